What follows belongs to an exercise in optimizing a design on an open flow for small area, a short achievable clock period and few clock cycles per item; a production flow would make more cautious choices.
At most, simulation tests tie the RTL to the original design; equivalence was not proved.
The runs stand in the order in which they began. Some may have run side by side, so a run need not build on the results above it, and the first need not be the original design.
The series may have gaps, and a smaller design here may also do less where the tests do not look.
For run 1, only the layout was checked, not whether the RTL still works.

==> flow/design.v <==
module modexp1 (
  input  wire [7:0] a,
  input  wire [7:0] b,
  input  wire [7:0] n,
  output wire [7:0] r
);
  reg [15:0] p;
  reg [7:0]  acc;    
  reg        c;
  reg        x, y;
  integer i, j;
  always @* begin
    acc = a & {8{b[0]}};
    p   = 16'd0;
    p[0] = acc[0];
    acc = {1'b0, acc[7:1]};
    for (i = 1; i < 8; i = i + 1) begin
      c = 1'b0;
      for (j = 0; j < 8; j = j + 1) begin
        x = acc[j];
        y = a[j] & b[i];
        acc[j] = x ^ y ^ c;
        c = (x & y) | (x & c) | (y & c);
      end
      p[i] = acc[0];
      acc = {c, acc[7:1]};
    end
    p[15:8] = acc;
  end
  reg [7:0] rem;
  reg [8:0] xr, d;
  reg       bc;
  integer k, t;
  always @* begin
    rem = p[15:8];
    for (k = 7; k >= 0; k = k - 1) begin
      xr = {rem, p[k]};
      bc = 1'b1;
      for (t = 0; t < 8; t = t + 1) begin
        d[t] = xr[t] ^ ~n[t] ^ bc;
        bc = (xr[t] & ~n[t]) | (xr[t] & bc) | (~n[t] & bc);
      end
      d[8] = xr[8] | bc;   
      rem = d[8] ? d[7:0] : xr[7:0];
    end
  end
  assign r = rem;
endmodule
module modexp_top (
  input  wire       clk,
  input  wire       rst,
  input  wire       in_valid,
  output wire       in_ready,
  input  wire [7:0] e,
  input  wire [7:0] n,
  input  wire [7:0] m,
  output reg        out_valid,
  output wire [7:0] r
);
  reg       busy;    
  reg       first;   
  reg       op_s;    
  reg       op_m;    
  reg       last;    
  reg [8:0] w;       
  reg [7:0] e_q, n_q, m_q, r_q;
  assign in_ready = !busy || last;
  assign r = r_q;
  wire accept = in_valid && in_ready && !rst;
  wire [7:0] a = first ? ((e_q == 8'd0) ? 8'd1 : m_q) : r_q;
  wire [7:0] b = op_s ? r_q : op_m ? m_q : 8'd1;
  wire [7:0] prod;
  modexp1 mm (.a(a), .b(b), .n(n_q), .r(prod));
  reg [8:0] w0;
  integer i;
  always @* begin
    w0 = 9'd0;
    for (i = 0; i < 8; i = i + 1)
      if (e_q[i]) w0 = {e_q, 1'b1} << (8 - i);
  end
  reg [8:0] w_n;
  reg       s_n, m_n, last_n;
  always @* begin
    w_n = w;
    s_n = 1'b0;
    m_n = 1'b0;
    if (first) begin
      w_n = w0;
      s_n = (w0[7:0] != 8'd0);
    end else if (op_s && w[8]) begin
      m_n = 1'b1;
    end else begin
      w_n = {w[7:0], 1'b0};
      s_n = 1'b1;
    end
    if (m_n)      last_n = (w_n[7:0] == 8'h80);
    else if (s_n) last_n = !w_n[8] && (w_n[7:0] == 8'h80);
    else          last_n = 1'b1;
  end
  always @(posedge clk) begin
    if (rst) begin
      busy      <= 1'b0;
      out_valid <= 1'b0;
    end else begin
      busy      <= accept || (busy && !last);
      out_valid <= busy && last;
    end
  end
  always @(posedge clk) begin
    if (accept) begin
      e_q   <= e;
      n_q   <= n;
      m_q   <= m;
      first <= 1'b1;
      op_s  <= 1'b0;
      op_m  <= 1'b0;
      last  <= 1'b0;
    end else if (busy && !last) begin
      w     <= w_n;
      first <= 1'b0;
      op_s  <= s_n;
      op_m  <= m_n;
      last  <= last_n;
    end
    if (busy)
      r_q <= prod;
  end
endmodule
==> flow/run.sh <==
#!/bin/bash
# synth_recipe.tcl (not shown) runs the flow's synth.tcl, then flattens the netlist and writes it again
# the make line also repeats each setting of config.mk as NAME=value (left out here)
make -C /OpenROAD-flow-scripts/flow DESIGN_CONFIG=/design/flow/config.mk WORK_HOME=/design/flow/orfs CLKGATE_MAP_FILE= SYNTH_SCRIPT=/design/flow/synth_recipe.tcl finish
==> flow/config.mk <==
export PLATFORM = sky130hd
export DESIGN_NAME = modexp_top
export DESIGN_NICKNAME = modexp_top
export VERILOG_FILES = /design/flow/design.v
export SDC_FILE = /design/flow/constraint.sdc
export NUM_CORES = 4
export LEC_CHECK = 0
export CAP_MARGIN = 20
export CORE_MARGIN = 2
export CORE_UTILIZATION = 60
export PLACE_DENSITY = 0.75
export SLEW_MARGIN = 20
==> flow/constraint.sdc <==
create_clock -name core_clock -period 320.0 [get_ports {clk}]
set_input_delay 64.0000 -clock core_clock [delete_from_list [all_inputs] [get_ports {clk}]]
set_output_delay 64.0000 -clock core_clock [all_outputs]
set_load 0.01 [all_outputs]
==> flow_summary.ini, run 1 <==
[critical_path]
worstPathCellList = nor2b_1, buf_4, inv_1, clkdlybuf4s50_1
worstReg2RegEnd = r_q[7]$_DFFE_PP_
worstSetupEndpoint = in_ready
crit_fanout = 16
start_kind = register
r2r_cells = 123
r2r_slack_ns = 282.33
crit_start = busy$_SDFF_PP0_
cp_data_arrival_time_ns = 1.88
worstPathRequired_ns = 256.00
critPathKind = register to output pin
endpoint_kind = output pin
rr_startpoint = first$_SDFFE_PP1P_
cpPeakStageDelay_ns = 0.56
cp_slowest_cell = dfxtp_1

[yosys]
yosysWarnings = 2
syn_nets = 728
synthTopCellsByArea = fa_1 (32%), edfxtp_1 (20%), nor2_1 (5.5%), ha_1 (4.5%), inv_1 (4.0%)
seq_area_frac_synth = 0.223
synthMuxAreaShare = 0.0759
synth_top_area_frac = 0.324
synth_compound_area_frac = 0.136
synth-adder-area-share = 0.369
yosys.area.top_type = fa_1
synthSimpleGateAreaFrac = 0.131
synth-main-ff-cell = edfxtp_1
synthDistinctLibCells = 66
synth_top_family_by_area = adder cells
synth_xor_area_frac = 0.00867
synthCells = 581
async_reset_ff_frac = 0
synth.cell_area_sq_mm = 0.00606
synth-seq-cells = 47
synth_edf_count = 41
postSynthAreaPerCell_sq_um = 10.4

[layout]
area_delta_synth_final_pct = 9.20
final_layout_size_suffix_gt1_frac = 0.0854
fin_nets = 755
n_fill_cell = 775
layout_commonest_cell = fa_1
layout_common_cells = fa_1 (98), nor2_1 (88), inv_1 (64)
antenna_cells = 0

[sta]
maxSlewHeadroom = 0.426
worst_pin_slew_ns = 0.860
hold_viol = 0
fin_skew_ns = 0.00960
fin_setup_tns_ns = 0
rsz0062_at_grt = no
finalSetupViolCount = 0
drv_slew = 0
max_freq_mhz = 15.2
fin_crit_ns = 65.88
final.period_utilization = 0.206

[die]
dieArea_sq_mm = 0.0109
rows = 36
core_sq_mm = 0.00977
io_pins = 37
start_util = 0.620
chipWidth_um = 105
fp.dieH_um = 105

[cts]
clock_latency_ns = 0.31
cts.sinks = 47
post-cts-setup-buffers = 0
ctsHoldBuffers = 0
root_buffer = clkbuf_8
clk_pin_slew_ns = 0.09
cts_tree = yes
clk_path_buf_depth = 2
numCtsBuffers = 5
h-tree-depth = 2
post_cts_resized = 0

[route]
wire_per_inst_um = 17.1
final_antenna_net_count = 0
drt_iter0_drc = 291
drc = 0
num_vias = 4408
wl_um = 12700
viasPerCell = 5.94
first_pass_iters = 5

[grt]
grt_pass1_wl_um = 22400
use_met1 = 0.341
grt.met2_usage = 0.433
grt_busiest_layer = met2
grtUsageMet3 = 0.0376
grt_overflow = 0
grt_usage = 0.254
antenna_found_initial = 0
grt_pass1_vias = 4672
grt_max_degree = 29

[placement]
routabilityCongestion = 0.896
portBuffers = 36
dpl.hpwl_um = 10500

[outcome]
status = no timing/DRC/antenna violations

[flow_run]
cap_violations = 0

[worst_hold_path]
min_path_type = register to register
Yosys cell counts (all sizes together) (7+ instances only):
| master | instances |
|---|---|
| nor2b | 14 |
| clkbuf | 12 |
| mux2 | 23 |
| a211oi | 7 |
| mux2i | 19 |
| ha | 22 |
| nand2b | 9 |
| a21oi | 26 |
| inv | 65 |
| nor2 | 89 |
| nand2 | 28 |
| fa | 98 |
| edfxtp | 41 |
| a22oi | 9 |
| o21ai | 25 |
sequential cells by signal, summed over array words and instances (netlist names):
name / cells
e_q: 8
busy: 1
last: 1
r_q: 8
out_valid: 1
m_q: 8
op_m: 1
n_q: 8
op_s: 1
first: 1
w: 9
worst max-delay path, delay by kind of cell, from the launching register on:
| family | cells | cell delay (ns) |
|---|---|---|
| buffers and inverters | 3 | 0.83 |
| DFF | 1 | 0.56 |
| and+or+nand+nor | 1 | 0.19 |
area by class of cell:
cell class / instances / area, sq um / area share
multi-input cells: 451 / 4370 / 0.660
flip-flops and latches: 47 / 1350 / 0.204
repair buffers: 38 / 375 / 0.0567
inverters: 65 / 246 / 0.0372
well taps: 133 / 166 / 0.0251
clock buffers: 5 / 68.8 / 0.0104
clock inverters: 3 / 42.5 / 0.00642
cells by family after synthesis:
logic type,Yosys count
AOI/OAI and AO/OA,113
xor gates and xnor gates,6
adders and majority gates,120
buffers and inverters,83
DFF,47
muxes,42
and+or+nand+nor,170
per-stage QoR:
step	worst slack, ns	util	area, sq um	hold slack (ns)	instances
2_1_floorplan	254.42	-	6060	0.417	581
3_3_place_gp	254.30	0.666	6510	0.445	734
3_5_place_dp	254.25	0.666	6510	0.452	734
4_1_cts	254.10	0.677	6620	0.461	742
5_1_grt	253.97	0.677	6620	0.485	742
6_report	254.12	0.677	6620	0.461	742
worst min path at each step:
stage | slack (ns) | from | depth (start not counted) | to
floorplan | 0.42 | op_m$_SDFFE_PP0P_ | 2 | op_m$_SDFFE_PP0P_
global placement | 0.45 | last$_SDFFE_PP0P_ | 2 | out_valid$_SDFF_PP0_
detailed placement | 0.45 | last$_SDFFE_PP0P_ | 2 | out_valid$_SDFF_PP0_
CTS | 0.46 | last$_SDFFE_PP0P_ | 2 | out_valid$_SDFF_PP0_
global route | 0.48 | last$_SDFFE_PP0P_ | 2 | out_valid$_SDFF_PP0_
finish | 0.46 | last$_SDFFE_PP0P_ | 2 | out_valid$_SDFF_PP0_
per-layer routing:
layer,vias to the layer above,routed length (um)
met2,117,6460
met3,25,612
met5,-,0
met4,0,256
li1,2050,-
met1,2216,5390
Power of run 1 is left out: the tool's default activity adds up to more than one toggle a clock period on the data nets, which glitch-free logic cannot reach.
==> inputs of run 2 (changes only) <==
--- a/flow/design.v
+++ b/flow/design.v
@@ -50,7 +50,7 @@
   input  wire       clk,
   input  wire       rst,
   input  wire       in_valid,
-  output wire       in_ready,
+  output reg        in_ready,
   input  wire [7:0] e,
   input  wire [7:0] n,
   input  wire [7:0] m,
@@ -63,11 +63,10 @@
   reg       op_m;    
   reg       last;    
   reg [8:0] w;       
-  reg [7:0] e_q, n_q, m_q, r_q;
-  assign in_ready = !busy || last;
+  reg [7:0] n_q, m_q, r_q;
   assign r = r_q;
   wire accept = in_valid && in_ready && !rst;
-  wire [7:0] a = first ? ((e_q == 8'd0) ? 8'd1 : m_q) : r_q;
+  wire [7:0] a = first ? ((w == 9'd1) ? 8'd1 : m_q) : r_q;
   wire [7:0] b = op_s ? r_q : op_m ? m_q : 8'd1;
   wire [7:0] prod;
   modexp1 mm (.a(a), .b(b), .n(n_q), .r(prod));
@@ -75,8 +74,8 @@
   integer i;
   always @* begin
     w0 = 9'd0;
-    for (i = 0; i < 8; i = i + 1)
-      if (e_q[i]) w0 = {e_q, 1'b1} << (8 - i);
+    for (i = 1; i < 9; i = i + 1)
+      if (w[i]) w0 = w << (9 - i);
   end
   reg [8:0] w_n;
   reg       s_n, m_n, last_n;
@@ -101,22 +100,27 @@
     if (rst) begin
       busy      <= 1'b0;
       out_valid <= 1'b0;
+      in_ready  <= 1'b1;
     end else begin
       busy      <= accept || (busy && !last);
       out_valid <= busy && last;
+      in_ready  <= !accept && (!busy || last || last_n);
     end
   end
   always @(posedge clk) begin
-    if (accept) begin
-      e_q   <= e;
-      n_q   <= n;
-      m_q   <= m;
+    if (in_ready) begin
+      w   <= {e, 1'b1};
+      n_q <= n;
+      m_q <= m;
+    end else begin
+      w   <= w_n;
+    end
+    if (in_ready) begin
       first <= 1'b1;
       op_s  <= 1'b0;
       op_m  <= 1'b0;
       last  <= 1'b0;
-    end else if (busy && !last) begin
-      w     <= w_n;
+    end else begin
       first <= 1'b0;
       op_s  <= s_n;
       op_m  <= m_n;
==> run 2 against run 1 <==
  * Register-to-register slack got worse by 1.3 ns
  * Sequential cell count decreased by 7
  * Sequential share of layout area decreased by 4.0 points
  * Largest cell class unchanged
  * Highest routed layer unchanged
==> flow_summary.ini, run 2 <==
[critical_path]
endpoint_kind = output pin
start_kind = register
crit_fanout = 3
worstPathRequired_ns = 256.00
critPathKind = register to output pin
crit_family = buffers and inverters
crit_buf_inv = 1
worstPathCellList = clkdlybuf4s50_1
cpPeakStageDelay_ns = 0.57
cp_slowest_cell = clkdlybuf4s50_1
cp_data_arrival_time_ns = 1.25

[layout]
top_register = w
largest_reg_flops = 9
layout_common_cells = fa_1 (98), nor2_1 (79), inv_1 (68)
n_fill_cell = 743
area_delta_synth_final_pct = 8.82
antenna_cells = 0
fin_nets = 752
layout_commonest_cell = fa_1
final_layout_size_suffix_gt1_frac = 0.0891
final_cells = 735

[yosys]
seq_area_frac_synth = 0.179
synth-main-ff-cell = edfxtp_1
synth.cell_area_sq_mm = 0.00583
synthTopCellsByArea = fa_1 (34%), edfxtp_1 (12%), dfxtp_1 (5.5%), mux2_2 (5.2%), nor2_1 (5.1%)
yosys.area.top_type = fa_1
yosysWarnings = 2
postSynthAreaPerCell_sq_um = 10.0
synthCells = 581
synth_top_area_frac = 0.336
synth-seq-cells = 40
yosysMostFrequentCell = fa_1
synthTopCellsByCount = fa_1 (98), nor2_1 (79), inv_1 (68), nand2_1 (37), o21ai_0 (33)
async_reset_ff_frac = 0
synthDistinctLibCells = 64
synth_edf_count = 24
syn_nets = 728

[cts]
h-tree-depth = 2
clk_pin_slew_ns = 0.09
root_buffer = clkbuf_8
cts.sinks = 40
numCtsBuffers = 5
clk_path_buf_depth = 2
clock_latency_ns = 0.30
post-cts-setup-buffers = 0
ctsHoldBuffers = 0
post_cts_resized = 0
cts_tree = yes

[sta]
worst_pin_slew_ns = 1.06
drv_slew = 0
rsz0062_at_grt = no
fin_crit_ns = 65.25
final.period_utilization = 0.204
hold_viol = 0
finalSetupViolCount = 0
max_freq_mhz = 15.3
maxSlewHeadroom = 0.285
holdWs_ns = 0.441
fin_skew_ns = 0.00805
fin_setup_tns_ns = 0

[route]
viasPerCell = 6.07
wl_met1_um = 5630
wl_met2_um = 6090
dr.max_layer_used = met4
drt_iter0_drc = 229
wl_um = 12700
num_vias = 4462
first_pass_iters = 6
final_antenna_net_count = 0
dr_wl_met3_um = 775
wire_per_inst_um = 17.3
drc = 0

[worst_hold_path]
min_path_type = register to register

[flow_run]
cap_violations = 0

[placement]
dpl.hpwl_um = 10500
portBuffers = 36
dpl.cell_count = 727
routabilityCongestion = 0.890

[die]
rows = 35
io_pins = 37
fp.dieH_um = 103
start_util = 0.625
chipWidth_um = 103
core_sq_mm = 0.00933
dieArea_sq_mm = 0.0105

[grt]
grt_pass1_vias = 4447
antenna_found_initial = 0
grt_max_degree = 34
grt_overflow = 0
grt_usage = 0.263
grt_pass1_wl_um = 21500

[outcome]
status = no timing/DRC/antenna violations
==> run 2: per-stage QoR <==
stage,utilization,area [sq um],worst slack [ns]
4_1_cts,0.680,6340,254.75
3_3_place_gp,0.671,6260,255.09
5_1_grt,0.680,6340,254.70
3_5_place_dp,0.671,6260,255.08
2_1_floorplan,-,5830,255.30
6_report,0.680,6340,254.75
==> run 2: kinds of logic (layout without fill, tap and decap cells) <==
family | Yosys count | in the layout | share of synthesized area
AO/OA/AOI/OAI | 116 | 116 | 0.150
XOR/XNOR | 6 | 6 | 0.00901
adder cells (fa/ha/maj) | 120 | 120 | 0.384
buffers and inverters | 89 | 114 | 0.0609
flip-flops | 40 | 40 | 0.179
multiplexers | 49 | 49 | 0.0936
AND/OR/NAND/NOR | 161 | 161 | 0.124
==> run 2: final timing paths <==
kind / from / to / slack [ns] / depth (start not counted)
min reg2reg: last$_SDFF_PP0_ / out_valid$_SDFF_PP0_ / 0.44 / 2
min: last$_SDFF_PP0_ / out_valid$_SDFF_PP0_ / 0.44 / 2
max reg2reg: first$_DFF_P_ / r_q[4]$_DFFE_PP_ / 281.08 / 126
max: r_q[5]$_DFFE_PP_ / r[5] / 254.75 / 1
==> run 2: per-layer routing <==
layer  track usage  up-vias
met3        0.0346       17
met1         0.375     2252
met4        0.0574        0
met2         0.436      160
li1              -     2033
met5             0        -
==> run 2: layout make-up <==
class                   instances  area, sq um  area share
repair buffers                 37          368      0.0580
flip-flops and latches         40         1040       0.164
multi-input cells             452         4430       0.699
well taps                     129          161      0.0254
clock inverters                 1         5.00    0.000789
clock buffers                   7         76.3      0.0120
inverters                      69          259      0.0408
Testbench counts for the RTL of run 2, summed over its fixed seeds: cycles 20,640, items 2,048.
Power of run 2 is left out for the same reason.
==> inputs of run 3 (changes only) <==
--- a/flow/design.v
+++ b/flow/design.v
@@ -66,8 +66,10 @@
   reg [7:0] n_q, m_q, r_q;
   assign r = r_q;
   wire accept = in_valid && in_ready && !rst;
+  wire e_ge2  = |w[8:2];
+  wire direct = first && e_ge2 && (m_q < n_q);
   wire [7:0] a = first ? ((w == 9'd1) ? 8'd1 : m_q) : r_q;
-  wire [7:0] b = op_s ? r_q : op_m ? m_q : 8'd1;
+  wire [7:0] b = op_s ? r_q : (op_m || direct) ? m_q : 8'd1;
   wire [7:0] prod;
   modexp1 mm (.a(a), .b(b), .n(n_q), .r(prod));
   reg [8:0] w0;
@@ -77,20 +79,19 @@
     for (i = 1; i < 9; i = i + 1)
       if (w[i]) w0 = w << (9 - i);
   end
-  reg [8:0] w_n;
-  reg       s_n, m_n, last_n;
+  reg [8:0] cw, w_n;
+  reg       cs, s_n, m_n, last_n;
   always @* begin
-    w_n = w;
+    cw = first ? w0 : w;
+    cs = first ? direct : op_s;
+    w_n = cw;
     s_n = 1'b0;
     m_n = 1'b0;
-    if (first) begin
-      w_n = w0;
-      s_n = (w0[7:0] != 8'd0);
-    end else if (op_s && w[8]) begin
+    if (cs && cw[8]) begin
       m_n = 1'b1;
     end else begin
-      w_n = {w[7:0], 1'b0};
-      s_n = 1'b1;
+      if (cs || !first) w_n = {cw[7:0], 1'b0};
+      s_n = (w_n[7:0] != 8'd0);
     end
     if (m_n)      last_n = (w_n[7:0] == 8'h80);
     else if (s_n) last_n = !w_n[8] && (w_n[7:0] == 8'h80);
==> run 3 against run 2 <==
  * Synthesized area grew 5.6%
  * Sequential share of layout area shrank 0.89 points
  * Die area grew 5.4%
  * Setup slack lost 0.0090 ns
  * Global-route usage grew 2.2 points
  * Clock skew grew 0.0052 ns
  * Sequential cell count is the same
  * Register-to-register slack gained 0.68 ns
  * Critical endpoint is now r[3]
==> flow_summary.ini, run 3 <==
[outcome]
status = no timing/DRC/antenna violations

[worst_hold_path]
holdPathStages = 2
min_path_type = register to register

[critical_path]
endpoint_kind = output pin
crit_buf_inv = 1
critPathKind = register to output pin
start_kind = register
crit_fanout = 3
crit_family = buffers and inverters
worstPathCellList = clkdlybuf4s50_1
worstPathRequired_ns = 256.00
r2r_cells = 128
cp_data_arrival_time_ns = 1.26
cp_slowest_cell = clkdlybuf4s50_1
cpPeakStageDelay_ns = 0.55
cp.depth = 1

[layout]
layout_commonest_cell = fa_1
top_register = w
n_fill_cell = 784
antenna_cells = 0
largest_reg_flops = 9
fin_util = 0.680
final_layout_size_suffix_gt1_frac = 0.0872
layout_common_cells = fa_1 (98), nor2_1 (93), inv_1 (67)
fin_nets = 807
area_delta_synth_final_pct = 8.90
final_cells = 787

[yosys]
seq_area_frac_synth = 0.169
synthMuxAreaShare = 0.0752
synth_compound_area_frac = 0.166
async_reset_ff_frac = 0
synthTopCellsByCount = fa_1 (98), nor2_1 (93), inv_1 (67), a21oi_1 (37), nand2_1 (36)
synthSimpleGateAreaFrac = 0.145
synth_edf_count = 24
synthCells = 631
yosysWarnings = 2
yosys.area.top_type = fa_1
synth-seq-cells = 40
synth.cell_area_sq_mm = 0.00616
yosysMostFrequentCell = fa_1
synthDistinctLibCells = 75
synth_top_family_by_area = adder cells
synth_xor_area_frac = 0.00853
postSynthAreaPerCell_sq_um = 9.76
synth-adder-area-share = 0.377
synth-main-ff-cell = edfxtp_1
syn_nets = 785
synthTopCellsByArea = fa_1 (32%), edfxtp_1 (12%), ha_1 (5.9%), nor2_1 (5.7%), dfxtp_1 (5.2%)
synth_top_area_frac = 0.319

[grt]
grt_busiest_layer = met2
grt.met2_usage = 0.484
grt_pass1_wl_um = 25100
grt_overflow = 0
grt_usage = 0.286
grtUsageMet3 = 0.0445
antenna_found_initial = 0
grt_max_degree = 32
grt_pass1_vias = 5022
use_met1 = 0.377

[cts]
clk_path_buf_depth = 2
cts_tree = yes
root_buffer = clkbuf_8
post-cts-setup-buffers = 0
ctsHoldBuffers = 0
cts.sinks = 40
clock_latency_ns = 0.31
numCtsBuffers = 5
post_cts_resized = 0
h-tree-depth = 2
clk_pin_slew_ns = 0.09

[placement]
dpl.hpwl_um = 11800
portBuffers = 36
dpl.cell_count = 779
routabilityCongestion = 0.918

[route]
final_antenna_net_count = 0
first_pass_iters = 5
drc = 0
num_vias = 4883
wl_um = 14800
wire_per_inst_um = 18.8
drt_iter0_drc = 247
viasPerCell = 6.20

[sta]
holdWs_ns = 0.415
drv_slew = 0
worst_pin_slew_ns = 0.894
hold_viol = 0
finalSetupViolCount = 0
fin_crit_ns = 65.26
final.period_utilization = 0.204
fin_skew_ns = 0.0133
fin_setup_tns_ns = 0
max_freq_mhz = 15.3
rsz0062_at_grt = no
maxSlewHeadroom = 0.404

[die]
core_sq_mm = 0.00986
dieArea_sq_mm = 0.0111
rows = 36
io_pins = 37
start_util = 0.624
fp.dieH_um = 105
chipWidth_um = 105

[flow_run]
cap_violations = 0
## run 3: changes by cell type after synthesis, sizes merged, moves of 5 or more
cell	before	now
ha	22	29
o32a	0	5
a221o	7	2
a22oi	13	8
mux2	28	22
nor3b	3	9
o21ai	33	26
a21oi	18	38
nor2	79	94
## run 3: layer usage
metal  wire (um)  vias to the layer above
li1            -                     2230
met4         373                        0
met5           0                        -
met3         872                       33
met1        6130                     2430
met2        7380                      190
## run 3: path summary, 6_finish.rpt
| kind | slack [ns] | from | endpoint |
|---|---|---|---|
| max reg2reg | 281.76 | n_q[1]$_DFFE_PP_ | r_q[3]$_DFFE_PP_ |
| min reg2reg | 0.42 | last$_SDFF_PP0_ | out_valid$_SDFF_PP0_ |
| min | 0.42 | last$_SDFF_PP0_ | out_valid$_SDFF_PP0_ |
| max | 254.74 | r_q[3]$_DFFE_PP_ | r[3] |
## run 3: cell type report
type                    instances  area [sq um]  area share
multi-input cells             501          4760       0.710
repair buffers                 38           375      0.0560
well taps                     133           166      0.0248
clock buffers                   5          68.8      0.0103
flip-flops and latches         40          1040       0.155
clock inverters                 3          42.5     0.00634
inverters                      67           251      0.0375
## run 3: kinds of logic (layout without fill, tap and decap cells)
logic type | count (synthesis) | count (layout)
buffers and inverters | 90 | 113
multiplexers | 42 | 42
AO/OA/AOI/OAI | 136 | 136
adder cells (fa/ha/maj) | 127 | 127
XOR/XNOR | 6 | 6
flip-flops | 40 | 40
AND/OR/NAND/NOR | 190 | 190
## run 3: stage by stage
step	setup WS [ns]	instance area, sq um
final	254.74	6710
after global routing	254.69	6710
after CTS	254.73	6700
after detailed placement	255.07	6590
after global placement	255.08	6590
after floorplan	255.22	6160
## run 3: worst reg2reg max path: cells and delay by family, from the launching register on
family / cells / cell delay [ns]
compound gates: 21 / 4.95
fa+ha+maj: 69 / 27.57
mux: 2 / 0.66
flops: 1 / 0.55
buf+inv: 17 / 1.64
simple gates: 19 / 2.56
Testbench counts for the RTL of run 3, summed over its fixed seeds: cycles 19,620, items 2,048.
Power of run 3 is left out for the same reason.
==> inputs of run 4 (changes only) <==
==> flow/flow/run.sh (new file) <==
#!/bin/bash
# Own layout flow: the standard layout (standard.sh) with two changes:
#  - ABC maps the logic with an area-oriented script (flow/abc_area.script)
#    instead of ORFS's delay-oriented one. Registers are mapped before ABC,
#    so they are the standard synthesis's.
#  - the port buffers that ORFS inserts are sky130_fd_sc_hd__buf_1.
# Each tool's log is under orfs/logs/; make's output goes to make_flow.log.
set -euo pipefail
W=$(pwd)
orig=$(grep -o 'SYNTH_SCRIPT=[^ ]*' standard.sh | head -1 | cut -d= -f2-)
cat > flow/own_synth.tcl <<EOT
proc abc {args} {
  set i [lsearch \$args -script]
  if {\$i >= 0} { set args [lreplace \$args \$i [expr {\$i + 1}] -script $W/flow/abc_area.script] }
  yosys abc {*}\$args
}
source $orig
EOT
{ cat config.mk
  echo "export BUFFER_PORTS_ARGS = -buffer_cell sky130_fd_sc_hd__buf_1"
  echo "export ABC_CLOCK_PERIOD_IN_PS = 50000"
} > flow/own.mk
sed -e "s#SYNTH_SCRIPT=[^ ]*#SYNTH_SCRIPT=$W/flow/own_synth.tcl#" \
    -e "s#DESIGN_CONFIG=[^ ]*#DESIGN_CONFIG=$W/flow/own.mk#" standard.sh > flow/own_standard.sh
bash flow/own_standard.sh > make_flow.log 2>&1
==> flow/flow/abc_area.script (new file) <==
strash
balance
rewrite
refactor
balance
rewrite
rewrite -z
balance
refactor -z
rewrite -z
balance
dch
map -a
mfs2
strash
dch
map -a
mfs2
strash
dch
map -a
mfs2
strash
dch
map -a
topo
stime -c
dnsize -c
==> flow/flow/own.mk (new file) <==
export PLATFORM = sky130hd
export DESIGN_NAME = modexp_top
export DESIGN_NICKNAME = bench
export VERILOG_FILES = /design/flow/design.v
export SDC_FILE = /design/flow/constraint.sdc
export NUM_CORES = 4
export LEC_CHECK = 0
export CAP_MARGIN = 20
export CORE_MARGIN = 2
export CORE_UTILIZATION = 60
export PLACE_DENSITY = 0.75
export SLEW_MARGIN = 20
export BUFFER_PORTS_ARGS = -buffer_cell sky130_fd_sc_hd__buf_1
export ABC_CLOCK_PERIOD_IN_PS = 50000
==> flow/flow/own_standard.sh (new file) <==
#!/bin/bash
# The standard flow's own layout of this design, on the ORFS make targets given (by default finish). After
# finish it leaves the final layout's DEF at /design/flow/out/final.def.
set -euo pipefail
make -C /OpenROAD-flow-scripts/flow DESIGN_CONFIG=/design/flow/flow/own.mk WORK_HOME=/design/flow/orfs CLKGATE_MAP_FILE= SYNTH_SCRIPT=/design/flow/flow/own_synth.tcl CAP_MARGIN=20 CORE_MARGIN=2 CORE_UTILIZATION=60 PLACE_DENSITY=0.75 SLEW_MARGIN=20 "${@:-finish}"
if [[ -f /design/flow/orfs/results/sky130hd/modexp_top/base/6_final.odb ]]; then
  : # left out here: write the final layout as DEF
fi
==> flow/flow/own_synth.tcl (new file) <==
proc abc {args} {
  set i [lsearch $args -script]
  if {$i >= 0} { set args [lreplace $args $i [expr {$i + 1}] -script /design/flow/flow/abc_area.script] }
  yosys abc {*}$args
}
source /design/flow/synth_recipe.tcl
==> flow/standard.sh (new file) <==
#!/bin/bash
# synth_recipe.tcl (not shown) runs the flow's synth.tcl, then flattens the netlist and writes it again
# the make line also repeats each setting of config.mk as NAME=value (left out here)
make -C /OpenROAD-flow-scripts/flow DESIGN_CONFIG=/design/flow/config.mk WORK_HOME=/design/flow/orfs CLKGATE_MAP_FILE= SYNTH_SCRIPT=/design/flow/synth_recipe.tcl "${@:-finish}"
removed: flow/run.sh
==> run 4 against run 3 <==
  * Cell area down 13%
  * Synthesized area down 12%
  * Clock-buffer cell count is 3 higher
  * Maximum frequency grew 0.56%
  * Synthesized cell count decreased by 2.1%
  * Via count shrank 8.6%
  * Global-route usage fell by 1.0 points
==> flow_summary.ini, run 4 <==
[critical_path]
worstReg2RegEnd = r_q[1]$_DFFE_PP_
r2r_cells = 131
crit_family = flip-flops
cp.depth = 1
rr_startpoint = n_q[1]$_DFFE_PP_
critPathKind = register to output pin
cp_data_arrival_time_ns = 0.90
start_kind = register
endpoint_kind = output pin
cp_slowest_cell = edfxtp_1
worstPathRequired_ns = 256.00
crit_buf_inv = 1
worstSetupEndpoint = r[0]
cpPeakStageDelay_ns = 0.43
worstPathCellList = buf_1
r2r_slack_ns = 283.19
crit_start = r_q[0]$_DFFE_PP_
crit_fanout = 3

[placement]
dpl.hpwl_um = 10200
routabilityCongestion = 0.900
pre_cts_ws_ns = 255.26
portBuffers = 36

[cts]
clk_pin_slew_ns = 0.09
numCtsBuffers = 5
post-cts-setup-buffers = 0
cts.sinks = 40
root_buffer = clkbuf_8
clock_latency_ns = 0.31
post_cts_resized = 0
cts_tree = yes
clk_path_buf_depth = 2
h-tree-depth = 2
ctsHoldBuffers = 0

[yosys]
yosysMostFrequentCell = nor2_1
postSynthAreaPerCell_sq_um = 8.76
synthTopCellsByCount = nor2_1 (119), nand2_1 (110), fa_1 (98), clkinv_1 (79), a21oi_1 (39)
seq_area_frac_synth = 0.192
synth_edf_count = 24
syn_nets = 772
synthCells = 618
synth.cell_area_sq_mm = 0.00541
yosys.area.top_type = fa_1
synth_top_area_frac = 0.363
synth-seq-cells = 40
synth-main-ff-cell = edfxtp_1
synthTopCellsByArea = fa_1 (36%), edfxtp_1 (13%), nor2_1 (8.3%), nand2_1 (7.6%), ha_1 (6.7%)
synthDistinctLibCells = 27
yosysWarnings = 2
async_reset_ff_frac = 0

[die]
fp.dieH_um = 99.0
io_pins = 37
dieArea_sq_mm = 0.00980
chipWidth_um = 99.0
start_util = 0.621
rows = 34
core_sq_mm = 0.00872

[grt]
grt_max_degree = 33
grt_pass1_vias = 4586
grt_overflow = 0
antenna_found_initial = 0
grt_usage = 0.276
grt_pass1_wl_um = 21700

[flow_run]
cap_violations = 0

[layout]
antenna_cells = 0
largest_reg_flops = 9
layout_commonest_cell = nor2_1
final_layout_size_suffix_gt1_frac = 0.0255
top_register = w
fin_util = 0.671
area_delta_synth_final_pct = 8.21
layout_common_cells = nor2_1 (119), nand2_1 (110), fa_1 (98)
fin_nets = 819

[route]
first_pass_iters = 5
num_vias = 4461
drt_iter0_drc = 175
wire_per_inst_um = 15.8
final_antenna_net_count = 0
wl_um = 12300
drc = 0
viasPerCell = 5.76

[sta]
hold_viol = 0
maxSlewHeadroom = 0.428
drv_slew = 0
finalSetupViolCount = 0
final.period_utilization = 0.203
fin_setup_tns_ns = 0
max_freq_mhz = 15.4
fin_crit_ns = 64.90
worst_pin_slew_ns = 0.854
worst_slack_ns = 255.10
rsz0062_at_grt = no
fin_skew_ns = 0.0175

[worst_hold_path]
hold_start = last$_SDFF_PP0_
min_path_type = register to register

[outcome]
status = no timing/DRC/antenna violations
==> run 4: kinds of logic after synthesis <==
logic type / Yosys count / synth area share
buffers and inverters: 79 / 0.0548
and+or+nand+nor: 246 / 0.176
adders and majority gates: 127 / 0.430
AOI/OAI and AO/OA: 113 / 0.125
xor gates and xnor gates: 6 / 0.00971
muxes: 7 / 0.0129
DFF: 40 / 0.192
==> run 4: area by class of cell <==
class | instances | area [sq um]
Multi-Input combinational cell | 499 | 4070
Fill cell | 704 | 2870
Sequential cell | 40 | 1040
Inverter | 79 | 297
Timing Repair Buffer | 40 | 165
Clock buffer | 8 | 144
Tap cell | 108 | 135
==> run 4: worst min-delay path by stage <==
stage	endpoint	slack [ns]	cells after the start
final	out_valid$_SDFF_PP0_	0.47	2
after global routing	out_valid$_SDFF_PP0_	0.49	2
after CTS	out_valid$_SDFF_PP0_	0.47	2
after detailed placement	out_valid$_SDFF_PP0_	0.43	2
after global placement	out_valid$_SDFF_PP0_	0.43	2
after floorplan	out_valid$_SDFF_PP0_	0.41	2
==> run 4: stage by stage <==
| step | hold WS, ns | instances | instance area [sq um] |
|---|---|---|---|
| floorplan | 0.414 | 618 | 5410 |
| global placement | 0.431 | 766 | 5710 |
| detailed placement | 0.431 | 766 | 5710 |
| CTS | 0.474 | 774 | 5860 |
| global route | 0.491 | 774 | 5860 |
| finish | 0.474 | 774 | 5860 |
==> run 4: per-layer routing <==
layer  global-route usage  part of all wire  vias up
met5                    0                 0        -
met2                0.469              0.50      152
met3               0.0362             0.068       16
li1                     -                 -     2126
met1                0.386              0.42     2167
met4               0.0506             0.011        0
Power of run 4 is left out for the same reason.
==> inputs of run 5 (changes only) <==
--- a/flow/design.v
+++ b/flow/design.v
@@ -62,39 +62,42 @@
   reg       op_s;    
   reg       op_m;    
   reg       last;    
-  reg [8:0] w;       
-  reg [7:0] n_q, m_q, r_q;
+  reg [2:0] pos;     
+  reg [7:0] e_q, n_q, m_q, r_q;
   assign r = r_q;
   wire accept = in_valid && in_ready && !rst;
-  wire e_ge2  = |w[8:2];
+  reg [2:0] lead1;
+  integer i;
+  always @* begin
+    lead1 = 3'd0;
+    for (i = 2; i < 8; i = i + 1)
+      if (e_q[i]) lead1 = i - 1;
+  end
+  wire e_ge2 = |e_q[7:1];
+  wire e_z   = !e_q[0] && !e_ge2;
   wire direct = first && e_ge2 && (m_q < n_q);
-  wire [7:0] a = first ? ((w == 9'd1) ? 8'd1 : m_q) : r_q;
+  wire [7:0] a = first ? (e_z ? 8'd1 : m_q) : r_q;
   wire [7:0] b = op_s ? r_q : (op_m || direct) ? m_q : 8'd1;
   wire [7:0] prod;
   modexp1 mm (.a(a), .b(b), .n(n_q), .r(prod));
-  reg [8:0] w0;
-  integer i;
+  wire [2:0] cur = first ? lead1 : pos;
+  wire       cs  = first ? direct : op_s;
+  wire       mul = cs && e_q[cur];
+  reg  [2:0] pos_n;
+  reg        s_n, last_n;
   always @* begin
-    w0 = 9'd0;
-    for (i = 1; i < 9; i = i + 1)
-      if (w[i]) w0 = w << (9 - i);
-  end
-  reg [8:0] cw, w_n;
-  reg       cs, s_n, m_n, last_n;
-  always @* begin
-    cw = first ? w0 : w;
-    cs = first ? direct : op_s;
-    w_n = cw;
-    s_n = 1'b0;
-    m_n = 1'b0;
-    if (cs && cw[8]) begin
-      m_n = 1'b1;
+    if (mul) begin
+      pos_n = cur;
+      s_n   = 1'b0;
+    end else if (first && !cs) begin
+      pos_n = lead1;
+      s_n   = e_ge2;
     end else begin
-      if (cs || !first) w_n = {cw[7:0], 1'b0};
-      s_n = (w_n[7:0] != 8'd0);
+      pos_n = cur - 3'd1;
+      s_n   = (cur != 3'd0);
     end
-    if (m_n)      last_n = (w_n[7:0] == 8'h80);
-    else if (s_n) last_n = !w_n[8] && (w_n[7:0] == 8'h80);
+    if (mul)      last_n = (pos_n == 3'd0);
+    else if (s_n) last_n = (pos_n == 3'd0) && !e_q[0];
     else          last_n = 1'b1;
   end
   always @(posedge clk) begin
@@ -110,13 +113,9 @@
   end
   always @(posedge clk) begin
     if (in_ready) begin
-      w   <= {e, 1'b1};
-      n_q <= n;
-      m_q <= m;
-    end else begin
-      w   <= w_n;
-    end
-    if (in_ready) begin
+      e_q   <= e;
+      n_q   <= n;
+      m_q   <= m;
       first <= 1'b1;
       op_s  <= 1'b0;
       op_m  <= 1'b0;
@@ -124,10 +123,10 @@
     end else begin
       first <= 1'b0;
       op_s  <= s_n;
-      op_m  <= m_n;
+      op_m  <= mul;
       last  <= last_n;
     end
-    if (busy)
-      r_q <= prod;
+    pos <= pos_n;
+    r_q <= prod;
   end
 endmodule
removed: flow/flow/own.mk
removed: flow/flow/own_standard.sh
removed: flow/flow/own_synth.tcl
==> run 5 against run 4 <==
  * Utilization is 0.27 points lower
  * Hold slack worse by 0.040 ns
  * Final cell count is 8.3% lower
  * Register-to-register slack better by 0.24 ns
  * Sequential share of layout area is 1.7 points higher
  * Maximum frequency is 0.50% lower
  * Largest cell class unchanged
==> flow_summary.ini, run 5 <==
[route]
drc = 0
viasPerCell = 5.66
wire_per_inst_um = 15.9
num_vias = 4021
wl_um = 11300
drt_iter0_drc = 229
first_pass_iters = 5
final_antenna_net_count = 0

[critical_path]
crit_family = flip-flops
cp_data_arrival_time_ns = 1.23
cp_slowest_cell = dfxtp_2
worstReg2RegEnd = r_q[3]$_DFF_P_
cpPeakStageDelay_ns = 0.72
worstPathRequired_ns = 256.00
worstSetupEndpoint = in_ready
endpoint_kind = output pin
crit_start = in_ready$_SDFF_PP1_
start_kind = register
r2r_slack_ns = 283.43
crit_buf_inv = 1
worstPathCellList = buf_1
rr_startpoint = n_q[1]$_DFFE_PP_
r2r_cells = 130
crit_fanout = 29
cp.depth = 1
critPathKind = register to output pin

[cts]
h-tree-depth = 2
ctsHoldBuffers = 0
root_buffer = clkbuf_8
numCtsBuffers = 5
clock_latency_ns = 0.30
cts_tree = yes
cts.sinks = 42
clk_pin_slew_ns = 0.08
clk_path_buf_depth = 2
post_cts_resized = 0
post-cts-setup-buffers = 0

[layout]
layout_commonest_cell = nor2_1
final_layout_size_suffix_gt1_frac = 0.0264
fin_nets = 760
ff_latch_area_sq_mm = 0.00108
n_fill_cell = 681
multiInputGateArea_sq_mm = 0.00381
layout_common_cells = nor2_1 (118), fa_1 (98), nand2_1 (82)
area_delta_synth_final_pct = 7.38
antenna_cells = 0

[die]
io_pins = 37
chipWidth_um = 96.8
fp.dieH_um = 96.8
rows = 33
dieArea_sq_mm = 0.00937
start_util = 0.623
core_sq_mm = 0.00830

[grt]
grt_pass1_vias = 4227
grt_usage = 0.256
antenna_found_initial = 0
grt_pass1_wl_um = 19300
grt_overflow = 0
grt_max_degree = 30

[sta]
max_freq_mhz = 15.3
worst_pin_slew_ns = 0.861
rsz0062_at_grt = no
hold_viol = 0
finalSetupViolCount = 0
fin_crit_ns = 65.23
worst_slack_ns = 254.78
fin_setup_tns_ns = 0
drv_slew = 0
final.period_utilization = 0.204
maxSlewHeadroom = 0.426
holdWs_ns = 0.434
fin_skew_ns = 0.00653

[yosys]
synthTopCellsByArea = fa_1 (38%), edfxtp_1 (14%), nor2_1 (8.6%), ha_1 (7.5%), dfxtp_1 (7.0%)
syn_nets = 715
synth_edf_count = 24
synth_top_area_frac = 0.380
yosysWarnings = 2
yosysMostFrequentCell = nor2_1
synth-main-ff-cell = edfxtp_1
async_reset_ff_frac = 0
synthTopCellsByCount = nor2_1 (118), fa_1 (98), nand2_1 (82), clkinv_1 (75), a21oi_1 (32)
synth.cell_area_sq_mm = 0.00517
postSynthAreaPerCell_sq_um = 9.25
yosys.area.top_type = fa_1
synthDistinctLibCells = 23
synthCells = 559
seq_area_frac_synth = 0.209
synth-seq-cells = 42

[outcome]
status = no timing/DRC/antenna violations

[worst_hold_path]
min_path_type = register to register

[placement]
pre_cts_ws_ns = 254.71
dpl.hpwl_um = 9380
portBuffers = 36
routabilityCongestion = 0.943

[flow_run]
cap_violations = 0
run 5: worst min path at each step:
| stage | from | to | slack, ns | depth (start not counted) |
|---|---|---|---|---|
| 6_report | last$_SDFF_PP0_ | out_valid$_SDFF_PP0_ | 0.43 | 2 |
| 5_1_grt | busy$_SDFF_PP0_ | out_valid$_SDFF_PP0_ | 0.47 | 2 |
| 3_5_place_dp | last$_SDFF_PP0_ | out_valid$_SDFF_PP0_ | 0.42 | 2 |
| 3_3_place_gp | last$_SDFF_PP0_ | out_valid$_SDFF_PP0_ | 0.42 | 2 |
| 4_1_cts | last$_SDFF_PP0_ | out_valid$_SDFF_PP0_ | 0.43 | 2 |
| 2_1_floorplan | last$_SDFF_PP0_ | out_valid$_SDFF_PP0_ | 0.41 | 2 |
run 5: cell families (layout without fill, tap and decap cells):
group / count (synthesis) / count (layout) / share of synthesized area
compound gates: 88 / 88 / 0.0995
xor+xnor: 8 / 8 / 0.0136
fa+ha+maj: 129 / 129 / 0.455
buf+inv: 75 / 121 / 0.0545
flops: 42 / 42 / 0.209
mux: 6 / 6 / 0.0116
simple gates: 211 / 211 / 0.157
run 5: routing by layer:
metal / vias to the layer above / wire length [um] / track usage / share of wire
met3: 31 / 451 / 0.0224 / 0.040
met4: 0 / 303 / 0.101 / 0.027
met1: 1969 / 4640 / 0.326 / 0.41
met2: 127 / 5860 / 0.454 / 0.52
met5: - / 0 / 0 / 0
li1: 1894 / - / - / -
run 5: layout make-up:
type / count / share of cell area
Tap cell: 105 / 0.0237
Clock buffer: 6 / 0.0149
Timing Repair Buffer: 38 / 0.0271
Clock inverter: 2 / 0.00293
Inverter: 75 / 0.0507
Multi-Input combinational cell: 442 / 0.686
Sequential cell: 42 / 0.195
run 5: stage by stage:
| step | std cells | util | area (sq um) |
|---|---|---|---|
| floorplan | 559 | - | 5170 |
| global placement | 702 | 0.657 | 5450 |
| detailed placement | 702 | 0.657 | 5450 |
| CTS | 710 | 0.669 | 5550 |
| global route | 710 | 0.669 | 5550 |
| finish | 710 | 0.669 | 5550 |
Testbench counts for the RTL of run 5, summed over its fixed seeds: cycles 19,620, items 2,048.
Power of run 5 is left out for the same reason.
==> inputs of run 6 (changes only) <==
--- a/flow/flow/run.sh
+++ b/flow/flow/run.sh
@@ -4,6 +4,7 @@
 #    instead of ORFS's delay-oriented one. Registers are mapped before ABC,
 #    so they are the standard synthesis's.
 #  - the port buffers that ORFS inserts are sky130_fd_sc_hd__buf_1.
+#  - clock tree synthesis inserts no dummy loads.
 # Each tool's log is under orfs/logs/; make's output goes to make_flow.log.
 set -euo pipefail
 W=$(pwd)
@@ -19,6 +20,7 @@
 { cat config.mk
   echo "export BUFFER_PORTS_ARGS = -buffer_cell sky130_fd_sc_hd__buf_1"
   echo "export ABC_CLOCK_PERIOD_IN_PS = 50000"
+  echo "export CTS_ARGS = -sink_clustering_enable -repair_clock_nets -dont_use_dummy_load"
 } > flow/own.mk
 sed -e "s#SYNTH_SCRIPT=[^ ]*#SYNTH_SCRIPT=$W/flow/own_synth.tcl#" \
     -e "s#DESIGN_CONFIG=[^ ]*#DESIGN_CONFIG=$W/flow/own.mk#" standard.sh > flow/own_standard.sh
==> flow/flow/own.mk (new file) <==
export PLATFORM = sky130hd
export DESIGN_NAME = modexp_top
export DESIGN_NICKNAME = bench
export VERILOG_FILES = /design/flow/design.v
export SDC_FILE = /design/flow/constraint.sdc
export NUM_CORES = 4
export LEC_CHECK = 0
export CAP_MARGIN = 20
export CORE_MARGIN = 2
export CORE_UTILIZATION = 60
export PLACE_DENSITY = 0.75
export SLEW_MARGIN = 20
export BUFFER_PORTS_ARGS = -buffer_cell sky130_fd_sc_hd__buf_1
export ABC_CLOCK_PERIOD_IN_PS = 50000
export CTS_ARGS = -sink_clustering_enable -repair_clock_nets -dont_use_dummy_load
==> flow/flow/own_standard.sh (new file) <==
#!/bin/bash
# The standard flow's own layout of this design, on the ORFS make targets given (by default finish). After
# finish it leaves the final layout's DEF at /design/flow/out/final.def.
set -euo pipefail
make -C /OpenROAD-flow-scripts/flow DESIGN_CONFIG=/design/flow/flow/own.mk WORK_HOME=/design/flow/orfs CLKGATE_MAP_FILE= SYNTH_SCRIPT=/design/flow/flow/own_synth.tcl CAP_MARGIN=20 CORE_MARGIN=2 CORE_UTILIZATION=60 PLACE_DENSITY=0.75 SLEW_MARGIN=20 "${@:-finish}"
if [[ -f /design/flow/orfs/results/sky130hd/modexp_top/base/6_final.odb ]]; then
  : # left out here: write the final layout as DEF
fi
==> flow/flow/own_synth.tcl (new file) <==
proc abc {args} {
  set i [lsearch $args -script]
  if {$i >= 0} { set args [lreplace $args $i [expr {$i + 1}] -script /design/flow/flow/abc_area.script] }
  yosys abc {*}$args
}
source /design/flow/synth_recipe.tcl
==> run 6 against run 5 <==
  * Hold slack about the same
  * Register-to-register slack worse by 0.02 ns
  * Maximum frequency about the same
  * First-iteration DRC count down 21%
  * Sequential share of layout area up 0.11 points
  * Clock skew up 0.011 ns
  * Highest routed layer unchanged
==> flow_summary.ini, run 6 <==
[cts]
numCtsBuffers = 5
cts.sinks = 42
post_cts_resized = 0
clk_path_buf_depth = 2
post-cts-setup-buffers = 0
root_buffer = clkbuf_8
h-tree-depth = 2
ctsHoldBuffers = 0
clock_latency_ns = 0.30
clk_pin_slew_ns = 0.08
cts_tree = yes

[sta]
maxSlewHeadroom = 0.431
worst_slack_ns = 254.77
final.period_utilization = 0.204
max_freq_mhz = 15.3
fin_setup_tns_ns = 0
drv_slew = 0
fin_skew_ns = 0.0170
holdWs_ns = 0.434
fin_crit_ns = 65.23
finalSetupViolCount = 0
rsz0062_at_grt = no
hold_viol = 0
worst_pin_slew_ns = 0.853

[route]
num_vias = 4010
viasPerCell = 5.67
drt_iter0_drc = 182
drc = 0
first_pass_iters = 5
final_antenna_net_count = 0
wl_um = 11100
wire_per_inst_um = 15.8

[yosys]
synthCells = 559
synthTopCellsByCount = nor2_1 (118), fa_1 (98), nand2_1 (82), clkinv_1 (75), a21oi_1 (32)
synthMuxAreaShare = 0.0116
synth_top_family_by_area = adder cells
yosys.area.top_type = fa_1
synthDistinctLibCells = 23
postSynthAreaPerCell_sq_um = 9.25
yosysWarnings = 2
synth_xor_area_frac = 0.0136
synthTopCellsByArea = fa_1 (38%), edfxtp_1 (14%), nor2_1 (8.6%), ha_1 (7.5%), dfxtp_1 (7.0%)
synth_top_area_frac = 0.380
synth-adder-area-share = 0.455
synth_compound_area_frac = 0.0995
synthSimpleGateAreaFrac = 0.157
synth.cell_area_sq_mm = 0.00517
async_reset_ff_frac = 0
yosysMostFrequentCell = nor2_1
syn_nets = 715
synth_edf_count = 24
synth-main-ff-cell = edfxtp_1
synth-seq-cells = 42
seq_area_frac_synth = 0.209

[critical_path]
cp_slowest_cell = dfxtp_2
cpPeakStageDelay_ns = 0.72
critPathKind = register to output pin
endpoint_kind = output pin
worstPathCellList = buf_1
crit_start = in_ready$_SDFF_PP1_
worstPathRequired_ns = 256.00
rr_startpoint = n_q[1]$_DFFE_PP_
start_kind = register
crit_fanout = 29
r2r_slack_ns = 283.41
cp_data_arrival_time_ns = 1.23
crit_family = flip-flops
crit_buf_inv = 1

[flow_run]
cap_violations = 0

[placement]
dpl_cell_area_sq_mm = 0.00545
dpl.hpwl_um = 9380
pre_cts_ws_ns = 254.71
routabilityCongestion = 0.943
portBuffers = 36

[grt]
antenna_found_initial = 0
grt_usage = 0.254
grt_overflow = 0
grt_pass1_wl_um = 19100
grt_pass1_vias = 4187
grt_max_degree = 30

[layout]
area_delta_synth_final_pct = 6.80
antenna_cells = 0
final_layout_size_suffix_gt1_frac = 0.0216
layout_common_cells = nor2_1 (118), fa_1 (98), nand2_1 (82)
n_fill_cell = 686
stdcell_area_sq_mm = 0.00552
ff_latch_area_sq_mm = 0.00108
fin_nets = 760
multiInputGateArea_sq_mm = 0.00381
layout_commonest_cell = nor2_1

[die]
rows = 33
start_util = 0.623
dieArea_sq_mm = 0.00937
io_pins = 37
chipWidth_um = 96.8
core_sq_mm = 0.00830
fp.dieH_um = 96.8

[worst_hold_path]
hold_start = last$_SDFF_PP0_
min_path_type = register to register

[outcome]
status = no timing/DRC/antenna violations
-- run 6: changes by cell type in the layout (fill, tap and decap cells not counted), sizes merged --
cell	previous run	this run
clkbuf	6	5
inv	1	0
clkinvlp	1	0
-- run 6: final cells by class --
type,instances,share of cell area
timing repair buffer,38,0.0272
sequential,42,0.196
tap,105,0.0238
clock buffer,5,0.0125
inverter,75,0.0510
multi-input combinational,442,0.689
-- run 6: final timing paths --
path                               end  depth (start not counted)
hold reg to reg   out_valid$_SDFF_PP0_                          2
hold / removal    out_valid$_SDFF_PP0_                          2
setup reg to reg        r_q[1]$_DFF_P_                        129
setup / recovery              in_ready                          1
-- run 6: logic make-up after synthesis --
group                      Yosys count
and+or+nand+nor                    211
DFF                                 42
buffers and inverters               75
AOI/OAI and AO/OA                   88
adders and majority gates          129
xor gates and xnor gates             8
muxes                                6
-- run 6: metrics by stage --
step           utilization  cells
2_1_floorplan            -    559
3_3_place_gp         0.657    702
3_5_place_dp         0.657    702
4_1_cts              0.665    707
5_1_grt              0.665    707
6_report             0.665    707
-- run 6: layer usage --
metal | share of wire | vias up | global-route usage
li1 | - | 1894 | -
met1 | 0.41 | 1966 | 0.325
met2 | 0.52 | 119 | 0.451
met3 | 0.043 | 31 | 0.0224
met4 | 0.030 | 0 | 0.0953
met5 | 0 | - | 0
Power of run 6 is left out for the same reason.
==> inputs of run 7 (changes only) <==
--- a/flow/design.v
+++ b/flow/design.v
@@ -28,20 +28,20 @@
     p[15:8] = acc;
   end
   reg [7:0] rem;
-  reg [8:0] xr, d;
-  reg       bc;
+  reg [8:0] xr;
+  reg [7:0] d;
+  reg       bw;
   integer k, t;
   always @* begin
     rem = p[15:8];
     for (k = 7; k >= 0; k = k - 1) begin
       xr = {rem, p[k]};
-      bc = 1'b1;
+      bw = 1'b0;
       for (t = 0; t < 8; t = t + 1) begin
-        d[t] = xr[t] ^ ~n[t] ^ bc;
-        bc = (xr[t] & ~n[t]) | (xr[t] & bc) | (~n[t] & bc);
+        d[t] = xr[t] ^ n[t] ^ bw;
+        bw = (~xr[t] & n[t]) | (~xr[t] & bw) | (n[t] & bw);
       end
-      d[8] = xr[8] | bc;   
-      rem = d[8] ? d[7:0] : xr[7:0];
+      rem = (xr[8] || !bw) ? d : xr[7:0];
     end
   end
   assign r = rem;
@@ -66,6 +66,7 @@
   reg [7:0] e_q, n_q, m_q, r_q;
   assign r = r_q;
   wire accept = in_valid && in_ready && !rst;
+  wire ld = !busy || last;
   reg [2:0] lead1;
   integer i;
   always @* begin
@@ -75,7 +76,14 @@
   end
   wire e_ge2 = |e_q[7:1];
   wire e_z   = !e_q[0] && !e_ge2;
-  wire direct = first && e_ge2 && (m_q < n_q);
+  reg  lt;   
+  integer j;
+  always @* begin
+    lt = 1'b0;
+    for (j = 0; j < 8; j = j + 1)
+      lt = (!m_q[j] && n_q[j]) || (!(m_q[j] ^ n_q[j]) && lt);
+  end
+  wire direct = first && e_ge2 && lt;
   wire [7:0] a = first ? (e_z ? 8'd1 : m_q) : r_q;
   wire [7:0] b = op_s ? r_q : (op_m || direct) ? m_q : 8'd1;
   wire [7:0] prod;
@@ -112,7 +120,7 @@
     end
   end
   always @(posedge clk) begin
-    if (in_ready) begin
+    if (ld) begin
       e_q   <= e;
       n_q   <= n;
       m_q   <= m;
removed: flow/flow/own.mk
removed: flow/flow/own_standard.sh
removed: flow/flow/own_synth.tcl
==> run 7 against run 6 <==
  * Clock skew shrank 0.0046 ns
  * Setup slack improved by 0.40 ns
  * Final cell count is 0.71% higher
  * Critical path depth unchanged
  * Sequential share of layout area rose by 0.10 points
  * Wire length shrank 6.4%
  * Clock-buffer cell count unchanged
  * Die area decreased by 0.96%
  * Via count fell by 2.5%
==> flow_summary.ini, run 7 <==
[outcome]
status = no timing/DRC/antenna violations

[die]
chipWidth_um = 96.4
start_util = 0.620
core_sq_mm = 0.00826
rows = 33
fp.dieH_um = 96.4
dieArea_sq_mm = 0.00928
io_pins = 37

[sta]
maxSlewHeadroom = 0.452
fin_setup_tns_ns = 0
drv_slew = 0
final.period_utilization = 0.203
fin_crit_ns = 64.83
holdWs_ns = 0.493
worst_pin_slew_ns = 0.813
fin_skew_ns = 0.0124
rsz0062_at_grt = no
hold_viol = 0
finalSetupViolCount = 0
max_freq_mhz = 15.4

[worst_hold_path]
min_path_type = register to register
hold_start = last$_SDFF_PN0_
holdPathStages = 2

[yosys]
synthCells = 562
postSynthAreaPerCell_sq_um = 9.11
yosysMostFrequentCell = nand2_1
synth-main-ff-cell = edfxtp_1
synthTopCellsByArea = fa_1 (38%), edfxtp_1 (14%), nand2_1 (7.8%), nor2_1 (7.6%), dfxtp_1 (7.0%)
synth_edf_count = 24
synthDistinctLibCells = 25
synth.cell_area_sq_mm = 0.00512
yosys.area.top_type = fa_1
synth-seq-cells = 42
yosysWarnings = 2
async_reset_ff_frac = 0
syn_nets = 710
synth_top_area_frac = 0.376
seq_area_frac_synth = 0.211
synthTopCellsByCount = nand2_1 (107), nor2_1 (103), fa_1 (96), clkinv_1 (74), ha_1 (25)

[critical_path]
rr_startpoint = n_q[1]$_DFFE_PN_
r2r_slack_ns = 281.43
cpPeakStageDelay_ns = 0.37
worstReg2RegEnd = r_q[1]$_DFF_P_
critPathKind = register to output pin
cp_data_arrival_time_ns = 0.83
cp_slowest_cell = dfxtp_1
r2r_cells = 128
crit_start = r_q[5]$_DFF_P_
endpoint_kind = output pin
worstPathCellList = buf_1
start_kind = register
cp.depth = 1
crit_fanout = 3
crit_family = flip-flops
crit_buf_inv = 1
worstPathRequired_ns = 256.00
worstSetupEndpoint = r[5]

[cts]
clk_pin_slew_ns = 0.08
post_cts_resized = 0
clock_latency_ns = 0.29
cts.sinks = 42
h-tree-depth = 2
root_buffer = clkbuf_8
clk_path_buf_depth = 2
post-cts-setup-buffers = 0
ctsHoldBuffers = 0
cts_tree = yes
numCtsBuffers = 5

[layout]
n_fill_cell = 713
area_delta_synth_final_pct = 7.19
final_layout_size_suffix_gt1_frac = 0.0297
layout_common_cells = nand2_1 (106), nor2_1 (103), fa_1 (96)
antenna_cells = 0
fin_nets = 757
layout_commonest_cell = nand2_1

[route]
drc = 0
num_vias = 3911
viasPerCell = 5.49
first_pass_iters = 4
drt_iter0_drc = 203
wl_um = 10400
final_antenna_net_count = 0
wire_per_inst_um = 14.7

[flow_run]
cap_violations = 0

[grt]
grt_usage = 0.245
grt_pass1_vias = 3827
antenna_found_initial = 0
grt_max_degree = 29
grt_overflow = 0
grt_pass1_wl_um = 17400

[placement]
portBuffers = 36
routabilityCongestion = 0.942
dpl.hpwl_um = 8880
[run 7: final cells by class]
| type | instances | area (sq um) | area share |
|---|---|---|---|
| tap | 105 | 131 | 0.0240 |
| clock buffer | 5 | 68.8 | 0.0125 |
| inverter | 74 | 278 | 0.0506 |
| multi-input combinational | 446 | 3760 | 0.686 |
| sequential | 42 | 1080 | 0.197 |
| timing repair buffer | 40 | 165 | 0.0301 |
[run 7: cell families (layout without fill, tap and decap cells)]
logic type,count (synthesis),after routing,share of synthesized area
buffers and inverters,74,119,0.0543
muxes,4,4,0.00782
DFF,42,42,0.211
adders and majority gates,121,121,0.437
xor gates and xnor gates,10,10,0.0171
AOI/OAI and AO/OA,85,85,0.0998
and+or+nand+nor,226,226,0.173
[run 7: layer usage]
metal,track usage,part of all wire
met1,0.334,0.41
met2,0.427,0.50
met3,0.0251,0.067
met4,0.0563,0.015
met5,0,0
[run 7: stage by stage]
step / std cells / area [sq um] / util / setup WS (ns)
after CTS: 712 / 5480 / 0.664 / 255.17
after global placement: 707 / 5410 / 0.656 / 255.51
after floorplan: 562 / 5120 / - / 255.62
after global routing: 712 / 5490 / 0.664 / 255.12
after detailed placement: 707 / 5410 / 0.656 / 255.48
final: 712 / 5490 / 0.664 / 255.17
[run 7: how the worst min path moves through the flow]
stage	endpoint
2_1_floorplan	out_valid$_SDFF_PP0_
3_3_place_gp	out_valid$_SDFF_PP0_
3_5_place_dp	out_valid$_SDFF_PP0_
4_1_cts	out_valid$_SDFF_PP0_
5_1_grt	out_valid$_SDFF_PP0_
6_report	out_valid$_SDFF_PP0_
Testbench counts for the RTL of run 7, summed over its fixed seeds: cycles 19,620, items 2,048.
Power of run 7 is left out for the same reason.
==> inputs of run 8 (changes only) <==
--- a/flow/design.v
+++ b/flow/design.v
@@ -107,6 +107,8 @@
     if (mul)      last_n = (pos_n == 3'd0);
     else if (s_n) last_n = (pos_n == 3'd0) && !e_q[0];
     else          last_n = 1'b1;
+    if (prod[7:1] == 7'd0 && (!prod[0] || (first && !direct)))
+      last_n = 1'b1;
   end
   always @(posedge clk) begin
     if (rst) begin
==> run 8 against run 7 <==
  * Wire length decreased by 0.38%
  * Utilization increased by 0.12 points
  * Die area increased by 0.33%
  * Clock-buffer cell count unchanged
  * Sequential share of layout area about the same
  * Clock skew decreased by 0.00081 ns
  * Cell area increased by 0.18%
  * Critical path type unchanged
  * Largest cell class unchanged
==> flow_summary.ini, run 8 <==
[outcome]
status = no timing/DRC/antenna violations

[route]
wl_um = 10400
drt_iter0_drc = 232
final_antenna_net_count = 0
viasPerCell = 5.52
first_pass_iters = 5
drc = 0
wire_per_inst_um = 14.6
num_vias = 3944

[yosys]
synth-seq-cells = 42
synth_top_family_by_area = adder cells
synthMuxAreaShare = 0.00975
syn_nets = 713
synthSimpleGateAreaFrac = 0.172
synth-main-ff-cell = edfxtp_1
synthCells = 565
yosys.area.top_type = fa_1
synth_top_area_frac = 0.374
synthTopCellsByArea = fa_1 (37%), edfxtp_1 (14%), nor2_1 (8.0%), nand2_1 (7.6%), dfxtp_1 (7.0%)
synth_xor_area_frac = 0.0171
synth.cell_area_sq_mm = 0.00513
async_reset_ff_frac = 0
synth_edf_count = 24
yosysMostFrequentCell = nor2_1
synthDistinctLibCells = 27
synth-adder-area-share = 0.435
seq_area_frac_synth = 0.211
synthTopCellsByCount = nor2_1 (109), nand2_1 (104), fa_1 (96), clkinv_1 (75), ha_1 (25)
synth_compound_area_frac = 0.101
postSynthAreaPerCell_sq_um = 9.09
yosysWarnings = 2

[flow_run]
cap_violations = 0

[cts]
h-tree-depth = 2
clk_path_buf_depth = 2
ctsHoldBuffers = 0
cts.sinks = 42
post_cts_resized = 0
root_buffer = clkbuf_8
numCtsBuffers = 5
cts_tree = yes
clk_pin_slew_ns = 0.08
clock_latency_ns = 0.30
post-cts-setup-buffers = 0

[placement]
portBuffers = 36
routabilityCongestion = 0.907
dpl.hpwl_um = 8840

[layout]
layout_common_cells = nor2_1 (109), nand2_1 (103), fa_1 (96)
fin_nets = 759
antenna_cells = 0
layout_commonest_cell = nor2_1
area_delta_synth_final_pct = 7.02
n_fill_cell = 690
final_layout_size_suffix_gt1_frac = 0.0296

[critical_path]
critPathKind = register to output pin
rr_startpoint = n_q[1]$_DFFE_PN_
endpoint_kind = output pin
cp_slowest_cell = dfxtp_1
cp_data_arrival_time_ns = 0.85
worstPathCellList = buf_1
r2r_slack_ns = 280.76
cpPeakStageDelay_ns = 0.38
crit_fanout = 3
worstReg2RegEnd = in_ready$_SDFF_PP1_
crit_family = flip-flops
r2r_cells = 132
crit_buf_inv = 1
worstPathRequired_ns = 256.00
start_kind = register

[die]
dieArea_sq_mm = 0.00931
core_sq_mm = 0.00826
fp.dieH_um = 96.5
io_pins = 37
chipWidth_um = 96.5
start_util = 0.622
rows = 33

[sta]
rsz0062_at_grt = no
hold_viol = 0
worst_pin_slew_ns = 0.909
drv_slew = 0
max_freq_mhz = 15.4
fin_crit_ns = 64.85
final.period_utilization = 0.203
maxSlewHeadroom = 0.387
fin_setup_tns_ns = 0
fin_skew_ns = 0.0116
finalSetupViolCount = 0

[grt]
grt_pass1_wl_um = 17300
grt_pass1_vias = 3694
antenna_found_initial = 0
grt_overflow = 0
grt_max_degree = 30
grt_usage = 0.244

[worst_hold_path]
min_to = out_valid$_SDFF_PP0_
holdPathStages = 2
min_path_type = register to register
hold_start = last$_SDFF_PN0_
==> run 8: tightest hold or removal path, delay by kind of cell (launching register included) <==
family / cells / cell delay, ns
flops: 1 / 0.31
simple gates: 2 / 0.10
==> run 8: kinds of logic after synthesis <==
family / count (synthesis)
XOR/XNOR: 10
flip-flops: 42
AND/OR/NAND/NOR: 227
AO/OA/AOI/OAI: 85
adder cells (fa/ha/maj): 121
buffers and inverters: 75
multiplexers: 5
==> run 8: worst max-delay path by stage <==
stage	start	to	slack (ns)	depth (start not counted)
after global placement	in_valid	in_ready$_SDFF_PP1_	255.48	4
after detailed placement	in_valid	in_ready$_SDFF_PP1_	255.41	4
after floorplan	in_valid	in_ready$_SDFF_PP1_	255.58	3
after CTS	r_q[2]$_DFF_P_	r[2]	255.16	1
after global routing	r_q[0]$_DFF_P_	r[0]	255.10	1
final	r_q[2]$_DFF_P_	r[2]	255.15	1
==> run 8: per-stage QoR <==
stage	util	std cells	setup slack (ns)	hold slack (ns)	cell area (sq um)
floorplan	-	565	255.58	0.414	5130
global placement	0.657	709	255.48	0.436	5420
detailed placement	0.657	709	255.41	0.439	5420
CTS	0.665	714	255.16	0.446	5490
global route	0.665	714	255.10	0.472	5500
finish	0.665	714	255.15	0.443	5500
==> run 8: area by class of cell <==
type	instances	area, sq um	area share
Sequential cell	42	1080	0.197
Multi-Input combinational cell	448	3770	0.687
Clock buffer	5	68.8	0.0125
Tap cell	105	131	0.0239
Inverter	75	282	0.0512
Timing Repair Buffer	39	158	0.0287
==> run 8: routing by layer <==
layer / vias to the layer above / global-route usage / share of wire / wire [um]
met5: - / 0 / 0 / 0
met4: 0 / 0.0481 / 0.015 / 151
met3: 12 / 0.0380 / 0.051 / 528
met2: 100 / 0.410 / 0.48 / 4940
met1: 1927 / 0.339 / 0.46 / 4770
li1: 1905 / - / - / -
Testbench counts for the RTL of run 8, summed over its fixed seeds: cycles 18,461, items 2,048.
Power of run 8 is left out for the same reason.
==> inputs of run 9 (changes only) <==
--- a/flow/flow/run.sh
+++ b/flow/flow/run.sh
@@ -20,7 +20,7 @@
 { cat config.mk
   echo "export BUFFER_PORTS_ARGS = -buffer_cell sky130_fd_sc_hd__buf_1"
   echo "export ABC_CLOCK_PERIOD_IN_PS = 50000"
-  echo "export CTS_ARGS = -sink_clustering_enable -repair_clock_nets -dont_use_dummy_load"
+  echo "export CTS_ARGS = -sink_clustering_enable -sink_clustering_size 64 -sink_clustering_max_diameter 400 -repair_clock_nets -dont_use_dummy_load"
 } > flow/own.mk
 sed -e "s#SYNTH_SCRIPT=[^ ]*#SYNTH_SCRIPT=$W/flow/own_synth.tcl#" \
     -e "s#DESIGN_CONFIG=[^ ]*#DESIGN_CONFIG=$W/flow/own.mk#" standard.sh > flow/own_standard.sh
==> flow/flow/own.mk (new file) <==
export PLATFORM = sky130hd
export DESIGN_NAME = modexp_top
export DESIGN_NICKNAME = bench
export VERILOG_FILES = /design/flow/design.v
export SDC_FILE = /design/flow/constraint.sdc
export NUM_CORES = 4
export LEC_CHECK = 0
export CAP_MARGIN = 20
export CORE_MARGIN = 2
export CORE_UTILIZATION = 60
export PLACE_DENSITY = 0.75
export SLEW_MARGIN = 20
export BUFFER_PORTS_ARGS = -buffer_cell sky130_fd_sc_hd__buf_1
export ABC_CLOCK_PERIOD_IN_PS = 50000
export CTS_ARGS = -sink_clustering_enable -sink_clustering_size 64 -sink_clustering_max_diameter 400 -repair_clock_nets -dont_use_dummy_load
==> flow/flow/own_standard.sh (new file) <==
#!/bin/bash
# The standard flow's own layout of this design, on the ORFS make targets given (by default finish). After
# finish it leaves the final layout's DEF at /design/flow/out/final.def.
set -euo pipefail
make -C /OpenROAD-flow-scripts/flow DESIGN_CONFIG=/design/flow/flow/own.mk WORK_HOME=/design/flow/orfs CLKGATE_MAP_FILE= SYNTH_SCRIPT=/design/flow/flow/own_synth.tcl CAP_MARGIN=20 CORE_MARGIN=2 CORE_UTILIZATION=60 PLACE_DENSITY=0.75 SLEW_MARGIN=20 "${@:-finish}"
if [[ -f /design/flow/orfs/results/sky130hd/modexp_top/base/6_final.odb ]]; then
  : # left out here: write the final layout as DEF
fi
==> flow/flow/own_synth.tcl (new file) <==
proc abc {args} {
  set i [lsearch $args -script]
  if {$i >= 0} { set args [lreplace $args $i [expr {$i + 1}] -script /design/flow/flow/abc_area.script] }
  yosys abc {*}$args
}
source /design/flow/synth_recipe.tcl
==> run 9 against run 8 <==
  * Final cell count stayed put
  * Synthesized area unchanged
  * Via count unchanged
  * Register-to-register slack about the same
  * Sequential share of layout area did not move
  * Sequential cell count did not move
  * Setup slack unchanged
  * Wire length unchanged
==> flow_summary.ini, run 9 <==
[critical_path]
start_kind = register
crit_start = r_q[2]$_DFF_P_
crit_buf_inv = 1
cpPeakStageDelay_ns = 0.38
cp_slowest_cell = dfxtp_1
worstPathRequired_ns = 256.00
worstPathCellList = buf_1
crit_family = flip-flops
critPathKind = register to output pin
cp_data_arrival_time_ns = 0.85
crit_fanout = 3
endpoint_kind = output pin
rr_startpoint = n_q[1]$_DFFE_PN_
r2r_slack_ns = 280.76

[yosys]
yosys.area.top_type = fa_1
postSynthAreaPerCell_sq_um = 9.09
synth-seq-cells = 42
synth_edf_count = 24
synth-main-ff-cell = edfxtp_1
synthTopCellsByArea = fa_1 (37%), edfxtp_1 (14%), nor2_1 (8.0%), nand2_1 (7.6%), dfxtp_1 (7.0%)
synth_top_area_frac = 0.374
syn_nets = 713
seq_area_frac_synth = 0.211
yosysMostFrequentCell = nor2_1
synth.cell_area_sq_mm = 0.00513
synthCells = 565
synthDistinctLibCells = 27
synthTopCellsByCount = nor2_1 (109), nand2_1 (104), fa_1 (96), clkinv_1 (75), ha_1 (25)
yosysWarnings = 2
async_reset_ff_frac = 0

[cts]
post-cts-setup-buffers = 0
post_cts_resized = 0
clock_latency_ns = 0.30
cts_tree = yes
ctsHoldBuffers = 0
h-tree-depth = 2
numCtsBuffers = 5
root_buffer = clkbuf_8
clk_path_buf_depth = 2
clk_pin_slew_ns = 0.08
cts.sinks = 42

[sta]
rsz0062_at_grt = no
max_freq_mhz = 15.4
fin_setup_tns_ns = 0
fin_crit_ns = 64.85
hold_viol = 0
worst_pin_slew_ns = 0.909
finalSetupViolCount = 0
drv_slew = 0
fin_skew_ns = 0.0116
final.period_utilization = 0.203
holdWs_ns = 0.443
maxSlewHeadroom = 0.387

[outcome]
status = no timing/DRC/antenna violations

[placement]
portBuffers = 36
dpl_cell_area_sq_mm = 0.00542
dpl.hpwl_um = 8840
routabilityCongestion = 0.907

[die]
core_sq_mm = 0.00826
io_pins = 37
start_util = 0.622
rows = 33
fp.dieH_um = 96.5
chipWidth_um = 96.5
dieArea_sq_mm = 0.00931

[grt]
grt_max_degree = 30
grt_pass1_vias = 3694
antenna_found_initial = 0
grt_usage = 0.244
grt_pass1_wl_um = 17300
grt_overflow = 0

[layout]
fin_util = 0.665
layout_commonest_cell = nor2_1
area_delta_synth_final_pct = 7.02
final_layout_size_suffix_gt1_frac = 0.0296
layout_common_cells = nor2_1 (109), nand2_1 (103), fa_1 (96)
antenna_cells = 0
stdcell_area_sq_mm = 0.00550
fin_nets = 759

[worst_hold_path]
hold_start = last$_SDFF_PN0_
min_path_type = register to register

[route]
wire_per_inst_um = 14.6
num_vias = 3944
drt_iter0_drc = 232
drc = 0
viasPerCell = 5.52
wl_um = 10400
first_pass_iters = 5
final_antenna_net_count = 0

[flow_run]
cap_violations = 0
==> run 9: cell counts after synthesis <==
No cell type changed its count.
==> run 9: cells by family after synthesis <==
group / count (synthesis) / synth area share
AND/OR/NAND/NOR: 227 / 0.172
adder cells (fa/ha/maj): 121 / 0.435
AO/OA/AOI/OAI: 85 / 0.101
buffers and inverters: 75 / 0.0548
flip-flops: 42 / 0.211
XOR/XNOR: 10 / 0.0171
multiplexers: 5 / 0.00975
==> run 9: cell type report <==
cell class	count	area, sq um
multi-input combinational	448	3770
fill	690	2760
sequential	42	1080
inverter	75	282
timing repair buffer	39	158
tap	105	131
clock buffer	5	68.8
==> run 9: per-stage QoR <==
stage / std cells / setup WS [ns]
6_report: 714 / 255.15
5_1_grt: 714 / 255.10
4_1_cts: 714 / 255.16
3_5_place_dp: 709 / 255.41
3_3_place_gp: 709 / 255.48
2_1_floorplan: 565 / 255.58
==> run 9: final timing paths <==
check	endpoint	cells after the start
setup / recovery	r[2]	1
hold / removal	out_valid$_SDFF_PP0_	2
setup reg to reg	in_ready$_SDFF_PP1_	132
hold reg to reg	out_valid$_SDFF_PP0_	2
==> run 9: metal layers <==
metal	wire length [um]	track usage
met1	4770	0.339
met2	4940	0.410
met3	528	0.0380
met4	151	0.0481
met5	0	0
Power of run 9 is left out for the same reason.
==> inputs of run 10 (changes only) <==
--- a/flow/flow/run.sh
+++ b/flow/flow/run.sh
@@ -20,7 +20,7 @@
 { cat config.mk
   echo "export BUFFER_PORTS_ARGS = -buffer_cell sky130_fd_sc_hd__buf_1"
   echo "export ABC_CLOCK_PERIOD_IN_PS = 50000"
-  echo "export CTS_ARGS = -sink_clustering_enable -sink_clustering_size 64 -sink_clustering_max_diameter 400 -repair_clock_nets -dont_use_dummy_load"
+  echo "export CTS_ARGS = -sink_clustering_enable -repair_clock_nets -dont_use_dummy_load -sink_clustering_size 50 -sink_clustering_max_diameter 500 -sink_clustering_levels 1"
 } > flow/own.mk
 sed -e "s#SYNTH_SCRIPT=[^ ]*#SYNTH_SCRIPT=$W/flow/own_synth.tcl#" \
     -e "s#DESIGN_CONFIG=[^ ]*#DESIGN_CONFIG=$W/flow/own.mk#" standard.sh > flow/own_standard.sh
--- a/flow/flow/own.mk
+++ b/flow/flow/own.mk
@@ -12,4 +12,4 @@
 export SLEW_MARGIN = 20
 export BUFFER_PORTS_ARGS = -buffer_cell sky130_fd_sc_hd__buf_1
 export ABC_CLOCK_PERIOD_IN_PS = 50000
-export CTS_ARGS = -sink_clustering_enable -sink_clustering_size 64 -sink_clustering_max_diameter 400 -repair_clock_nets -dont_use_dummy_load
+export CTS_ARGS = -sink_clustering_enable -repair_clock_nets -dont_use_dummy_load -sink_clustering_size 50 -sink_clustering_max_diameter 500 -sink_clustering_levels 1
==> run 10 against run 9 <==
  * Final cell count unchanged
  * Critical endpoint unchanged
  * Sequential share of layout area stayed put
  * Setup slack unchanged
  * Die area stayed put
  * Largest cell class unchanged
  * Synthesized cell count stayed put
  * Hold slack did not move
==> flow_summary.ini, run 10 <==
[outcome]
status = no timing/DRC/antenna violations

[critical_path]
cpPeakStageDelay_ns = 0.38
r2r_slack_ns = 280.76
crit_buf_inv = 1
cp_data_arrival_time_ns = 0.85
rr_startpoint = n_q[1]$_DFFE_PN_
crit_fanout = 3
crit_start = r_q[2]$_DFF_P_
worstPathCellList = buf_1
crit_family = flip-flops
cp_slowest_cell = dfxtp_1
r2r_cells = 132
cp.depth = 1
critPathKind = register to output pin
endpoint_kind = output pin
worstReg2RegEnd = in_ready$_SDFF_PP1_
start_kind = register
worstSetupEndpoint = r[2]
worstPathRequired_ns = 256.00

[yosys]
synth_edf_count = 24
syn_nets = 713
synth_top_family_by_area = adder cells
async_reset_ff_frac = 0
seq_area_frac_synth = 0.211
synthTopCellsByCount = nor2_1 (109), nand2_1 (104), fa_1 (96), clkinv_1 (75), ha_1 (25)
synth-adder-area-share = 0.435
synth_top_area_frac = 0.374
synthTopCellsByArea = fa_1 (37%), edfxtp_1 (14%), nor2_1 (8.0%), nand2_1 (7.6%), dfxtp_1 (7.0%)
synth-seq-cells = 42
synth_compound_area_frac = 0.101
postSynthAreaPerCell_sq_um = 9.09
synth_xor_area_frac = 0.0171
synthCells = 565
synthDistinctLibCells = 27
yosysMostFrequentCell = nor2_1
synthMuxAreaShare = 0.00975
synth-main-ff-cell = edfxtp_1
yosysWarnings = 2
synthSimpleGateAreaFrac = 0.172
yosys.area.top_type = fa_1
synth.cell_area_sq_mm = 0.00513

[placement]
routabilityCongestion = 0.907
portBuffers = 36
dpl.hpwl_um = 8840

[sta]
rsz0062_at_grt = no
maxSlewHeadroom = 0.387
worst_pin_slew_ns = 0.909
max_freq_mhz = 15.4
hold_viol = 0
fin_crit_ns = 64.85
fin_skew_ns = 0.0116
drv_slew = 0
fin_setup_tns_ns = 0
final.period_utilization = 0.203
finalSetupViolCount = 0

[route]
viasPerCell = 5.52
final_antenna_net_count = 0
wl_um = 10400
num_vias = 3944
wire_per_inst_um = 14.6
drt_iter0_drc = 232
first_pass_iters = 5
drc = 0

[cts]
ctsHoldBuffers = 0
root_buffer = clkbuf_8
clk_path_buf_depth = 2
h-tree-depth = 2
clk_pin_slew_ns = 0.08
post_cts_resized = 0
cts_tree = yes
numCtsBuffers = 5
cts.sinks = 42
clock_latency_ns = 0.30
post-cts-setup-buffers = 0

[grt]
antenna_found_initial = 0
grt_usage = 0.244
grt_overflow = 0
grt_pass1_vias = 3694
grt_pass1_wl_um = 17300
grt_max_degree = 30

[die]
dieArea_sq_mm = 0.00931
fp.dieH_um = 96.5
chipWidth_um = 96.5
rows = 33
start_util = 0.622
core_sq_mm = 0.00826
io_pins = 37

[layout]
final_layout_size_suffix_gt1_frac = 0.0296
layout_common_cells = nor2_1 (109), nand2_1 (103), fa_1 (96)
fin_nets = 759
area_delta_synth_final_pct = 7.02
multiInputGateArea_sq_mm = 0.00377
ff_latch_area_sq_mm = 0.00108
n_fill_cell = 690
layout_commonest_cell = nor2_1
antenna_cells = 0

[worst_hold_path]
holdPathStages = 2
min_path_type = register to register

[flow_run]
cap_violations = 0
## run 10: cell counts after synthesis
Identical to the previous run, type by type.
## run 10: stage by stage
step / hold WS [ns] / std cells / setup slack [ns] / utilization / cell area, sq um
3_5_place_dp: 0.439 / 709 / 255.41 / 0.657 / 5420
4_1_cts: 0.446 / 714 / 255.16 / 0.665 / 5490
2_1_floorplan: 0.414 / 565 / 255.58 / - / 5130
5_1_grt: 0.472 / 714 / 255.10 / 0.665 / 5500
6_report: 0.443 / 714 / 255.15 / 0.665 / 5500
3_3_place_gp: 0.436 / 709 / 255.48 / 0.657 / 5420
## run 10: worst reg2reg max path: cells and delay by family, from the launching register on
kind            cells  cell delay (ns)
fa+ha+maj          64            27.31
simple gates       24             2.96
flops               1             0.70
xor+xnor            6             1.07
buf+inv            13             2.79
compound gates     25             4.29
## run 10: final cells by class
cell class              count  share of cell area
clock buffers               5              0.0125
inverters                  75              0.0512
multi-input cells         448               0.687
flip-flops and latches     42               0.197
well taps                 105              0.0239
repair buffers             39              0.0287
## run 10: routing by layer
layer | up-vias | GRT usage | wire length [um]
li1 | 1905 | - | -
met1 | 1927 | 0.339 | 4770
met2 | 100 | 0.410 | 4940
met3 | 12 | 0.0380 | 528
met4 | 0 | 0.0481 | 151
met5 | - | 0 | 0
## run 10: cell families (layout without fill, tap and decap cells)
group | Yosys count | after routing
buffers and inverters | 75 | 119
AO/OA/AOI/OAI | 85 | 85
multiplexers | 5 | 5
adder cells (fa/ha/maj) | 121 | 121
XOR/XNOR | 10 | 10
flip-flops | 42 | 42
AND/OR/NAND/NOR | 227 | 227
## run 10: worst min path at each step
stage	to	slack [ns]	startpoint
floorplan	out_valid$_SDFF_PP0_	0.41	last$_SDFF_PN0_
global placement	out_valid$_SDFF_PP0_	0.44	last$_SDFF_PN0_
detailed placement	out_valid$_SDFF_PP0_	0.44	last$_SDFF_PN0_
CTS	out_valid$_SDFF_PP0_	0.45	last$_SDFF_PN0_
global route	out_valid$_SDFF_PP0_	0.47	last$_SDFF_PN0_
finish	out_valid$_SDFF_PP0_	0.44	last$_SDFF_PN0_
Power of run 10 is left out for the same reason.
==> inputs of run 11 (changes only) <==
--- a/flow/flow/run.sh
+++ b/flow/flow/run.sh
@@ -20,7 +20,7 @@
 { cat config.mk
   echo "export BUFFER_PORTS_ARGS = -buffer_cell sky130_fd_sc_hd__buf_1"
   echo "export ABC_CLOCK_PERIOD_IN_PS = 50000"
-  echo "export CTS_ARGS = -sink_clustering_enable -repair_clock_nets -dont_use_dummy_load -sink_clustering_size 50 -sink_clustering_max_diameter 500 -sink_clustering_levels 1"
+  echo "export CTS_ARGS = -repair_clock_nets -dont_use_dummy_load -buf_list sky130_fd_sc_hd__clkbuf_16"
 } > flow/own.mk
 sed -e "s#SYNTH_SCRIPT=[^ ]*#SYNTH_SCRIPT=$W/flow/own_synth.tcl#" \
     -e "s#DESIGN_CONFIG=[^ ]*#DESIGN_CONFIG=$W/flow/own.mk#" standard.sh > flow/own_standard.sh
--- a/flow/flow/own.mk
+++ b/flow/flow/own.mk
@@ -12,4 +12,4 @@
 export SLEW_MARGIN = 20
 export BUFFER_PORTS_ARGS = -buffer_cell sky130_fd_sc_hd__buf_1
 export ABC_CLOCK_PERIOD_IN_PS = 50000
-export CTS_ARGS = -sink_clustering_enable -repair_clock_nets -dont_use_dummy_load -sink_clustering_size 50 -sink_clustering_max_diameter 500 -sink_clustering_levels 1
+export CTS_ARGS = -repair_clock_nets -dont_use_dummy_load -buf_list sky130_fd_sc_hd__clkbuf_16
==> run 11 against run 10 <==
  * Synthesized area unchanged
  * Wire length up 1.1%
  * Global-route usage fell by 0.14 points
  * Sequential share of layout area is 0.20 points lower
  * Largest cell class unchanged
==> flow_summary.ini, run 11 <==
[route]
first_pass_iters = 5
final_antenna_net_count = 0
wire_per_inst_um = 14.7
viasPerCell = 5.61
drc = 0
num_vias = 4004
wl_um = 10500
drt_iter0_drc = 241

[worst_hold_path]
min_path_type = register to register

[die]
fp.dieH_um = 96.5
io_pins = 37
dieArea_sq_mm = 0.00931
rows = 33
core_sq_mm = 0.00826
start_util = 0.622
chipWidth_um = 96.5

[sta]
fin_skew_ns = 0.00909
drv_slew = 0
hold_viol = 0
fin_crit_ns = 64.83
maxSlewHeadroom = 0.394
rsz0062_at_grt = no
finalSetupViolCount = 0
worst_pin_slew_ns = 0.899
final.period_utilization = 0.203
max_freq_mhz = 15.4
fin_setup_tns_ns = 0

[grt]
grt_overflow = 0
antenna_found_initial = 0
grt_usage = 0.242
grt_pass1_vias = 3696
grt_max_degree = 30
grt_pass1_wl_um = 17300

[critical_path]
cp.depth = 1
critPathKind = register to output pin
crit_buf_inv = 1
worstSetupEndpoint = r[3]
crit_start = r_q[3]$_DFF_P_
cp_data_arrival_time_ns = 0.83
r2r_slack_ns = 280.71
crit_fanout = 3
worstPathCellList = buf_1
rr_startpoint = n_q[1]$_DFFE_PN_
r2r_cells = 132
worstReg2RegEnd = in_ready$_SDFF_PP1_
endpoint_kind = output pin
start_kind = register
crit_family = flip-flops
cp_slowest_cell = dfxtp_1
cpPeakStageDelay_ns = 0.36
worstPathRequired_ns = 256.00

[yosys]
synth_top_area_frac = 0.374
synth_edf_count = 24
synthCells = 565
async_reset_ff_frac = 0
yosysWarnings = 2
synth-main-ff-cell = edfxtp_1
synthTopCellsByCount = nor2_1 (109), nand2_1 (104), fa_1 (96), clkinv_1 (75), ha_1 (25)
yosysMostFrequentCell = nor2_1
synthTopCellsByArea = fa_1 (37%), edfxtp_1 (14%), nor2_1 (8.0%), nand2_1 (7.6%), dfxtp_1 (7.0%)
synthDistinctLibCells = 27
syn_nets = 713
postSynthAreaPerCell_sq_um = 9.09
synth-seq-cells = 42
seq_area_frac_synth = 0.211
yosys.area.top_type = fa_1
synth.cell_area_sq_mm = 0.00513

[cts]
cts.sinks = 42
clk_path_buf_depth = 2
ctsHoldBuffers = 0
clk_pin_slew_ns = 0.06
post_cts_resized = 0
numCtsBuffers = 5
clock_latency_ns = 0.28
post-cts-setup-buffers = 0
h-tree-depth = 2
root_buffer = clkbuf_16
cts_tree = yes

[layout]
layout_commonest_cell = nor2_1
final_cells = 714
n_fill_cell = 678
antenna_cells = 0
fin_nets = 759
layout_common_cells = nor2_1 (109), nand2_1 (103), fa_1 (96)
area_delta_synth_final_pct = 8.11
final_layout_size_suffix_gt1_frac = 0.0296

[outcome]
status = no timing/DRC/antenna violations

[placement]
portBuffers = 36
dpl.cell_count = 709
dpl.hpwl_um = 8840
routabilityCongestion = 0.907

[flow_run]
cap_violations = 0
-- run 11: cell counts after synthesis --
Identical to the previous run, type by type.
-- run 11: cell type report --
type | count | area [sq um] | area share
inverters | 75 | 282 | 0.0507
repair buffers | 39 | 158 | 0.0284
well taps | 105 | 131 | 0.0237
multi-input cells | 448 | 3770 | 0.680
flip-flops and latches | 42 | 1080 | 0.195
clock buffers | 5 | 125 | 0.0225
-- run 11: layer usage --
| layer | share of wire | wire length [um] | vias to the layer above | track usage |
|---|---|---|---|---|
| li1 | - | - | 1909 | - |
| met1 | 0.46 | 4850 | 1972 | 0.346 |
| met2 | 0.48 | 5000 | 109 | 0.413 |
| met3 | 0.048 | 502 | 14 | 0.0287 |
| met4 | 0.015 | 159 | 0 | 0.0317 |
| met5 | 0 | 0 | - | 0 |
-- run 11: worst min path at each step --
| stage | endpoint | cells after the start | slack [ns] | startpoint |
|---|---|---|---|---|
| global placement | out_valid$_SDFF_PP0_ | 2 | 0.44 | last$_SDFF_PN0_ |
| finish | out_valid$_SDFF_PP0_ | 2 | 0.44 | last$_SDFF_PN0_ |
| detailed placement | out_valid$_SDFF_PP0_ | 2 | 0.44 | last$_SDFF_PN0_ |
| global route | out_valid$_SDFF_PP0_ | 2 | 0.47 | last$_SDFF_PN0_ |
| CTS | out_valid$_SDFF_PP0_ | 2 | 0.44 | last$_SDFF_PN0_ |
| floorplan | out_valid$_SDFF_PP0_ | 2 | 0.41 | last$_SDFF_PN0_ |
-- run 11: kinds of logic (layout without fill, tap and decap cells) --
kind of cell	count (synthesis)	after routing	share of synthesized area
AND/OR/NAND/NOR	227	227	0.172
flip-flops	42	42	0.211
XOR/XNOR	10	10	0.0171
adder cells (fa/ha/maj)	121	121	0.435
multiplexers	5	5	0.00975
buffers and inverters	75	119	0.0548
AO/OA/AOI/OAI	85	85	0.101
-- run 11: metrics by stage --
stage                util  worst slack (ns)  instance area (sq um)  hold slack [ns]
floorplan               -            255.58                   5130            0.414
global placement    0.657            255.48                   5420            0.436
detailed placement  0.657            255.41                   5420            0.439
CTS                 0.672            255.18                   5550            0.443
global route        0.672            255.13                   5550            0.469
finish              0.672            255.17                   5550            0.443
Power of run 11 is left out for the same reason.
==> inputs of run 12 (changes only) <==
--- a/flow/design.v
+++ b/flow/design.v
@@ -90,11 +90,29 @@
   modexp1 mm (.a(a), .b(b), .n(n_q), .r(prod));
   wire [2:0] cur = first ? lead1 : pos;
   wire       cs  = first ? direct : op_s;
-  wire       mul = cs && e_q[cur];
+  wire       sq  = cs && e_q[cur];   
+  reg  [2:0] jpos;
+  reg        jany;
+  integer k;
+  always @* begin
+    jpos = 3'd0;
+    jany = 1'b0;
+    for (k = 0; k < 7; k = k + 1)
+      if (e_q[k] && k < cur) begin
+        jpos = k;
+        jany = 1'b1;
+      end
+  end
+  wire       jump = (prod == 8'd1) && !sq && !(first && !cs);
+  reg        mul;
   reg  [2:0] pos_n;
   reg        s_n, last_n;
   always @* begin
-    if (mul) begin
+    mul = sq || (jump && jany);
+    if (jump) begin
+      pos_n = jpos;
+      s_n   = 1'b0;
+    end else if (sq) begin
       pos_n = cur;
       s_n   = 1'b0;
     end else if (first && !cs) begin
--- a/flow/flow/run.sh
+++ b/flow/flow/run.sh
@@ -20,7 +20,7 @@
 { cat config.mk
   echo "export BUFFER_PORTS_ARGS = -buffer_cell sky130_fd_sc_hd__buf_1"
   echo "export ABC_CLOCK_PERIOD_IN_PS = 50000"
-  echo "export CTS_ARGS = -repair_clock_nets -dont_use_dummy_load -buf_list sky130_fd_sc_hd__clkbuf_16"
+  echo "export CTS_ARGS = -sink_clustering_enable -repair_clock_nets -dont_use_dummy_load"
 } > flow/own.mk
 sed -e "s#SYNTH_SCRIPT=[^ ]*#SYNTH_SCRIPT=$W/flow/own_synth.tcl#" \
     -e "s#DESIGN_CONFIG=[^ ]*#DESIGN_CONFIG=$W/flow/own.mk#" standard.sh > flow/own_standard.sh
removed: flow/flow/own.mk
removed: flow/flow/own_standard.sh
removed: flow/flow/own_synth.tcl
==> run 12 against run 11 <==
  * Still clean on timing, DRC and antenna
  * Synthesized area is 3.3% higher
  * Wire length up 13%
  * First-iteration DRC count is 13% higher
  * Synthesized cell count up 5.5%
  * Final cell count grew 4.5%
  * Clock-buffer cell count is the same
  * Setup slack worse by 0.0040 ns
  * Critical path depth is the same
  * Utilization down 1.8 points
  * Die area is 3.2% higher
  * Sequential cell count unchanged
  * Highest routed layer unchanged
==> flow_summary.ini, run 12 <==
[outcome]
status = no timing/DRC/antenna violations

[die]
start_util = 0.614
core_sq_mm = 0.00864
rows = 34
dieArea_sq_mm = 0.00961
chipWidth_um = 98.0
io_pins = 37
fp.dieH_um = 98.0

[grt]
grt_max_degree = 30
antenna_found_initial = 0
grt_pass1_wl_um = 20100
grt_pass1_vias = 4148
grt_overflow = 0
grt_usage = 0.265

[yosys]
yosysMostFrequentCell = nor2_1
yosysWarnings = 2
synthTopCellsByArea = fa_1 (36%), edfxtp_1 (14%), nor2_1 (8.1%), nand2_1 (7.1%), dfxtp_1 (6.8%)
synthTopCellsByCount = nor2_1 (114), nand2_1 (100), fa_1 (96), clkinv_1 (83), a21oi_1 (27)
synthMuxAreaShare = 0.00944
yosys.area.top_type = fa_1
synth_compound_area_frac = 0.114
synth-seq-cells = 42
synth_top_family_by_area = adder cells
seq_area_frac_synth = 0.204
async_reset_ff_frac = 0
synth-adder-area-share = 0.424
syn_nets = 745
synth_xor_area_frac = 0.0149
synthDistinctLibCells = 29
synth.cell_area_sq_mm = 0.00530
synth-main-ff-cell = edfxtp_1
postSynthAreaPerCell_sq_um = 8.90
synth_top_area_frac = 0.362
synth_edf_count = 24
synthCells = 596
synthSimpleGateAreaFrac = 0.175

[route]
wire_per_inst_um = 15.9
viasPerCell = 5.64
dr.max_layer_used = met4
drt_iter0_drc = 272
drc = 0
wl_um = 11800
first_pass_iters = 6
num_vias = 4206
final_antenna_net_count = 0
dr_wl_met3_um = 919
wl_met2_um = 5410
wl_met1_um = 5120

[cts]
clock_latency_ns = 0.29
post_cts_resized = 0
post-cts-setup-buffers = 0
h-tree-depth = 2
cts.sinks = 42
clk_path_buf_depth = 2
cts_tree = yes
numCtsBuffers = 5
clk_pin_slew_ns = 0.08
root_buffer = clkbuf_8
ctsHoldBuffers = 0

[sta]
drv_slew = 0
hold_viol = 0
fin_setup_tns_ns = 0
fin_skew_ns = 0.0121
fin_crit_ns = 64.84
maxSlewHeadroom = 0.288
rsz0062_at_grt = no
final.period_utilization = 0.203
max_freq_mhz = 15.4
finalSetupViolCount = 0
worst_pin_slew_ns = 1.06

[layout]
layout_commonest_cell = nor2_1
fin_nets = 789
final_cells = 746
area_delta_synth_final_pct = 6.58
antenna_cells = 0
stdcell_area_sq_mm = 0.00565
layout_common_cells = nor2_1 (114), nand2_1 (99), fa_1 (96)
final_layout_size_suffix_gt1_frac = 0.0251

[critical_path]
crit_family = flip-flops
worstPathRequired_ns = 256.00
start_kind = register
crit_fanout = 3
cp_data_arrival_time_ns = 0.84
endpoint_kind = output pin
cp_slowest_cell = dfxtp_1
crit_buf_inv = 1
worstPathCellList = buf_1
cpPeakStageDelay_ns = 0.38
critPathKind = register to output pin

[worst_hold_path]
min_path_type = register to register

[placement]
dpl.hpwl_um = 9960
dpl.cell_count = 741
portBuffers = 36
dpl_cell_area_sq_mm = 0.00558
routabilityCongestion = 0.977

[flow_run]
cap_violations = 0
-- run 12: cell types whose count changed in the layout (fill, tap and decap cells not counted), moves of 3 or more --
cell and delta:
nor2_1 +5, clkinv_1 +8, a21oi_1 +7, nand2_1 -4
nor3_1 +3, o22ai_1 +4, clkbuf_8 +5, o21ai_0 -4
clkbuf_16 -5, nand3_1 +6
-- run 12: cells by family (layout without fill, tap and decap cells) --
| logic type | count (synthesis) | in the layout |
|---|---|---|
| flops | 42 | 42 |
| simple gates | 237 | 237 |
| xor+xnor | 9 | 9 |
| mux | 5 | 5 |
| compound gates | 98 | 98 |
| fa+ha+maj | 122 | 122 |
| buf+inv | 83 | 125 |
-- run 12: worst paths after layout --
| kind | startpoint | endpoint | slack (ns) | cells past startpoint |
|---|---|---|---|---|
| setup / recovery | r_q[7]$_DFF_P_ | r[7] | 255.16 | 1 |
| hold reg to reg | last$_SDFF_PN0_ | out_valid$_SDFF_PP0_ | 0.45 | 2 |
| hold / removal | last$_SDFF_PN0_ | out_valid$_SDFF_PP0_ | 0.45 | 2 |
| setup reg to reg | n_q[1]$_DFFE_PN_ | in_ready$_SDFF_PP1_ | 278.99 | 132 |
-- run 12: cell type report --
class	instances	area, sq um
Fill cell	737	2980
Timing Repair Buffer	37	143
Tap cell	108	135
Clock buffer	5	68.8
Sequential cell	42	1080
Multi-Input combinational cell	471	3910
Inverter	83	312
-- run 12: metrics by stage --
stage	setup WS, ns	hold WS (ns)	utilization
2_1_floorplan	255.58	0.414	-
4_1_cts	255.17	0.448	0.654
6_report	255.16	0.449	0.655
3_5_place_dp	255.42	0.433	0.646
5_1_grt	255.11	0.485	0.655
3_3_place_gp	255.47	0.441	0.646
-- run 12: per-layer routing --
metal  vias up  GRT usage
met2       132      0.417
met3        32     0.0659
li1       2013          -
met1      2029      0.364
met5         -          0
met4         0     0.0919
Testbench counts for the RTL of run 12, summed over its fixed seeds: cycles 17,987, items 2,048.
Power of run 12 is left out for the same reason.

## static timing again, ports no longer ideal
How much do the figures lean on ideal ports? The routed layouts below were timed once more, with nothing changed but the port constraints. Step 1 assumes that a clkbuf_16 drives the clock port and a buf_2 every other input. Step 2 times the ports against the registers' clock, not the clock port: input delays grow and output delays shrink by t, the midpoint of the rising clock arrivals with the driver on. Slacks: no drivers / after step 1 / after step 2; pairs: no drivers / after step 1.
| run | t (ns) | setup slack, ns | worst setup path after step 2 | worst slew at a driven data input, ns |
|---|---|---|---|---|
| run 1 | 0.336 | 254.119 / 254.085 / 254.290 | input to register | 0.05 |
| run 2 | 0.320 | 254.748 / 254.721 / 255.041 | register to output | 0.04 |
| run 3 | 0.336 | 254.739 / 254.704 / 255.040 | register to output | 0.04 |
| run 4 | 0.320 | 255.101 / 255.078 / 255.167 | input to register | 0.04 |
| run 5 | 0.323 | 254.775 / 254.748 / 255.071 | register to output | 0.03 |
| run 6 | 0.319 | 254.770 / 254.741 / 255.060 | register to output | 0.03 |
| run 7 | 0.312 | 255.171 / 255.146 / 255.458 | register to output | 0.04 |
| run 8 | 0.320 | 255.149 / 255.119 / 255.431 | input to register | 0.03 |
| run 9 | 0.320 | 255.149 / 255.119 / 255.431 | input to register | 0.03 |
| run 10 | 0.320 | 255.149 / 255.119 / 255.431 | input to register | 0.03 |
| run 11 | 0.299 | 255.167 / 255.141 / 255.386 | input to register | 0.04 |
| run 12 | 0.312 | 255.163 / 255.135 / 255.447 | register to output | 0.03 |
After both steps every run listed still meets setup and hold.
